From an optimization exercise on the open Yosys and OpenROAD flow, aimed at small area and few clock cycles; shortcuts taken in it are not production practice.
At most, simulation tests tie the RTL to the original design; equivalence was not proved.
Order is by start time. A run may have started before the one above it ended, and the first run may already hold edits.
Not every run is shown, and edits may drop behaviour that the tests do not exercise.
Function not checked in run 3: the RTL went through the layout flow alone.

<file path="flow/config.mk">
export PLATFORM = sky130hd
export DESIGN_NAME = sobel_top
export DESIGN_NICKNAME = sobel_top
export VERILOG_FILES = /design/flow/design.v
export SDC_FILE = /design/flow/constraint.sdc
export NUM_CORES = 4
export LEC_CHECK = 0
export CAP_MARGIN = 20
export CORE_MARGIN = 2
export CORE_UTILIZATION = 40
export SLEW_MARGIN = 20
</file>
<file path="flow/constraint.sdc">
create_clock -name core_clock -period 5.0 [get_ports {i_clk}]
set_input_delay 1.0000 -clock core_clock [delete_from_list [all_inputs] [get_ports {i_clk}]]
set_output_delay 1.0000 -clock core_clock [all_outputs]
set_load 0.01 [all_outputs]
</file>
<file path="flow/design.v">
module line_buffer(
  clka,
  wea,
  addra,
  dina,
  clkb,
  addrb,
  doutb
);
input clka;
input [0 : 0] wea;
input [2 : 0] addra;
input [63 : 0] dina;
input clkb;
input [5 : 0] addrb;
output reg [7 : 0] doutb;
reg [63:0] mem [0:7];
always @(posedge clka)
begin
    if(wea)
        mem[addra] <= dina;
end
always @(posedge clkb)
begin
    doutb <= mem[addrb[5:3]][8*addrb[2:0] +: 8];
end
endmodule
module output_fifo(
  rst,
  wr_clk,
  rd_clk,
  din,
  wr_en,
  rd_en,
  dout,
  full,
  empty
);
input rst;
input wr_clk;
input rd_clk;
input [7 : 0] din;
input wr_en;
input rd_en;
output [63 : 0] dout;
output full;
output empty;
reg [7:0] mem [0:63];
reg [5:0] wr_ptr;
reg [2:0] rd_ptr;
reg [6:0] count;
wire do_wr = wr_en & ~full;
wire do_rd = rd_en & ~empty;
assign full  = (count == 7'd64);
assign empty = (count < 7'd8);
assign dout  = {mem[{rd_ptr,3'd0}], mem[{rd_ptr,3'd1}], mem[{rd_ptr,3'd2}], mem[{rd_ptr,3'd3}],
                mem[{rd_ptr,3'd4}], mem[{rd_ptr,3'd5}], mem[{rd_ptr,3'd6}], mem[{rd_ptr,3'd7}]};
always @(posedge wr_clk)
begin
    if(do_wr)
        mem[wr_ptr] <= din;
end
always @(posedge wr_clk)
begin
    if(rst)
    begin
        wr_ptr <= 0;
        rd_ptr <= 0;
        count  <= 0;
    end
    else
    begin
        if(do_wr)
            wr_ptr <= wr_ptr + 1'b1;
        if(do_rd)
            rd_ptr <= rd_ptr + 1'b1;
        count <= count + (do_wr ? 7'd1 : 7'd0) - (do_rd ? 7'd8 : 7'd0);
    end
end
endmodule
module filter_x(
input            i_clk,
input            i_rst,
input [7:0]      i_pixel_1,
input [7:0]      i_pixel_2,
input [7:0]      i_pixel_3,
input            i_pixel_valid,
output           o_pixel_ack,
output reg       o_pixel_valid,
input            i_pixel_ack,
output  [9:0]    o_pixel
);
reg [23:0] line1;
reg [23:0] line2;
reg [23:0] line3;
reg        pix_val_int;
reg        pix_val_int_1;
reg [9:0]  line1_filt;
reg [9:0]  line3_filt;
reg [9:0]  int_pixel;
assign o_pixel_ack = i_pixel_ack;
assign o_pixel = int_pixel;
always @(posedge i_clk)
begin
    if(i_pixel_valid)
	 begin
	     line1  <=  {i_pixel_1,i_pixel_2,i_pixel_3};
		  line2  <=  line1;
		  line3  <=  line2;
	 end
end
always @(posedge i_clk)
begin
   line1_filt   <=  line1[23:16] + 2*line1[15:8] + line1[7:0];
   line3_filt   <=  line3[23:16] + 2*line3[15:8] + line3[7:0];
end
always @(posedge i_clk)
begin
    if(line1_filt > line3_filt)
        int_pixel  <=  line1_filt-line3_filt;
    else
	     int_pixel  <=  line3_filt-line1_filt;
end
always @(posedge i_clk)
begin
   if(!i_rst)
   begin
      pix_val_int    <=   1'b0;
      pix_val_int_1  <=   1'b0;
   end
   else
   begin
      pix_val_int    <=   i_pixel_valid & o_pixel_ack;  
      pix_val_int_1  <=   pix_val_int;
   end
end
always @(posedge i_clk)
begin
    if(!i_rst)
        o_pixel_valid   <=    1'b0;
    else if(pix_val_int_1)
	     o_pixel_valid   <=    1'b1;
	  else if(o_pixel_valid & i_pixel_ack)
        o_pixel_valid   <=    1'b0;
end		  
endmodule
module filter_y(
input            i_clk,
input            i_rst,
input [7:0]      i_pixel_1,
input [7:0]      i_pixel_2,
input [7:0]      i_pixel_3,
input            i_pixel_valid,
output           o_pixel_ack,
output reg       o_pixel_valid,
input            i_pixel_ack,
output  [9:0]    o_pixel
);
reg [23:0] line1;
reg [23:0] line2;
reg [23:0] line3;
reg        pix_val_int;
reg        pix_val_int_1;
reg [9:0]  line1_filt;
reg [9:0]  line3_filt;
reg [9:0]  int_pixel;
assign o_pixel_ack = i_pixel_ack;
assign o_pixel = int_pixel;
always @(posedge i_clk)
begin
    if(i_pixel_valid)
	 begin
	     line1  <=  {i_pixel_1,i_pixel_2,i_pixel_3};
		  line2  <=  line1;
		  line3  <=  line2;
	 end
end
always @(posedge i_clk)
begin
   line1_filt   <=  line1[23:16] + 2*line2[23:16] + line3[23:16];
   line3_filt   <=  line1[7:0] + 2*line2[7:0] + line3[7:0];
end
always @(posedge i_clk)
begin
    if(line1_filt > line3_filt)
        int_pixel  <=  line1_filt-line3_filt;
    else
	     int_pixel  <=  line3_filt-line1_filt;
end
always @(posedge i_clk)
begin
   if(!i_rst)
   begin
      pix_val_int    <=   1'b0;
      pix_val_int_1  <=   1'b0;
   end
   else
   begin
      pix_val_int    <=   i_pixel_valid & o_pixel_ack;  
      pix_val_int_1  <=   pix_val_int;
   end
end
always @(posedge i_clk)
begin
    if(!i_rst)
        o_pixel_valid   <=    1'b0;
    else if(pix_val_int_1)
	     o_pixel_valid   <=    1'b1;
	  else if(o_pixel_valid & i_pixel_ack)
        o_pixel_valid   <=    1'b0;
end		  
endmodule
module sobel_top(
input        i_clk,
input        i_rst,
input        i_line1_data_valid,
input [63:0] i_line1_data,
output       o_line1_data_ack,
input        i_line2_data_valid,
input [63:0] i_line2_data,
output       o_line2_data_ack,
input        i_line3_data_valid,
input [63:0] i_line3_data,
output       o_line3_data_ack,
output       o_sobel_data_valid,
output [63:0]o_sobel_data,
input        i_sobel_data_ack,
input        i_filter
);
reg [2:0]  line1_wr_addr;
reg [2:0]  line2_wr_addr;
reg [2:0]  line3_wr_addr;
reg [5:0]  line_rd_addr;
wire [7:0] line1_data;
wire [7:0] line2_data;
wire [7:0] line3_data;
wire [7:0] filt_out_pixel;
wire [9:0] x_filt_out_pixel;
wire [9:0] y_filt_out_pixel;
reg        line_data_valid;
wire       filter_rdy;
wire       filt_pixel_valid;
wire       out_fifo_full;
wire       out_fifo_empty;
localparam IDLE    = 'b0,
           RD_LINE = 'b1;
reg    rd_state;
assign o_line1_data_ack =  filter_rdy;
assign o_line2_data_ack =  filter_rdy;
assign o_line3_data_ack =  filter_rdy;
assign o_sobel_data_valid =  !out_fifo_empty;
assign filt_out_pixel =  ((x_filt_out_pixel +  y_filt_out_pixel)>>1) > 60 ? 8'h00 : 8'hFF;
always @(posedge i_clk)
begin
    if(!i_rst)
    begin
	     rd_state    <=    IDLE;
	     line_rd_addr  <=  0;
	     line_data_valid <=   1'b0;
    end
	 else
    begin	 
		case(rd_state)
			IDLE:begin
					line_rd_addr  <=  0;
					line_data_valid <=   1'b0;
					if(i_filter)
					begin
						line_data_valid <=   1'b1;
						line_rd_addr    <=   line_rd_addr + 1'b1;
						rd_state        <=   RD_LINE;
					end
			end
			RD_LINE:begin
					if((line_rd_addr != 0) & filter_rdy)
						line_rd_addr    <=   line_rd_addr + 1'b1;
					if(line_rd_addr == 0)
					begin
						line_data_valid <=   1'b0;
						if(!i_filter)
							rd_state    <=   IDLE;
					end	 
			end
		endcase
	end
end
always @(posedge i_clk)
begin
   if(!i_rst)
	begin
		line1_wr_addr <=  0;
      line2_wr_addr <=  0;
      line3_wr_addr <=  0;
	end
	else
	begin
		if(i_line1_data_valid)
			line1_wr_addr <= line1_wr_addr + 1'b1;
		if(i_line2_data_valid)
			line2_wr_addr <= line2_wr_addr + 1'b1;	 
		if(i_line3_data_valid)
			line3_wr_addr <= line3_wr_addr + 1'b1;	 
	end
end	
line_buffer lb1 (
  .clka(i_clk),  
  .wea(i_line1_data_valid),  
  .addra(line1_wr_addr),  
  .dina({i_line1_data[31:24],i_line1_data[23:16],i_line1_data[15:8],i_line1_data[7:0],i_line1_data[63:56],i_line1_data[55:48],i_line1_data[47:40],i_line1_data[39:32]}),  
  .clkb(i_clk),  
  .addrb(line_rd_addr),  
  .doutb(line1_data)  
);
line_buffer lb2 (
  .clka(i_clk),  
  .wea(i_line2_data_valid),  
  .addra(line2_wr_addr),  
  .dina({i_line2_data[31:24],i_line2_data[23:16],i_line2_data[15:8],i_line2_data[7:0],i_line2_data[63:56],i_line2_data[55:48],i_line2_data[47:40],i_line2_data[39:32]}),  
  .clkb(i_clk),  
  .addrb(line_rd_addr),  
  .doutb(line2_data)  
);
line_buffer lb3 (
  .clka(i_clk),  
  .wea(i_line3_data_valid),  
  .addra(line3_wr_addr),  
  .dina({i_line3_data[31:24],i_line3_data[23:16],i_line3_data[15:8],i_line3_data[7:0],i_line3_data[63:56],i_line3_data[55:48],i_line3_data[47:40],i_line3_data[39:32]}),  
  .clkb(i_clk),  
  .addrb(line_rd_addr),  
  .doutb(line3_data)  
);
filter_x filtx (
    .i_clk(i_clk), 
    .i_rst(i_rst), 
    .i_pixel_1(line1_data), 
    .i_pixel_2(line2_data), 
    .i_pixel_3(line3_data), 
    .i_pixel_valid(line_data_valid), 
    .o_pixel_ack(filter_rdy), 
    .o_pixel_valid(filt_pixel_valid), 
    .i_pixel_ack(~out_fifo_full), 
    .o_pixel(x_filt_out_pixel)
    );
filter_y filty (
    .i_clk(i_clk), 
    .i_rst(i_rst), 
    .i_pixel_1(line1_data), 
    .i_pixel_2(line2_data), 
    .i_pixel_3(line3_data), 
    .i_pixel_valid(line_data_valid), 
    .o_pixel_ack(), 
    .o_pixel_valid(), 
    .i_pixel_ack(~out_fifo_full), 
    .o_pixel(y_filt_out_pixel)
    );	 
output_fifo op_fifo (
  .wr_clk(i_clk),  
  .rd_clk(i_clk),  
  .rst(~i_rst),
  .din(filt_out_pixel),  
  .wr_en(filt_pixel_valid),  
  .rd_en(i_sobel_data_ack),  
  .dout({o_sobel_data[39:32],o_sobel_data[47:40],o_sobel_data[55:48],o_sobel_data[63:56],o_sobel_data[7:0],o_sobel_data[15:8],o_sobel_data[23:16],o_sobel_data[31:24]}),  
  .full(out_fifo_full),  
  .empty(out_fifo_empty)  
);	 
endmodule
</file>
<file path="flow/run.sh">
#!/bin/bash
# synth_recipe.tcl (not shown) runs the flow's synth.tcl, then flattens the netlist and writes it again
# the make line also repeats each setting of config.mk as NAME=value (left out here)
make -C /OpenROAD-flow-scripts/flow DESIGN_CONFIG=/design/flow/config.mk WORK_HOME=/design/flow/orfs CLKGATE_MAP_FILE= SYNTH_SCRIPT=/design/flow/synth_recipe.tcl finish
</file>
==> results of run 1 <==
registers in the layout, indices dropped and copies added, names as in the netlist, 6 cells and up, named ones only:
| name | count |
|---|---|
| filtx.int_pixel | 10 |
| filtx.line1 | 24 |
| filtx.line1_filt | 10 |
| filtx.line2 | 24 |
| filtx.line3 | 24 |
| filtx.line3_filt | 10 |
| filty.int_pixel | 10 |
| filty.line1_filt | 10 |
| filty.line3_filt | 10 |
| lb1.doutb | 8 |
| lb1.mem | 512 |
| lb2.doutb | 8 |
| lb2.mem | 512 |
| lb3.doutb | 8 |
| lb3.mem | 512 |
| line_rd_addr | 6 |
| op_fifo.count | 7 |
| op_fifo.mem | 64 |
| op_fifo.wr_ptr | 6 |
cells in the mapped netlist (3+ instances only):
library cell / instances
nor2_1: 124
a22o_1: 9
nand4_1: 6
nand2b_1: 14
a22oi_1: 19
nand3_1: 24
buf_4: 76
nand2_1: 67
buf_2: 45
nor2b_1: 41
clkbuf_1: 65
fa_1: 37
o21bai_1: 6
dfxtp_1: 126
a211oi_1: 20
and3_1: 5
mux2i_1: 62
a21oi_1: 69
inv_1: 84
o41ai_1: 4
and2_1: 22
o21ai_0: 26
a221oi_1: 4
a221o_1: 9
ha_1: 101
edfxtp_1: 1672
o21a_1: 11
a21o_1: 22
buf_6: 9
o221ai_1: 5
xor2_1: 26
mux2_2: 28
xnor2_1: 39
o211ai_1: 24
nor3_1: 18
or3_1: 3
a31oi_1: 7
mux4_2: 454
buf_1: 12
nor4_1: 3
path summary, 6_finish.rpt:
kind | to | slack, ps | depth (start not counted) | startpoint
setup reg to reg | lb1.doutb[1] | 1800 | 8 | register
hold / removal | filtx.line1[5] | 400 | 0 | lb3.doutb[5]
setup / recovery | o_sobel_data[42] | 1030 | 3 | register
hold reg to reg | filtx.line1[5] | 400 | 0 | lb3.doutb[5]
critical path: stages, from the launching register on:
cell and delay, ps:
dfxtp_1 850, mux4_2 410, mux2_2 370, clkdlybuf4s50_1 510
cell families (layout without fill, tap and decap cells):
kind of cell / after synthesis / after routing / synth area share
flip-flops: 1798 / 1798 / 0.740
other: 0 / 15 / 0
multiplexers: 544 / 544 / 0.157
AND/OR/NAND/NOR: 337 / 337 / 0.0224
XOR/XNOR: 65 / 65 / 0.00799
adder cells (fa/ha/maj): 138 / 138 / 0.0281
AO/OA/AOI/OAI: 247 / 247 / 0.0236
buffers and inverters: 292 / 774 / 0.0211
cell type report:
cell class                      count  share of cell area
Sequential cell                  1798               0.636
Multi-Input combinational cell   1331               0.208
Antenna cell                       15            0.000452
Inverter                           84             0.00380
Clock inverter                     99              0.0139
Tap cell                         2340              0.0353
Timing Repair Buffer              352              0.0443
Clock buffer                      239              0.0586
metal layers:
layer  part of all wire  routed length (um)  up-vias
met3              0.054                9050      297
met5            0.00091                 152        -
met1               0.41               68100    17700
met2               0.51               84600      960
li1                   -                   -    14600
met4              0.031                5190       22
stage by stage:
| stage | hold WS (ps) | area [um2] |
|---|---|---|
| after global routing | 425 | 82900 |
| after global placement | 389 | 76900 |
| final | 403 | 83000 |
| after detailed placement | 389 | 76900 |
| after floorplan | 386 | 71300 |
| after CTS | 403 | 82900 |
==> flow_metrics.py, run 1 <==
metrics = {
    "outcome": {
        "outcome": "timing/DRC/antenna clean",
    },
    "layout": {
        "seq_area_um2": 52800,
        "nFillCells": 14600,
        "final_common_cell": "edfxtp_1",
        "finish.utilization": 0.470,
        "multi_input_area_um2": 17200,
        "final_cells": 6258,
        "nNetsFinal": 4086,
        "layout-drive-gt1-share": 0.222,
        "mostFrequentLayoutCells": "1672 x edfxtp_1, 454 x mux4_2, 266 x clkdlybuf4s50_1",
        "syn2layout_area_growth_pct": 16.4,
    },
    "clocking": {
        "cts_hold_buf": 0,
        "clk_pin_slew_worst_paths_ps": 60,
        "cts_root_buffer": "clkbuf_16",
        "htreeDepth": 4,
        "clk_latency_ps": 840,
        "max-clock-path-buffers": 3,
        "cts_tree": "built",
        "cts_resized": 0,
        "clock_sinks": 1798,
        "post_cts_buffers": 0,
        "numCtsBuffers": 182,
    },
    "timing": {
        "rsz0062_at_grt": "false",
        "relSlewSlack": 0.317,
        "setup_tns_ps": 0,
        "slew_violations": 0,
        "finClkSkew_ps": 53.5,
        "final_hold_viol_count": 0,
        "final.period_utilization": 0.793,
        "fin_crit_ps": 3970,
        "max_slew.worst_pin.slew_ps": 1030,
        "fin_ws_ps": 1030,
        "fmax_mhz": 252,
        "setup_viol": 0,
    },
    "grt": {
        "busiest_layer": "met2",
        "grt_antenna_before_repair": 63,
        "met2_usage": 0.312,
        "grt_max_degree": 75,
        "grt_usage": 0.186,
        "grtUsageMet3": 0.0358,
        "grt_pass1_vias": 34500,
        "met1_usage": 0.241,
        "grt_overflow": 0,
        "grt_first_pass_wirelength_mm": 242,
    },
    "critical_path": {
        "worstSetupStartpointType": "register",
        "critPathCaptureType": "primary output",
        "cp_max_fo": 16,
        "critical_path_class": "reg2out",
        "cp.required_ps": 4000,
        "crit_arrival_ps": 2970,
    },
    "routing": {
        "drc_errors": 0,
        "drtAntennaViolNets": 0,
        "vias_per_cell": 5.37,
        "drt_iter0_drc": 3025,
        "dr.pass1.iters": 6,
        "vias": 33600,
        "post_drt_wl_per_cell_um": 26.7,
        "routed_wl_mm": 167,
    },
    "floorplanning": {
        "top_level_ports": 267,
        "die_h_um": 426,
        "die_w_um": 426,
        "fp.dieArea_um2": 182000,
        "core_area_um2": 176000,
        "initial_core_util": 0.404,
        "rows": 154,
    },
    "min_path": {
        "hold_class": "reg2reg",
    },
    "synthesis": {
        "yosysSeqAreaShare": 0.740,
        "synth_area_leader_cell": "edfxtp_1",
        "syn_nets": 3758,
        "ys_types": 60,
        "avgSynthCellArea_um2": 20.8,
        "yosysWarnings": 5,
        "ys_top_cells_by_area": "edfxtp_1 70%, mux4_2 14%, dfxtp_1 3.5%",
        "async_flop_share": 0,
        "syn_inst": 3421,
        "synth_enable_flop_cells": 1672,
        "synth_ff_type": "edfxtp_1",
        "synth.cell_area_um2": 71200,
        "ys_ff_latch": 1798,
        "yosysTopAreaCellShare": 0.705,
    },
    "placement": {
        "placedCellCount": 5905,
        "gp_congestion": 0.775,
        "dp_slack_ps": 1230,
        "hpwl_mm": 106,
        "portBuffers": 266,
    },
    "flow_run": {
        "maxCapViolations": 0,
    },
}
Testbench counts, summed over its fixed seeds: cycles 14,784.
Power of run 1 is not shown: the default activity estimate is doubtful for this run.
==> run 2: changes to the inputs <==
==> flow/design.v (replaced) <==
module line_buffer(
  input             i_clk,
  input             i_shift,
  input      [63:0] i_word,
  input             i_take_prev,
  output     [63:0] o_cur,
  output     [15:0] o_prev
);
reg [63:0] w0, w1, w2, w3, w4, w5, w6, w7;
reg [15:0] prev;
always @(posedge i_clk)
begin
    if(i_shift)
    begin
        w0 <= i_word;
        w1 <= w0;
        w2 <= w1;
        w3 <= w2;
        w4 <= w3;
        w5 <= w4;
        w6 <= w5;
        w7 <= w6;
    end
end
always @(posedge i_clk)
begin
    if(i_take_prev)
        prev <= w7[63:48];
end
assign o_cur  = w7;
assign o_prev = prev;
endmodule
module filter_x(
input      [7:0] a0, b0, c0,
input      [7:0] a1, c1,
input      [7:0] a2, b2, c2,
output     [7:0] o_pixel
);
wire [10:0] p = {3'd0,a0} + {3'd0,b0} + {3'd0,a1} + 11'd60
              - {3'd0,b2} - {3'd0,c1} - {3'd0,c2};
wire [10:0] q = {3'd0,b0} + {3'd0,c0} + {3'd0,c1} + 11'd60
              - {3'd0,a1} - {3'd0,a2} - {3'd0,b2};
wire edge_p = (p > 11'd120);
wire edge_q = (q > 11'd120);
assign o_pixel = (edge_p | edge_q) ? 8'h00 : 8'hFF;
endmodule
module sobel_top(
input        i_clk,
input        i_rst,
input        i_line1_data_valid,
input [63:0] i_line1_data,
output       o_line1_data_ack,
input        i_line2_data_valid,
input [63:0] i_line2_data,
output       o_line2_data_ack,
input        i_line3_data_valid,
input [63:0] i_line3_data,
output       o_line3_data_ack,
output       o_sobel_data_valid,
output [63:0]o_sobel_data,
input        i_sobel_data_ack,
input        i_filter
);
reg  [2:0] rd_word;     
reg        rd_done;     
wire out_valid = i_filter & ~rd_done;
wire out_take  = out_valid & i_sobel_data_ack;
always @(posedge i_clk)
begin
    if(!i_rst)
    begin
        rd_word <= 3'd0;
        rd_done <= 1'b0;
    end
    else
    begin
        if(out_take)
        begin
            rd_word <= rd_word + 1'b1;
            if(rd_word == 3'd7)
                rd_done <= 1'b1;
        end
        if(!i_filter)
            rd_done <= 1'b0;
    end
end
wire all_waiting = out_valid & (rd_word == 3'd0);
assign o_line1_data_ack   = ~all_waiting;
assign o_line2_data_ack   = ~all_waiting;
assign o_line3_data_ack   = ~all_waiting;
assign o_sobel_data_valid = out_valid;
function [63:0] lanes_to_pixels(input [63:0] d);
    lanes_to_pixels = {d[31:0], d[63:32]};
endfunction
wire [63:0] cur1, cur2, cur3;
wire [15:0] prev1, prev2, prev3;
line_buffer lb1 (
  .i_clk(i_clk),
  .i_shift(i_line1_data_valid | out_take),
  .i_word(lanes_to_pixels(i_line1_data)),
  .i_take_prev(out_take),
  .o_cur(cur1),
  .o_prev(prev1)
);
line_buffer lb2 (
  .i_clk(i_clk),
  .i_shift(i_line2_data_valid | out_take),
  .i_word(lanes_to_pixels(i_line2_data)),
  .i_take_prev(out_take),
  .o_cur(cur2),
  .o_prev(prev2)
);
line_buffer lb3 (
  .i_clk(i_clk),
  .i_shift(i_line3_data_valid | out_take),
  .i_word(lanes_to_pixels(i_line3_data)),
  .i_take_prev(out_take),
  .o_cur(cur3),
  .o_prev(prev3)
);
wire [79:0] col1 = {cur1, prev1};
wire [79:0] col2 = {cur2, prev2};
wire [79:0] col3 = {cur3, prev3};
wire [63:0] res;    
genvar i;
generate
for(i = 0; i < 8; i = i + 1)
begin : lane
    filter_x f (
        .a0(col1[8*i+16 +: 8]), .b0(col2[8*i+16 +: 8]), .c0(col3[8*i+16 +: 8]),
        .a1(col1[8*i+8  +: 8]),                          .c1(col3[8*i+8  +: 8]),
        .a2(col1[8*i    +: 8]), .b2(col2[8*i    +: 8]), .c2(col3[8*i    +: 8]),
        .o_pixel(res[8*i +: 8])
    );
end
endgenerate
assign o_sobel_data = {res[31:0], res[63:32]};
endmodule
==> run 2 against run 1 <==
- now fails the layout checks on setup timing
- die area shrank 1.6%
- cell count increased by 24%
- clock-buffer cell count down 52
- synthesized cell count increased by 22%
- utilization is 4.1 points higher
- design area grew 7.2%
- critical path type unchanged
==> flow_metrics.py, run 2 <==
metrics = {
    "layout": {
        "diodes": 0,
        "seq_area_um2": 47600,
        "nFillCells": 14400,
        "syn2layout_area_growth_pct": 26.8,
        "nNetsFinal": 6311,
        "multi_input_area_um2": 21400,
        "final_cells": 7738,
        "layout-drive-gt1-share": 0.264,
        "final_common_cell": "edfxtp_1",
        "mostFrequentLayoutCells": "1584 x edfxtp_1, 729 x inv_1, 658 x buf_4",
        "final_area_um2": 88900,
    },
    "floorplanning": {
        "core_area_um2": 174000,
        "rows": 153,
        "fp.dieArea_um2": 179000,
        "top_level_ports": 267,
        "die_w_um": 423,
        "die_h_um": 423,
        "initial_core_util": 0.403,
    },
    "flow_run": {
        "maxCapViolations": 0,
    },
    "critical_path": {
        "reg2reg_from": "rd_done",
        "critical_path_class": "reg2out",
        "cp_max_fo": 5,
        "cp.required_ps": 4000,
        "r2r-end": "lb2.w2[33]",
        "critPathCaptureType": "primary output",
        "reg2reg_depth": 4,
        "crit_arrival_ps": 6150,
        "worstSetupStartpointType": "register",
        "r2r_setup_slack_ps": 2840,
    },
    "timing": {
        "setup_tns_ps": -123450,
        "holdWs_ps": 388,
        "max_slew.worst_pin.slew_ps": 782,
        "rsz0062_at_grt": "true",
        "finClkSkew_ps": 56.6,
        "final.period_utilization": 1.43,
        "fin_ws_ps": -2150,
        "fmax_mhz": 140,
        "fin_crit_ps": 7150,
        "final_hold_viol_count": 0,
        "relSlewSlack": 0.478,
        "setup_viol": 64,
        "slew_violations": 0,
    },
    "clocking": {
        "clk_pin_slew_worst_paths_ps": 60,
        "cts_hold_buf": 0,
        "cts_root_buffer": "clkbuf_16",
        "clock_sinks": 1588,
        "htreeDepth": 4,
        "cts_tree": "built",
        "clk_latency_ps": 830,
        "max-clock-path-buffers": 3,
        "numCtsBuffers": 161,
    },
    "synthesis": {
        "syn_inst": 4179,
        "ys_ff_latch": 1588,
        "synth.cell_area_um2": 70100,
        "synth_area_leader_cell": "edfxtp_1",
        "syn_nets": 5197,
        "avgSynthCellArea_um2": 16.8,
        "synth_fa_ha_area_frac": 0.189,
        "synth.most_common_cell": "edfxtp_1",
        "muxShareOfSynthArea": 0.00204,
        "yosys.area_share.xor_xnor": 0.0162,
        "yosys.area_share.simple": 0.0283,
        "yosysTopAreaCellShare": 0.679,
        "yosysSeqAreaShare": 0.680,
        "synth_compound_area_frac": 0.0364,
        "yosysWarnings": 2,
        "synth_ff_type": "edfxtp_1",
        "synth_enable_flop_cells": 1584,
        "async_flop_share": 0,
        "synth_common_cells": "1584 x edfxtp_1, 780 x inv_1, 419 x ha_1",
        "ys_types": 69,
        "ys_top_cells_by_area": "edfxtp_1 68%, fa_1 11%, ha_1 7.5%",
        "synth_top_family_by_area": "adder cells",
    },
    "placement": {
        "gp_congestion": 0.922,
        "hpwl_mm": 107,
        "portBuffers": 266,
        "placedCellCount": 7327,
        "placed_area_um2": 80400,
    },
    "routing": {
        "dr.pass1.iters": 5,
        "routed_wl_mm": 145,
        "vias_per_cell": 4.57,
        "drc_errors": 0,
        "vias": 35400,
        "post_drt_wl_per_cell_um": 18.7,
        "drt_iter0_drc": 2107,
        "drtAntennaViolNets": 0,
    },
    "grt": {
        "grt_first_pass_wirelength_mm": 219,
        "grt_usage": 0.164,
        "grt_pass1_vias": 37300,
        "grt_overflow": 0,
        "grt_antenna_before_repair": 6,
        "grt_max_degree": 103,
    },
    "outcome": {
        "outcome": "finished with violations",
        "violations": "setup timing",
    },
    "min_path": {
        "min_to": "lb1.w7[11]",
        "hp-start": "lb1.w6[11]",
        "hold_class": "reg2reg",
        "hold_depth": 0,
    },
}
## run 2: layer usage
metal	vias to the layer above	track usage	wire, um
met3	228	0.0295	6440
met1	17600	0.224	64600
met5	-	0	0
met2	678	0.263	69200
li1	16900	-	-
met4	0	0.0612	4550
## run 2: cell families (layout without fill, tap and decap cells)
group	after synthesis	in the layout
multiplexers	14	14
AO/OA/AOI/OAI	384	384
AND/OR/NAND/NOR	406	406
adder cells (fa/ha/maj)	819	819
buffers and inverters	838	2072
XOR/XNOR	130	130
flip-flops	1588	1588
## run 2: final cells by class
class / count / share of cell area
sequential: 1588 / 0.536
tap: 2325 / 0.0327
clock buffer: 187 / 0.0469
timing repair buffer: 1009 / 0.100
clock inverter: 96 / 0.0102
multi-input combinational: 1753 / 0.241
inverter: 780 / 0.0329
## run 2: timing repair
item / 4_1_cts / 5_1_grt
setup buffers: 93 / 44
pin swaps: 208 / 242
endpoints found under the setup margin: 64 / 64
resized for setup: 644 / 207
## run 2: through the flow
stage          setup WS (ps)  utilization
2_1_floorplan           -923            -
3_3_place_gp           -1950        0.462
4_1_cts                -2340        0.504
6_report               -2150        0.511
3_5_place_dp           -1970        0.462
5_1_grt                -2390        0.511
## run 2: how the worst max path moves through the flow
stage / slack, ps / from / to / depth (start not counted)
2_1_floorplan: -920 / lb1.w7[24] / o_sobel_data[57] / 17
3_3_place_gp: -1950 / lb2.w7[34] / o_sobel_data[0] / 22
3_5_place_dp: -1970 / lb2.w7[24] / o_sobel_data[59] / 21
4_1_cts: -2340 / lb1.w7[24] / o_sobel_data[61] / 21
5_1_grt: -2390 / lb2.w7[40] / o_sobel_data[13] / 24
6_report: -2150 / lb1.w7[24] / o_sobel_data[57] / 21
## run 2: critical path, cell delays in order (launching register included)
cell and delay (ps):
edfxtp_1 390, ha_2 210, inv_2 40, fa_2 350, buf_4 150, xnor2_2 130, fa_1 480, inv_1 50
fa_1 490, inv_1 50, fa_1 490, ha_2 200, inv_1 60, fa_2 370, xor2_2 170, nor4_2 80
a221o_1 400, or4_4 500, nor4b_4 310, buf_4 220, buf_6 120, buf_6 90
Testbench counts for the RTL of run 2, summed over its fixed seeds: cycles 3,072.
Power of run 2 is not shown: the default activity estimate is doubtful for this run.
==> run 3: changes to the inputs <==
--- a/flow/design.v
+++ b/flow/design.v
@@ -31,18 +31,70 @@
 assign o_prev = prev;
 endmodule
 module filter_x(
-input      [7:0] a0, b0, c0,
-input      [7:0] a1, c1,
-input      [7:0] a2, b2, c2,
-output     [7:0] o_pixel
+input      [79:0] i_a,       
+input      [79:0] i_b,
+input      [79:0] i_c,
+output     [63:0] o_pixel    
 );
-wire [10:0] p = {3'd0,a0} + {3'd0,b0} + {3'd0,a1} + 11'd60
-              - {3'd0,b2} - {3'd0,c1} - {3'd0,c2};
-wire [10:0] q = {3'd0,b0} + {3'd0,c0} + {3'd0,c1} + 11'd60
-              - {3'd0,a1} - {3'd0,a2} - {3'd0,b2};
-wire edge_p = (p > 11'd120);
-wire edge_q = (q > 11'd120);
-assign o_pixel = (edge_p | edge_q) ? 8'h00 : 8'hFF;
+wire [8:0] u [0:9];
+wire [8:0] v [0:9];
+wire [8:0] e [0:9];    
+genvar j;
+generate
+for(j = 0; j < 10; j = j + 1)
+begin : colsum
+    y_filter #(.W(8)) add_u (.i_x(i_a[8*j +: 8]), .i_y(i_b[8*j +: 8]), .i_ci(1'b0), .o_s(u[j][7:0]), .o_co(u[j][8]));
+    y_filter #(.W(8)) add_v (.i_x(i_b[8*j +: 8]), .i_y(i_c[8*j +: 8]), .i_ci(1'b0), .o_s(v[j][7:0]), .o_co(v[j][8]));
+    if(j >= 1 && j <= 8)
+    begin : diff
+        wire co;
+        y_filter #(.W(8)) sub_e (.i_x(i_a[8*j +: 8]), .i_y(~i_c[8*j +: 8]), .i_ci(1'b1), .o_s(e[j][7:0]), .o_co(co));
+        assign e[j][8] = ~co;
+    end
+end
+for(j = 0; j < 8; j = j + 1)
+begin : col
+    wire [10:0] p, q;
+    sum3 sp (.i_x({2'b00, u[j+2]}), .i_y(~{2'b00, v[j]}), .i_z({{2{e[j+1][8]}}, e[j+1]}), .o_s(p));
+    sum3 sq (.i_x({2'b00, v[j+2]}), .i_y(~{2'b00, u[j]}), .i_z(~{{2{e[j+1][8]}}, e[j+1]}), .o_s(q));
+    wire big_p = p[10] ? (p[9:0] < 10'd964) : (p[9:0] > 10'd60);    
+    wire big_q = q[10] ? (q[9:0] < 10'd963) : (q[9:0] > 10'd59);    
+    assign o_pixel[8*j +: 8] = (big_p | big_q) ? 8'h00 : 8'hFF;
+end
+endgenerate
+endmodule
+module sum3(
+input  [10:0] i_x, i_y, i_z,
+output [10:0] o_s
+);
+wire [10:0] s, c;
+wire        co;
+genvar i;
+generate
+for(i = 0; i < 11; i = i + 1)
+begin : csa
+    assign {c[i], s[i]} = i_x[i] + i_y[i] + i_z[i];
+end
+endgenerate
+y_filter #(.W(11)) add (.i_x(s), .i_y({c[9:0], 1'b1}), .i_ci(1'b0), .o_s(o_s), .o_co(co));
+endmodule
+module y_filter #(parameter W = 8) (
+input  [W-1:0] i_x,
+input  [W-1:0] i_y,
+input          i_ci,
+output [W-1:0] o_s,
+output         o_co
+);
+wire [W:0] c;
+assign c[0] = i_ci;
+genvar i;
+generate
+for(i = 0; i < W; i = i + 1)
+begin : bit_
+    assign {c[i+1], o_s[i]} = i_x[i] + i_y[i] + c[i];
+end
+endgenerate
+assign o_co = c[W];
 endmodule
 module sobel_top(
 input        i_clk,
@@ -118,21 +170,12 @@
   .o_cur(cur3),
   .o_prev(prev3)
 );
-wire [79:0] col1 = {cur1, prev1};
-wire [79:0] col2 = {cur2, prev2};
-wire [79:0] col3 = {cur3, prev3};
 wire [63:0] res;    
-genvar i;
-generate
-for(i = 0; i < 8; i = i + 1)
-begin : lane
-    filter_x f (
-        .a0(col1[8*i+16 +: 8]), .b0(col2[8*i+16 +: 8]), .c0(col3[8*i+16 +: 8]),
-        .a1(col1[8*i+8  +: 8]),                          .c1(col3[8*i+8  +: 8]),
-        .a2(col1[8*i    +: 8]), .b2(col2[8*i    +: 8]), .c2(col3[8*i    +: 8]),
-        .o_pixel(res[8*i +: 8])
-    );
-end
-endgenerate
+filter_x filt (
+    .i_a({cur1, prev1}),
+    .i_b({cur2, prev2}),
+    .i_c({cur3, prev3}),
+    .o_pixel(res)
+);
 assign o_sobel_data = {res[31:0], res[63:32]};
 endmodule
==> run 3 against run 2 <==
- the layout still fails its checks (setup timing)
- setup slack got worse by 1400 ps
- cell count decreased by 25%
- clock-buffer cell count is 21 higher
- register-to-register slack got worse by 390 ps
- via count down 29%
- global-route usage down 1.9 points
- non-clock buffer count shrank 412
- die area shrank 12%
- largest cell class unchanged
- highest routed layer unchanged
==> flow_metrics.py, run 3 <==
metrics = {
    "routing": {
        "dr.pass1.iters": 5,
        "drt_iter0_drc": 1503,
        "routed_wl_mm": 111,
        "drc_errors": 0,
        "vias": 25100,
        "vias_per_cell": 4.33,
        "drtAntennaViolNets": 0,
        "post_drt_wl_per_cell_um": 19.1,
    },
    "grt": {
        "grt_usage": 0.145,
        "grt_first_pass_wirelength_mm": 168,
        "grt_pass1_vias": 27400,
        "grt_antenna_before_repair": 0,
        "grt_max_degree": 91,
        "grt_overflow": 0,
    },
    "timing": {
        "setup_tns_ps": -210730,
        "relSlewSlack": 0.467,
        "max_slew.worst_pin.slew_ps": 798,
        "holdWs_ps": 389,
        "finClkSkew_ps": 41.9,
        "fin_crit_ps": 8560,
        "fin_ws_ps": -3560,
        "final.period_utilization": 1.71,
        "slew_violations": 0,
        "rsz0062_at_grt": "true",
        "setup_viol": 64,
        "final_hold_viol_count": 0,
        "fmax_mhz": 117,
    },
    "clocking": {
        "clk_pin_slew_worst_paths_ps": 60,
        "max-clock-path-buffers": 3,
        "clock_sinks": 1588,
        "numCtsBuffers": 161,
        "cts_root_buffer": "clkbuf_16",
        "clk_latency_ps": 790,
        "htreeDepth": 4,
        "cts_tree": "built",
    },
    "floorplanning": {
        "rows": 144,
        "die_h_um": 397,
        "die_w_um": 397,
        "initial_core_util": 0.402,
        "fp.dieArea_um2": 158000,
        "core_area_um2": 154000,
        "top_level_ports": 267,
    },
    "synthesis": {
        "yosysWarnings": 3,
        "syn_nets": 3673,
        "synth_area_leader_cell": "edfxtp_1",
        "yosysSeqAreaShare": 0.770,
        "synth.most_common_cell": "edfxtp_1",
        "syn_inst": 2931,
        "synth_enable_flop_cells": 1584,
        "ys_types": 33,
        "avgSynthCellArea_um2": 21.1,
        "ys_top_cells_by_area": "edfxtp_1 77%, fa_1 16%, inv_1 3.2%",
        "synth_ff_type": "edfxtp_1",
        "synth.cell_area_um2": 61900,
        "yosysTopAreaCellShare": 0.769,
        "synth_common_cells": "1584 x edfxtp_1, 535 x inv_1, 484 x fa_1",
        "ys_ff_latch": 1588,
        "async_flop_share": 0,
    },
    "layout": {
        "syn2layout_area_growth_pct": 22.8,
        "nFillCells": 12600,
        "diodes": 0,
        "mostFrequentLayoutCells": "1584 x edfxtp_1, 495 x inv_1, 259 x fa_1",
        "seq_area_um2": 47600,
        "final_cells": 5802,
        "final_area_um2": 76000,
        "layout-drive-gt1-share": 0.246,
        "multi_input_area_um2": 12700,
        "nNetsFinal": 4375,
        "final_common_cell": "edfxtp_1",
    },
    "critical_path": {
        "crit_arrival_ps": 7560,
        "critical_path_class": "reg2out",
        "cp_max_fo": 4,
        "critPathCaptureType": "primary output",
        "cp.required_ps": 4000,
        "worstSetupStartpointType": "register",
    },
    "placement": {
        "placedCellCount": 5438,
        "placed_area_um2": 69400,
        "hpwl_mm": 80.2,
        "portBuffers": 266,
        "gp_congestion": 0.845,
    },
    "flow_run": {
        "maxCapViolations": 0,
    },
    "outcome": {
        "violations": "setup timing",
        "outcome": "finished with violations",
    },
    "min_path": {
        "hold_class": "reg2reg",
    },
}
==> run 3: cell types whose count changed in the layout (fill, tap and decap cells not counted), moves of 45 or more <==
cell	before	now
xnor2_1	71	11
buf_4	658	252
fa_2	32	225
inv_1	729	495
ha_1	350	46
nor2_1	125	31
a21o_1	45	0
fa_1	368	259
nand2_1	74	3
==> run 3: critical path: stages (launching register included) <==
cell and delay, ps:
edfxtp_1 480, ha_4 210, fa_2 380, fa_2 390
fa_2 420, fa_1 500, inv_1 60, fa_1 510
fa_2 410, fa_2 390, fa_2 410, fa_2 400
fa_2 350, fa_2 580, nand3_2 90, or4_4 430
a22oi_2 320, buf_12 160, buf_8 100, buf_6 90
buf_6 90
==> run 3: cell type report <==
cell class / count / area share
Multi-Input combinational cell: 750 / 0.167
Tap cell: 2044 / 0.0337
Timing Repair Buffer: 597 / 0.0771
Sequential cell: 1588 / 0.627
Inverter: 535 / 0.0266
Clock buffer: 208 / 0.0553
Clock inverter: 80 / 0.0130
==> run 3: worst paths after layout <==
path                            startpoint          endpoint  slack, ps  cells after the start
worst max-delay path             lb3.w7[0]  o_sobel_data[46]      -3560                     20
worst min-delay path             lb1.w5[3]         lb1.w6[3]        390                      0
worst max register to register     rd_done        lb3.w5[55]       2450                      4
worst min register to register   lb1.w5[3]         lb1.w6[3]        390                      0
==> run 3: per-stage QoR <==
step / worst slack [ps] / utilization
5_1_grt: -3750 / 0.494
3_5_place_dp: -3410 / 0.451
6_report: -3560 / 0.494
2_1_floorplan: -2250 / -
3_3_place_gp: -3310 / 0.451
4_1_cts: -3710 / 0.492
==> run 3: logic make-up after synthesis <==
kind of cell,synth area share
buffers and inverters,0.0395
XOR/XNOR,0.00410
AO/OA/AOI/OAI,0.00489
flip-flops,0.770
AND/OR/NAND/NOR,0.0132
adder cells (fa/ha/maj),0.168
==> run 3: metal layers <==
layer  GRT usage  share of wire  vias up
met2       0.227           0.48      454
met5           0              0        -
li1            -              -    11600
met3      0.0340          0.045      159
met1       0.202           0.45    12900
met4      0.0480          0.025        0
==> run 3: repair_timing <==
| action | in CTS | in global routing |
|---|---|---|
| pin swaps | 192 | 83 |
| hold buffers | 0 | 0 |
| endpoints found under the hold margin | 0 | 0 |
| gates resized for setup | 469 | 73 |
| endpoints found under the setup margin | 64 | 64 |
| buffers inserted | 63 | 16 |
Power of run 3 is not shown: the default activity estimate is doubtful for this run.
==> run 4: changes to the inputs <==
==> flow/design.v (replaced) <==
module line_buffer(
  input             i_clk,
  input             i_load,
  input      [63:0] i_word,
  input             i_rot,
  output     [63:0] o_next,    
  output     [15:0] o_top,     
  output     [15:0] o_prev
);
reg [63:0] w0, w1, w2, w3, w4, w5, w6, w7;
reg [15:0] prev;
always @(posedge i_clk)
begin
    if(i_load | i_rot)
    begin
        w0 <= i_load ? i_word : w7;
        w1 <= w0;
        w2 <= w1;
        w3 <= w2;
        w4 <= w3;
        w5 <= w4;
        w6 <= w5;
        w7 <= w6;
    end
end
always @(posedge i_clk)
begin
    if(i_load)
        prev <= w7[63:48];
end
assign o_next = w6;
assign o_top  = w7[63:48];
assign o_prev = prev;
endmodule
module filter_x(
input      [79:0] i_a,       
input      [79:0] i_b,
input      [79:0] i_c,
output     [7:0]  o_flat
);
genvar j;
generate
for(j = 0; j < 8; j = j + 1)
begin : col
    wire [7:0] a0 = i_a[8*(j+2) +: 8], a1 = i_a[8*(j+1) +: 8], a2 = i_a[8*j +: 8];
    wire [7:0] b0 = i_b[8*(j+2) +: 8],                           b2 = i_b[8*j +: 8];
    wire [7:0] c0 = i_c[8*(j+2) +: 8], c1 = i_c[8*(j+1) +: 8], c2 = i_c[8*j +: 8];
    wire p_in, q_in;
    y_filter sp (.x0(a0), .x1(b0), .x2(a1), .y0(b2), .y1(c1), .y2(c2), .o_in(p_in));
    y_filter sq (.x0(b0), .x1(c0), .x2(c1), .y0(a1), .y1(a2), .y2(b2), .o_in(q_in));
    assign o_flat[j] = p_in & q_in;
end
endgenerate
endmodule
module y_filter(
input  [7:0] x0, x1, x2,
input  [7:0] y0, y1, y2,
output       o_in
);
wire [7:0] sx, cx, sy, cy;
genvar i;
generate
for(i = 0; i < 8; i = i + 1)
begin : l1
    assign {cx[i], sx[i]} = x0[i] + x1[i] + x2[i];
    assign {cy[i], sy[i]} = y0[i] + y1[i] + y2[i];
end
endgenerate
wire [10:0] v0 = {3'b000, sx};
wire [10:0] v1 = {2'b00, cx, 1'b0};
wire [10:0] v2 = ~{3'b000, sy};
wire [10:0] v3 = ~{2'b00, cy, 1'b0};
wire [10:0] s2, c2, s3, c3;
generate
for(i = 0; i < 11; i = i + 1)
begin : l2
    assign {c2[i], s2[i]} = v0[i] + v1[i] + v2[i];
end
endgenerate
wire [10:0] c2s = {c2[9:0], 1'b0};
generate
for(i = 0; i < 11; i = i + 1)
begin : l3
    assign {c3[i], s3[i]} = s2[i] + c2s[i] + v3[i];
end
endgenerate
wire [10:0] d = s3 + {c3[9:0], 1'b0} + 11'd62;
assign o_in = (d <= 11'd120);
endmodule
module sobel_top(
input        i_clk,
input        i_rst,
input        i_line1_data_valid,
input [63:0] i_line1_data,
output       o_line1_data_ack,
input        i_line2_data_valid,
input [63:0] i_line2_data,
output       o_line2_data_ack,
input        i_line3_data_valid,
input [63:0] i_line3_data,
output       o_line3_data_ack,
output       o_sobel_data_valid,
output [63:0]o_sobel_data,
input        i_sobel_data_ack,
input        i_filter
);
reg  [2:0] rd_word;     
reg        rd_done;     
reg        res_ok;      
reg        recov;       
reg  [7:0] res;
wire out_valid = i_filter & ~rd_done & res_ok & ~recov;
wire out_take  = out_valid & i_sobel_data_ack;
wire rot       = out_take | recov;
wire shift1 = i_line1_data_valid | rot;
wire shift2 = i_line2_data_valid | rot;
wire shift3 = i_line3_data_valid | rot;
wire all_shift = shift1 & shift2 & shift3;
wire any_shift = shift1 | shift2 | shift3;
always @(posedge i_clk)
begin
    if(!i_rst)
    begin
        rd_word <= 3'd0;
        rd_done <= 1'b0;
        res_ok  <= 1'b0;
        recov   <= 1'b0;
    end
    else
    begin
        if(rot)
            rd_word <= rd_word + 1'b1;
        if(out_take && rd_word == 3'd7)
            rd_done <= 1'b1;
        if(!i_filter)
            rd_done <= 1'b0;
        if(all_shift)
            res_ok <= 1'b1;
        else if(any_shift)
            res_ok <= 1'b0;
        if(i_filter & ~rd_done & ~res_ok & ~recov)
            recov <= 1'b1;
        else if(recov && rd_word == 3'd7)
            recov <= 1'b0;
    end
end
wire all_waiting = out_valid & (rd_word == 3'd0);
assign o_line1_data_ack   = ~all_waiting;
assign o_line2_data_ack   = ~all_waiting;
assign o_line3_data_ack   = ~all_waiting;
assign o_sobel_data_valid = out_valid;
function [63:0] lanes_to_pixels(input [63:0] d);
    lanes_to_pixels = {d[31:0], d[63:32]};
endfunction
wire [63:0] next1, next2, next3;
wire [15:0] top1, top2, top3;
wire [15:0] prev1, prev2, prev3;
line_buffer lb1 (
  .i_clk(i_clk),
  .i_load(i_line1_data_valid),
  .i_word(lanes_to_pixels(i_line1_data)),
  .i_rot(rot),
  .o_next(next1),
  .o_top(top1),
  .o_prev(prev1)
);
line_buffer lb2 (
  .i_clk(i_clk),
  .i_load(i_line2_data_valid),
  .i_word(lanes_to_pixels(i_line2_data)),
  .i_rot(rot),
  .o_next(next2),
  .o_top(top2),
  .o_prev(prev2)
);
line_buffer lb3 (
  .i_clk(i_clk),
  .i_load(i_line3_data_valid),
  .i_word(lanes_to_pixels(i_line3_data)),
  .i_rot(rot),
  .o_next(next3),
  .o_top(top3),
  .o_prev(prev3)
);
wire [7:0] res_next;
filter_x filt (
    .i_a({next1, recov ? prev1 : top1}),
    .i_b({next2, recov ? prev2 : top2}),
    .i_c({next3, recov ? prev3 : top3}),
    .o_flat(res_next)
);
always @(posedge i_clk)
begin
    if(all_shift)
        res <= res_next;
end
wire [63:0] res_bytes = {{8{res[7]}}, {8{res[6]}}, {8{res[5]}}, {8{res[4]}},
                         {8{res[3]}}, {8{res[2]}}, {8{res[1]}}, {8{res[0]}}};
assign o_sobel_data = {res_bytes[31:0], res_bytes[63:32]};
endmodule
==> run 4 against run 3 <==
- now clean on timing, DRC and antenna
- maximum frequency rose by 74%
- global-route usage up 3.1 points
- design area increased by 12%
- clock-buffer cell count fell by 8
- clock skew increased by 23 ps
==> flow_metrics.py, run 4 <==
metrics = {
    "floorplanning": {
        "rows": 155,
        "die_h_um": 428,
        "core_area_um2": 178000,
        "die_w_um": 428,
        "top_level_ports": 267,
        "fp.dieArea_um2": 183000,
        "initial_core_util": 0.403,
    },
    "clocking": {
        "cts_root_buffer": "clkbuf_16",
        "clock_sinks": 1598,
        "numCtsBuffers": 166,
        "htreeDepth": 4,
        "cts_hold_buf": 0,
        "cts_tree": "built",
        "max-clock-path-buffers": 3,
        "clk_pin_slew_worst_paths_ps": 80,
        "clk_latency_ps": 840,
    },
    "routing": {
        "post_drt_wl_per_cell_um": 22.2,
        "dr.pass1.iters": 7,
        "drc_errors": 0,
        "vias": 34100,
        "vias_per_cell": 4.72,
        "drtAntennaViolNets": 0,
        "drt_iter0_drc": 2782,
        "routed_wl_mm": 160,
    },
    "timing": {
        "setup_viol": 0,
        "fin_crit_ps": 4930,
        "rsz0062_at_grt": "true",
        "holdWs_ps": 383,
        "fmax_mhz": 203,
        "slew_violations": 0,
        "final.period_utilization": 0.986,
        "relSlewSlack": 0.335,
        "max_slew.worst_pin.slew_ps": 997,
        "final_hold_viol_count": 0,
        "finClkSkew_ps": 64.5,
    },
    "placement": {
        "gp_congestion": 0.871,
        "portBuffers": 266,
        "hpwl_mm": 116,
    },
    "layout": {
        "syn2layout_area_growth_pct": 18.5,
        "layout-drive-gt1-share": 0.157,
        "mostFrequentLayoutCells": "1592 x edfxtp_1, 841 x inv_1, 506 x fa_1",
        "final_common_cell": "edfxtp_1",
        "nNetsFinal": 5718,
    },
    "synthesis": {
        "synth_enable_flop_cells": 1592,
        "ys_top_cells_by_area": "edfxtp_1 66%, fa_1 14%, ha_1 4.8%",
        "synth_ff_type": "edfxtp_1",
        "synth.most_common_cell": "edfxtp_1",
        "avgSynthCellArea_um2": 17.3,
        "ys_ff_latch": 1598,
        "synth.cell_area_um2": 71900,
        "synth_common_cells": "1592 x edfxtp_1, 849 x inv_1, 512 x fa_1",
        "synth_area_leader_cell": "edfxtp_1",
        "yosysSeqAreaShare": 0.667,
        "ys_types": 71,
        "async_flop_share": 0,
        "yosysWarnings": 2,
        "syn_inst": 4160,
        "yosysTopAreaCellShare": 0.665,
        "syn_nets": 5146,
    },
    "critical_path": {
        "critPathCaptureType": "register",
        "crit_arrival_ps": 5480,
        "critical_path_class": "reg2reg",
        "worstSetupStartpointType": "register",
        "cp_max_fo": 8,
        "cp.required_ps": 5550,
    },
    "grt": {
        "grt_first_pass_wirelength_mm": 232,
        "grt_pass1_vias": 34800,
        "grt_max_degree": 142,
        "grt_antenna_before_repair": 11,
        "grt_usage": 0.176,
        "grt_overflow": 0,
    },
    "flow_run": {
        "maxCapViolations": 0,
    },
    "outcome": {
        "outcome": "timing/DRC/antenna clean",
    },
    "min_path": {
        "hold_class": "reg2reg",
    },
}
## run 4: worst paths after layout
kind               endpoint  slack, ps  depth (start not counted)  startpoint
hold / removal    lb2.w6[6]        380                          0   lb2.w5[6]
setup reg to reg     res[0]         70                         19       recov
setup / recovery     res[0]         70                         19       recov
hold reg to reg   lb2.w6[6]        380                          0   lb2.w5[6]
## run 4: routing by layer
| metal | part of all wire | global-route usage | up-vias |
|---|---|---|---|
| met5 | 0.00016 | 0 | - |
| met4 | 0.028 | 0.0559 | 4 |
| met3 | 0.044 | 0.0331 | 244 |
| met2 | 0.49 | 0.289 | 751 |
| met1 | 0.44 | 0.238 | 17600 |
| li1 | - | - | 15600 |
## run 4: cells by family after synthesis
kind of cell             count (synthesis)  synth area share
XOR/XNOR                                69           0.00841
buffers and inverters                  937            0.0520
multiplexers                           251            0.0386
AO/OA/AOI/OAI                          259            0.0237
adder cells (fa/ha/maj)                787             0.190
flip-flops                            1598             0.667
AND/OR/NAND/NOR                        259            0.0201
## run 4: through the flow
stage | area, um2 | cells | setup TNS (ps) | setup WS (ps) | utilization
2_1_floorplan | 71900 | 4160 | -903810 | -1260 | -
3_3_place_gp | 78800 | 6890 | 0 | 7.02 | 0.442
3_5_place_dp | 78800 | 6890 | -38.4 | -23.3 | 0.442
4_1_cts | 84500 | 7197 | 0 | 1.93 | 0.474
5_1_grt | 85200 | 7224 | -139 | -123 | 0.478
6_report | 85200 | 7227 | 0 | 69.4 | 0.478
## run 4: final cells by class
type / instances / area, um2
repair buffers: 492 / 4790
multi-input cells: 1625 / 20700
diodes: 4 / 10.0
inverters: 849 / 3190
clock buffers: 200 / 4300
fillers: 15200 / 93200
well taps: 2355 / 2950
clock inverters: 104 / 1340
flip-flops and latches: 1598 / 47900
## run 4: critical path, cell delays in order (launching register included)
cell and delay, ps:
dfxtp_4 360, buf_12 120, buf_12 140, buf_8 150, buf_4 140, mux2i_4 240
inv_1 80, fa_1 550, fa_1 430, fa_1 460, ha_1 300, inv_1 110
ha_4 230, a21oi_2 120, o22ai_1 100, o21a_1 240, o21ai_1 130, mux2_2 360
a311oi_2 320, nor4_1 100
## run 4: timing repair
| action | CTS | global route |
|---|---|---|
| pin swaps | 0 | 43 |
| setup buffers | 3 | 26 |
| resized for setup | 10 | 88 |
| cloned | 0 | 0 |
| setup endpoints to repair | 2 | 7 |
Testbench counts for the RTL of run 4, summed over its fixed seeds: cycles 3,072.
Power of run 4 is not shown: the default activity estimate is doubtful for this run.
==> run 5: changes to the inputs <==
--- a/flow/design.v
+++ b/flow/design.v
@@ -66,26 +66,26 @@
     assign {cy[i], sy[i]} = y0[i] + y1[i] + y2[i];
 end
 endgenerate
-wire [10:0] v0 = {3'b000, sx};
-wire [10:0] v1 = {2'b00, cx, 1'b0};
-wire [10:0] v2 = ~{3'b000, sy};
-wire [10:0] v3 = ~{2'b00, cy, 1'b0};
-wire [10:0] s2, c2, s3, c3;
-generate
-for(i = 0; i < 11; i = i + 1)
+wire [9:0] v0 = {2'b00, sx};
+wire [9:0] v1 = {1'b0, cx, 1'b0};
+wire [9:0] v2 = {2'b00, ~sy};
+wire [9:0] v3 = {1'b0, ~cy, 1'b0};
+wire [9:0] s2, c2, s3, c3;
+generate
+for(i = 0; i < 10; i = i + 1)
 begin : l2
     assign {c2[i], s2[i]} = v0[i] + v1[i] + v2[i];
 end
 endgenerate
-wire [10:0] c2s = {c2[9:0], 1'b0};
-generate
-for(i = 0; i < 11; i = i + 1)
+wire [9:0] c2s = {c2[8:0], 1'b0};
+generate
+for(i = 0; i < 10; i = i + 1)
 begin : l3
     assign {c3[i], s3[i]} = s2[i] + c2s[i] + v3[i];
 end
 endgenerate
-wire [10:0] d = s3 + {c3[9:0], 1'b0} + 11'd62;
-assign o_in = (d <= 11'd120);
+wire [10:0] r = {1'b0, s3} + {c3, 1'b0};
+assign o_in = (r >= 11'd705) && (r <= 11'd825);
 endmodule
 module sobel_top(
 input        i_clk,
--- a/flow/config.mk
+++ b/flow/config.mk
@@ -7,5 +7,8 @@
 export LEC_CHECK = 0
 export CAP_MARGIN = 20
 export CORE_MARGIN = 2
-export CORE_UTILIZATION = 40
+export CORE_UTILIZATION = 60
+export CTS_BUF_LIST = sky130_fd_sc_hd__clkbuf_8
+export CTS_CLUSTER_DIAMETER = 60
+export CTS_CLUSTER_SIZE = 18
 export SLEW_MARGIN = 20
==> run 5 against run 4 <==
- still clean
- register-to-register slack improved by 240 ps
- via count fell by 7.0%
- cell count fell by 19%
- synthesized cell count fell by 7.2%
- die area fell by 35%
- global-route usage rose by 6.2 points
- hold slack improved by 24 ps
- clock skew fell by 11 ps
- design area fell by 9.8%
- maximum frequency rose by 5.0%
- routed wire length fell by 14%
- sequential share of layout area rose by 6.1 points
- critical endpoint unchanged
==> flow_metrics.py, run 5 <==
metrics = {
    "synthesis": {
        "ys_ff_latch": 1598,
        "synth_enable_flop_cells": 1592,
        "syn_inst": 3861,
        "ys_types": 83,
        "yosysWarnings": 2,
        "synth_common_cells": "1592 x edfxtp_1, 682 x inv_1, 512 x fa_1",
        "avgSynthCellArea_um2": 18.1,
        "yosysTopAreaCellShare": 0.685,
        "async_flop_share": 0,
        "synth_ff_type": "edfxtp_1",
        "ys_top_cells_by_area": "edfxtp_1 69%, fa_1 15%, inv_1 3.7%",
        "synth.cell_area_um2": 69700,
        "yosysSeqAreaShare": 0.687,
        "synth_area_leader_cell": "edfxtp_1",
        "syn_nets": 4703,
        "synth.most_common_cell": "edfxtp_1",
    },
    "critical_path": {
        "reg2reg_from": "recov",
        "r2r_setup_slack_ps": 310,
        "critPathCaptureType": "register",
        "cp_common_cell": "fa_1",
        "critPathBufInv": 3,
        "cp_max_fo": 20,
        "path_delay_family": "adder cells",
        "cp.required_ps": 5660,
        "critical_path_class": "reg2reg",
        "critical_path.cell_chain": "buf_4 > mux2_2 > fa_1 > inv_1 > fa_1 > fa_1 > inv_1 > ha_1 > o21ai_0 > nand2b_1 > a221oi_1 > o2111ai_1 > mux2_2 > nor4_2",
        "worstSetupStartpointType": "register",
        "r2r-end": "res[0]",
        "critPathSlowestCell": "fa_1",
        "cpPeakStageDelay_ps": 510,
        "crit_arrival_ps": 5360,
        "reg2reg_depth": 14,
    },
    "floorplanning": {
        "rows": 125,
        "die_w_um": 345,
        "die_h_um": 345,
        "initial_core_util": 0.603,
        "top_level_ports": 267,
        "core_area_um2": 116000,
        "fp.dieArea_um2": 119000,
    },
    "flow_run": {
        "maxCapViolations": 0,
    },
    "timing": {
        "final_hold_viol_count": 0,
        "fin_crit_ps": 4690,
        "max_slew.worst_pin.slew_ps": 902,
        "holdWs_ps": 407,
        "fmax_mhz": 213,
        "setup_tns_ps": 0,
        "final.period_utilization": 0.939,
        "fin_ws_ps": 306,
        "finClkSkew_ps": 53.3,
        "slew_violations": 0,
        "rsz0062_at_grt": "false",
        "relSlewSlack": 0.399,
        "setup_viol": 0,
    },
    "routing": {
        "drt_iter0_drc": 2820,
        "dr.pass1.iters": 5,
        "vias_per_cell": 5.45,
        "post_drt_wl_per_cell_um": 23.7,
        "vias": 31800,
        "routed_wl_mm": 138,
        "drtAntennaViolNets": 0,
        "drc_errors": 0,
    },
    "min_path": {
        "hold_class": "reg2reg",
        "hold_depth": 0,
        "hp-start": "lb3.w3[27]",
        "min_to": "lb3.w4[27]",
    },
    "outcome": {
        "outcome": "timing/DRC/antenna clean",
    },
    "layout": {
        "final_common_cell": "edfxtp_1",
        "seq_area_um2": 47900,
        "multi_input_area_um2": 18800,
        "finish.utilization": 0.664,
        "syn2layout_area_growth_pct": 10.2,
        "mostFrequentLayoutCells": "1592 x edfxtp_1, 700 x inv_1, 512 x fa_1",
        "nFillCells": 8009,
        "layout-drive-gt1-share": 0.114,
        "nNetsFinal": 5089,
    },
    "clocking": {
        "numCtsBuffers": 112,
        "post_cts_buffers": 0,
        "cts_root_buffer": "clkbuf_8",
        "clk_latency_ps": 840,
        "htreeDepth": 3,
        "clk_pin_slew_worst_paths_ps": 100,
        "clock_sinks": 1598,
        "max-clock-path-buffers": 3,
        "cts_hold_buf": 0,
        "cts_resized": 0,
        "cts_tree": "built",
    },
    "grt": {
        "grt_antenna_before_repair": 8,
        "grt_first_pass_wirelength_mm": 202,
        "grt_usage": 0.238,
        "grt_max_degree": 113,
        "grt_overflow": 0,
        "grt_pass1_vias": 31600,
    },
    "placement": {
        "hpwl_mm": 102,
        "portBuffers": 266,
        "dp_slack_ps": 158,
        "gp_congestion": 0.919,
    },
}
## run 5: changes by cell type in the layout (fill, tap and decap cells not counted), sizes merged, moves of 22 or more
cell    delta
xnor2     -22
clkbuf    -85
ha       -144
nand2b    -27
buf      -133
inv      -143
clkinv    -45
## run 5: cell families (layout without fill, tap and decap cells)
group	count (synthesis)	after routing	share of synthesized area
xor gates and xnor gates	42	42	0.00527
buffers and inverters	769	1211	0.0445
and+or+nand+nor	251	251	0.0204
other	0	4	0
DFF	1598	1598	0.687
adders and majority gates	643	643	0.170
muxes	256	256	0.0406
AOI/OAI and AO/OA	302	302	0.0316
## run 5: metal layers
layer  track usage  vias up  wire length [um]
met5             0        -                 0
met4        0.0522        0              2850
met3        0.0315      173              7140
met2         0.374      893             64900
met1         0.365    16300             63200
li1              -    14400                 -
## run 5: final cells by class
type,count,area share
well taps,1524,0.0248
repair buffers,359,0.0464
clock inverters,55,0.00684
inverters,682,0.0333
clock buffers,115,0.0206
diodes,4,0.000130
multi-input cells,1494,0.244
flip-flops and latches,1598,0.624
## run 5: worst max path at each step
stage              from      to  slack, ps  cells past startpoint
2_1_floorplan  i_filter  res[0]      -1090                      4
3_3_place_gp      recov  res[0]        270                     17
3_5_place_dp      recov  res[0]        160                     17
4_1_cts           recov  res[0]        120                     17
5_1_grt           recov  res[1]         20                     16
6_report          recov  res[0]        310                     14
## run 5: metrics by stage
step / area [um2] / instances
2_1_floorplan: 69800 / 3861
3_3_place_gp: 74700 / 5657
3_5_place_dp: 74700 / 5657
4_1_cts: 76800 / 5827
5_1_grt: 76800 / 5830
6_report: 76800 / 5831
Testbench counts for the RTL of run 5, summed over its fixed seeds: cycles 3,072.
Power of run 5 is not shown: the default activity estimate is doubtful for this run.
==> run 6: changes to the inputs <==
--- a/flow/config.mk
+++ b/flow/config.mk
@@ -8,7 +8,7 @@
 export CAP_MARGIN = 20
 export CORE_MARGIN = 2
 export CORE_UTILIZATION = 60
-export CTS_BUF_LIST = sky130_fd_sc_hd__clkbuf_8
-export CTS_CLUSTER_DIAMETER = 60
-export CTS_CLUSTER_SIZE = 18
+export CTS_BUF_LIST = sky130_fd_sc_hd__clkbuf_16
+export CTS_CLUSTER_DIAMETER = 100
+export CTS_CLUSTER_SIZE = 30
 export SLEW_MARGIN = 20
==> run 6 against run 5 <==
- utilization is 0.080 points lower
- routed wire length is 0.40% lower
- non-clock buffer count stayed put
- maximum frequency is 0.45% higher
- highest routed layer is now met5
==> flow_metrics.py, run 6 <==
metrics = {
    "critical_path": {
        "critPathSlowestCell": "fa_1",
        "critical_path_class": "reg2reg",
        "cpPeakStageDelay_ps": 500,
        "worstSetupStartpointType": "register",
        "crit_arrival_ps": 5080,
        "critical_path.cell_chain": "buf_4 > mux2i_1 > inv_1 > fa_1 > inv_1 > fa_1 > fa_1 > inv_1 > ha_1 > inv_1 > fa_1 > nor2b_1 > o21ai_0 > o221a_2 > o221a_2 > mux2i_1 > nor4_2",
        "cp_max_fo": 12,
        "critPathCaptureType": "register",
        "cp.required_ps": 5410,
        "reg2reg_depth": 17,
    },
    "timing": {
        "fmax_mhz": 214,
        "final_hold_viol_count": 0,
        "setup_viol": 0,
        "final.period_utilization": 0.935,
        "max_slew.worst_pin.slew_ps": 935,
        "slew_violations": 0,
        "fin_crit_ps": 4670,
        "relSlewSlack": 0.377,
        "rsz0062_at_grt": "false",
        "finClkSkew_ps": 39.0,
    },
    "floorplanning": {
        "core_area_um2": 116000,
        "initial_core_util": 0.603,
        "die_w_um": 345,
        "top_level_ports": 267,
        "rows": 125,
        "die_h_um": 345,
        "fp.dieArea_um2": 119000,
    },
    "grt": {
        "grt_max_degree": 113,
        "grt_pass1_vias": 31100,
        "grt_usage": 0.237,
        "grt_first_pass_wirelength_mm": 200,
        "grt_overflow": 0,
        "grt_antenna_before_repair": 6,
    },
    "synthesis": {
        "ys_ff_latch": 1598,
        "ys_top_cells_by_area": "edfxtp_1 69%, fa_1 15%, inv_1 3.7%",
        "async_flop_share": 0,
        "synth.cell_area_um2": 69700,
        "synth_enable_flop_cells": 1592,
        "synth_ff_type": "edfxtp_1",
        "syn_nets": 4703,
        "ys_types": 83,
        "yosysWarnings": 2,
        "yosysTopAreaCellShare": 0.685,
        "yosysSeqAreaShare": 0.687,
        "avgSynthCellArea_um2": 18.1,
        "syn_inst": 3861,
        "synth_common_cells": "1592 x edfxtp_1, 682 x inv_1, 512 x fa_1",
        "synth_area_leader_cell": "edfxtp_1",
        "synth.most_common_cell": "edfxtp_1",
    },
    "min_path": {
        "hold_class": "reg2reg",
        "hold_depth": 0,
    },
    "clocking": {
        "clk_pin_slew_worst_paths_ps": 110,
        "clk_latency_ps": 700,
        "clock_sinks": 1598,
        "htreeDepth": 3,
        "numCtsBuffers": 68,
        "cts_root_buffer": "clkbuf_16",
        "cts_tree": "built",
        "max-clock-path-buffers": 3,
        "post_cts_buffers": 0,
    },
    "routing": {
        "drc_errors": 0,
        "dr.pass1.iters": 5,
        "drtAntennaViolNets": 0,
        "vias_per_cell": 5.50,
        "post_drt_wl_per_cell_um": 23.9,
        "vias": 31600,
        "routed_wl_mm": 137,
        "drt_iter0_drc": 3153,
    },
    "placement": {
        "gp_congestion": 0.919,
        "hpwl_mm": 102,
        "portBuffers": 266,
    },
    "layout": {
        "syn2layout_area_growth_pct": 10.0,
        "mostFrequentLayoutCells": "1592 x edfxtp_1, 691 x inv_1, 512 x fa_1",
        "diodes": 0,
        "layout-drive-gt1-share": 0.101,
        "final_common_cell": "edfxtp_1",
        "nNetsFinal": 5045,
        "finish.utilization": 0.663,
        "nFillCells": 7979,
    },
    "outcome": {
        "outcome": "timing/DRC/antenna clean",
    },
    "flow_run": {
        "maxCapViolations": 0,
    },
}
run 6: cell types whose count changed in the layout (fill, tap and decap cells not counted), sizes merged:
cell      delta
bufinv       -3
diode        -4
inv         -21
clkbuf      -46
clkinv       -8
clkinvlp     -1
run 6: kinds of logic (layout without fill, tap and decap cells):
logic type / count (synthesis) / in the layout / synth area share
multiplexers: 256 / 256 / 0.0406
flip-flops: 1598 / 1598 / 0.687
XOR/XNOR: 42 / 42 / 0.00527
adder cells (fa/ha/maj): 643 / 643 / 0.170
buffers and inverters: 769 / 1132 / 0.0445
AO/OA/AOI/OAI: 302 / 302 / 0.0316
AND/OR/NAND/NOR: 251 / 251 / 0.0204
run 6: layout make-up:
cell class	count	area (um2)	share of cell area
timing repair buffer	359	3570	0.0465
inverter	682	2560	0.0334
clock buffer	69	1730	0.0225
sequential	1598	47900	0.624
clock inverter	22	295	0.00385
tap	1524	1910	0.0248
multi-input combinational	1494	18800	0.244
run 6: critical path, delay by kind of cell (launching register included):
| family | cells | cell delay [ps] |
|---|---|---|
| and+or+nand+nor | 2 | 240 |
| DFF | 1 | 450 |
| muxes | 2 | 470 |
| buffers and inverters | 5 | 550 |
| adders and majority gates | 5 | 1960 |
| AOI/OAI and AO/OA | 3 | 730 |
run 6: what timing repair did:
item	in CTS	in global routing
hold buffers	0	0
resized for setup	0	5
setup endpoints to repair	0	2
run 6: final timing paths:
check / startpoint / end / slack, ps
max: recov / res[0] / 330
min reg2reg: lb1.w3[13] / lb1.w4[13] / 400
max reg2reg: recov / res[0] / 330
min: lb1.w3[13] / lb1.w4[13] / 400
run 6: layer usage:
metal  share of wire  GRT usage
met1            0.46      0.363
met2            0.47      0.372
met3           0.049     0.0295
met4           0.021     0.0496
met5        0.000073          0
run 6: per-stage QoR:
step	area, um2	setup WS, ps	setup TNS [ps]	instances	hold WS, ps
global placement	74700	272	0	5657	400
floorplan	69800	-1090	-642820	3861	400
global route	76800	79.2	0	5748	407
finish	76800	327	0	5748	405
detailed placement	74700	158	0	5657	405
CTS	76700	104	0	5748	404
Power of run 6 is not shown: the default activity estimate is doubtful for this run.
==> run 7: changes to the inputs <==
--- a/flow/config.mk
+++ b/flow/config.mk
@@ -7,7 +7,7 @@
 export LEC_CHECK = 0
 export CAP_MARGIN = 20
 export CORE_MARGIN = 2
-export CORE_UTILIZATION = 60
+export CORE_UTILIZATION = 75
 export CTS_BUF_LIST = sky130_fd_sc_hd__clkbuf_16
 export CTS_CLUSTER_DIAMETER = 100
 export CTS_CLUSTER_SIZE = 30
==> run 7 against run 6 <==
- critical path type unchanged
- via count up 4.7%
- sequential cell count unchanged
- first-iteration DRC count up 30%
- still clean on timing, DRC and antenna
- register-to-register slack worse by 80 ps
- critical endpoint unchanged
==> flow_metrics.py, run 7 <==
metrics = {
    "synthesis": {
        "yosysTopAreaCellShare": 0.685,
        "yosysSeqAreaShare": 0.687,
        "yosys.area_share.xor_xnor": 0.00527,
        "syn_inst": 3861,
        "avgSynthCellArea_um2": 18.1,
        "yosys.area_share.simple": 0.0204,
        "synth_top_family_by_area": "adder cells",
        "yosysWarnings": 2,
        "synth_enable_flop_cells": 1592,
        "async_flop_share": 0,
        "synth_area_leader_cell": "edfxtp_1",
        "synth.most_common_cell": "edfxtp_1",
        "muxShareOfSynthArea": 0.0406,
        "synth.cell_area_um2": 69700,
        "ys_ff_latch": 1598,
        "ys_types": 83,
        "synth_ff_type": "edfxtp_1",
        "synth_fa_ha_area_frac": 0.170,
        "synth_common_cells": "1592 x edfxtp_1, 682 x inv_1, 512 x fa_1",
        "syn_nets": 4703,
        "ys_top_cells_by_area": "edfxtp_1 69%, fa_1 15%, inv_1 3.7%",
        "synth_compound_area_frac": 0.0316,
    },
    "clocking": {
        "cts_root_buffer": "clkbuf_16",
        "clock_sinks": 1598,
        "htreeDepth": 3,
        "max-clock-path-buffers": 3,
        "cts_hold_buf": 0,
        "clk_latency_ps": 700,
        "post_cts_buffers": 0,
        "clk_pin_slew_worst_paths_ps": 110,
        "numCtsBuffers": 66,
        "cts_tree": "built",
    },
    "timing": {
        "finClkSkew_ps": 40.1,
        "fmax_mhz": 210,
        "slew_violations": 0,
        "setup_viol": 0,
        "fin_crit_ps": 4760,
        "holdWs_ps": 412,
        "relSlewSlack": 0.369,
        "max_slew.worst_pin.slew_ps": 947,
        "final_hold_viol_count": 0,
        "final.period_utilization": 0.951,
    },
    "floorplanning": {
        "die_w_um": 309,
        "top_level_ports": 267,
        "rows": 111,
        "fp.dieArea_um2": 95400,
        "die_h_um": 309,
        "initial_core_util": 0.759,
        "core_area_um2": 91900,
    },
    "placement": {
        "portBuffers": 266,
        "gp_congestion": 0.956,
        "hpwl_mm": 103,
    },
    "critical_path": {
        "critPathCaptureType": "register",
        "cp.required_ps": 5520,
        "critical_path.cell_chain": "buf_4 > mux2i_1 > fa_1 > fa_1 > fa_1 > inv_1 > ha_1 > nor2b_4 > o21a_1 > or3_1 > a221o_1 > mux2_2 > nor4_2",
        "cp_common_cell": "fa_1",
        "critical_path_class": "reg2reg",
        "crit_arrival_ps": 5280,
        "critPathSlowestCell": "fa_1",
        "cp_max_fo": 14,
        "cpPeakStageDelay_ps": 520,
        "worstSetupStartpointType": "register",
    },
    "routing": {
        "dr.pass1.iters": 6,
        "drt_iter0_drc": 4084,
        "post_drt_wl_per_cell_um": 27.1,
        "vias": 33100,
        "drtAntennaViolNets": 0,
        "drc_errors": 0,
        "vias_per_cell": 6.06,
        "routed_wl_mm": 148,
    },
    "layout": {
        "nNetsFinal": 5027,
        "syn2layout_area_growth_pct": 9.26,
        "mostFrequentLayoutCells": "1592 x edfxtp_1, 696 x inv_1, 512 x fa_1",
        "final_common_cell": "edfxtp_1",
        "layout-drive-gt1-share": 0.0974,
    },
    "flow_run": {
        "maxCapViolations": 0,
    },
    "grt": {
        "grt_pass1_vias": 33700,
        "grt_max_degree": 125,
        "grt_usage": 0.320,
        "grt_first_pass_wirelength_mm": 214,
        "grt_overflow": 0,
        "grt_antenna_before_repair": 7,
    },
    "outcome": {
        "outcome": "timing/DRC/antenna clean",
    },
    "min_path": {
        "hold_class": "reg2reg",
    },
}
## run 7: path summary, 6_finish.rpt
kind                  start         to  slack, ps  cells after the start
setup / recovery      recov     res[0]        240                     13
setup reg to reg      recov     res[0]        240                     13
hold reg to reg   lb1.w3[5]  lb1.w4[5]        410                      0
hold / removal    lb1.w3[5]  lb1.w4[5]        410                      0
## run 7: routing by layer
metal | up-vias | track usage | part of all wire
met3 | 281 | 0.0471 | 0.075
met2 | 1668 | 0.525 | 0.50
met5 | - | 0 | 0.00011
li1 | 14200 | - | -
met1 | 16900 | 0.456 | 0.39
met4 | 2 | 0.104 | 0.036
## run 7: through the flow
step | setup slack (ps) | utilization | setup TNS, ps | cell area [um2] | instances
2_1_floorplan | -1090 | - | -642820 | 69800 | 3861
3_3_place_gp | 247 | 0.807 | 0 | 74200 | 5360
3_5_place_dp | 110 | 0.807 | 0 | 74200 | 5360
4_1_cts | 103 | 0.828 | 0 | 76200 | 5454
5_1_grt | -33.8 | 0.829 | -33.8 | 76200 | 5454
6_report | 243 | 0.829 | 0 | 76200 | 5456
## run 7: final cells by class
cell class	count	area (um2)
clock buffer	68	1700
inverter	682	2560
antenna	2	5.00
clock inverter	26	251
multi-input combinational	1494	18800
sequential	1598	47900
tap	1243	1560
fill	4313	15700
timing repair buffer	343	3420
## run 7: worst max-delay path, delay by kind of cell, from the launching register on
| family | cells | cell delay (ps) |
|---|---|---|
| fa+ha+maj | 4 | 1880 |
| simple gates | 3 | 710 |
| mux | 2 | 700 |
| compound gates | 2 | 520 |
| flops | 1 | 500 |
| buf+inv | 2 | 270 |
## run 7: cells by family (layout without fill, tap and decap cells)
family | Yosys count | in the layout
AOI/OAI and AO/OA | 302 | 302
xor gates and xnor gates | 42 | 42
adders and majority gates | 643 | 643
buffers and inverters | 769 | 1119
DFF | 1598 | 1598
muxes | 256 | 256
other | 0 | 2
and+or+nand+nor | 251 | 251
## run 7: timing repair
action	CTS	global route
endpoints found under the hold margin	0	0
resized for setup	0	9
endpoints found under the setup margin	0	2
Power of run 7 is not shown: the default activity estimate is doubtful for this run.
==> run 8: changes to the inputs <==
--- a/flow/design.v
+++ b/flow/design.v
@@ -13,7 +13,7 @@
 begin
     if(i_load | i_rot)
     begin
-        w0 <= i_load ? i_word : w7;
+        w0 <= ({64{i_load}} & i_word) | ({64{i_rot}} & w7);
         w1 <= w0;
         w2 <= w1;
         w3 <= w2;
--- a/flow/config.mk
+++ b/flow/config.mk
@@ -7,7 +7,7 @@
 export LEC_CHECK = 0
 export CAP_MARGIN = 20
 export CORE_MARGIN = 2
-export CORE_UTILIZATION = 75
+export CORE_UTILIZATION = 60
 export CTS_BUF_LIST = sky130_fd_sc_hd__clkbuf_16
 export CTS_CLUSTER_DIAMETER = 100
 export CTS_CLUSTER_SIZE = 30
==> run 8 against run 7 <==
- still clean
- routed wire length decreased by 2.3%
- global-route usage decreased by 7.1 points
- non-clock buffer count unchanged
- critical path depth increased by 1
- sequential cell count unchanged
- synthesized area decreased by 0.70%
- design area about the same
- maximum frequency increased by 0.72%
- sequential share of layout area increased by 0.056 points
- clock skew decreased by 3.7 ps
==> flow_metrics.py, run 8 <==
metrics = {
    "floorplanning": {
        "core_area_um2": 114000,
        "die_h_um": 344,
        "die_w_um": 344,
        "top_level_ports": 267,
        "rows": 124,
        "fp.dieArea_um2": 118000,
        "initial_core_util": 0.606,
    },
    "placement": {
        "dp_slack_ps": 138,
        "hpwl_mm": 104,
        "portBuffers": 266,
        "gp_congestion": 0.907,
        "placed_area_um2": 74000,
    },
    "routing": {
        "dr.pass1.iters": 5,
        "routed_wl_mm": 144,
        "vias": 32200,
        "drc_errors": 0,
        "post_drt_wl_per_cell_um": 25.3,
        "vias_per_cell": 5.64,
        "drt_iter0_drc": 3349,
        "drtAntennaViolNets": 0,
    },
    "min_path": {
        "hold_class": "reg2reg",
    },
    "synthesis": {
        "yosysTopAreaCellShare": 0.690,
        "yosysWarnings": 2,
        "syn_inst": 3876,
        "synth_area_leader_cell": "edfxtp_1",
        "synth_ff_type": "edfxtp_1",
        "ys_types": 83,
        "ys_top_cells_by_area": "edfxtp_1 69%, fa_1 15%, inv_1 3.7%",
        "synth_common_cells": "1592 x edfxtp_1, 683 x inv_1, 512 x fa_1",
        "async_flop_share": 0,
        "synth_enable_flop_cells": 1592,
        "avgSynthCellArea_um2": 17.9,
        "synth.cell_area_um2": 69300,
        "yosysSeqAreaShare": 0.692,
        "syn_nets": 4718,
        "synth.most_common_cell": "edfxtp_1",
        "ys_ff_latch": 1598,
    },
    "timing": {
        "final.period_utilization": 0.945,
        "setup_viol": 0,
        "fin_ws_ps": 277,
        "fmax_mhz": 212,
        "max_slew.worst_pin.slew_ps": 908,
        "relSlewSlack": 0.395,
        "final_hold_viol_count": 0,
        "rsz0062_at_grt": "false",
        "fin_crit_ps": 4720,
        "slew_violations": 0,
        "holdWs_ps": 397,
        "finClkSkew_ps": 36.4,
        "setup_tns_ps": 0,
    },
    "grt": {
        "grt_usage": 0.249,
        "grt_pass1_vias": 31600,
        "grt_antenna_before_repair": 4,
        "grt_first_pass_wirelength_mm": 207,
        "grt_overflow": 0,
        "grt_max_degree": 156,
    },
    "clocking": {
        "clock_sinks": 1598,
        "cts_tree": "built",
        "clk_pin_slew_worst_paths_ps": 110,
        "htreeDepth": 3,
        "max-clock-path-buffers": 3,
        "cts_root_buffer": "clkbuf_16",
        "clk_latency_ps": 690,
        "numCtsBuffers": 68,
    },
    "layout": {
        "syn2layout_area_growth_pct": 9.93,
        "mostFrequentLayoutCells": "1592 x edfxtp_1, 688 x inv_1, 512 x fa_1",
        "nNetsFinal": 5023,
        "layout-drive-gt1-share": 0.0524,
        "nFillCells": 7805,
        "final_area_um2": 76100,
        "final_common_cell": "edfxtp_1",
    },
    "critical_path": {
        "cp_max_fo": 4,
        "worstSetupStartpointType": "register",
        "critPathSlowestCell": "fa_1",
        "path_delay_family": "adder cells",
        "cpPeakStageDelay_ps": 620,
        "critical_path_class": "reg2reg",
        "critPathBufInv": 3,
        "crit_arrival_ps": 5220,
        "cp_common_cell": "fa_1",
        "critPathCaptureType": "register",
        "cp.required_ps": 5500,
        "critical_path.cell_chain": "clkinvlp_4 > fa_1 > inv_1 > fa_1 > fa_1 > inv_1 > ha_1 > fa_1 > a211oi_2 > nor2_1 > a2111oi_0 > o21ai_0 > a21boi_0 > nor4_2",
    },
    "flow_run": {
        "maxCapViolations": 0,
    },
    "outcome": {
        "outcome": "timing/DRC/antenna clean",
    },
}
==> run 8: cell count changes in the layout (fill, tap and decap cells not counted), moves of 6 or more <==
cell,change
a22o_1,+190
o21bai_1,+9
a21oi_1,+21
a211oi_1,+7
o21a_1,-10
a211o_1,-6
xnor2_1,+6
nand2_1,-7
mux2_2,-195
inv_1,-8
==> run 8: metrics by stage <==
stage,utilization,instances
2_1_floorplan,-,3876
3_3_place_gp,0.647,5623
3_5_place_dp,0.647,5623
4_1_cts,0.666,5713
5_1_grt,0.666,5713
6_report,0.666,5714
==> run 8: kinds of logic (layout without fill, tap and decap cells) <==
family / count (synthesis) / count (layout) / share of synthesized area
XOR/XNOR: 47 / 47 / 0.00594
AND/OR/NAND/NOR: 245 / 245 / 0.0200
multiplexers: 59 / 59 / 0.00892
adder cells (fa/ha/maj): 643 / 643 / 0.172
other: 0 / 1 / 0
buffers and inverters: 791 / 1116 / 0.0463
AO/OA/AOI/OAI: 493 / 493 / 0.0552
flip-flops: 1598 / 1598 / 0.692
==> run 8: cell type report <==
class / count / area, um2 / area share
Sequential cell: 1598 / 47900 / 0.630
Multi-Input combinational cell: 1487 / 18200 / 0.239
Timing Repair Buffer: 343 / 3480 / 0.0458
Inverter: 683 / 2570 / 0.0337
Tap cell: 1512 / 1890 / 0.0248
Clock buffer: 72 / 1800 / 0.0237
Clock inverter: 18 / 293 / 0.00385
Antenna cell: 1 / 2.50 / 0.0000329
==> run 8: final timing paths <==
check / from / endpoint / slack (ps) / depth (start not counted)
worst max register to register: lb1.w6[10] / res[2] / 280 / 14
worst max-delay path: lb1.w6[10] / res[2] / 280 / 14
worst min-delay path: lb3.w3[49] / lb3.w4[49] / 400 / 0
worst min register to register: lb3.w3[49] / lb3.w4[49] / 400 / 0
==> run 8: worst reg2reg max path: cells and delay by family (launching register included) <==
family	cells	cell delay, ps
adder cells (fa/ha/maj)	5	2310
AO/OA/AOI/OAI	4	1070
buffers and inverters	3	430
flip-flops	1	420
AND/OR/NAND/NOR	2	330
==> run 8: metal layers <==
metal	GRT usage	vias up	part of all wire
met5	0	-	0
met4	0.0629	0	0.026
met3	0.0360	173	0.061
met2	0.386	1004	0.47
met1	0.381	16700	0.45
li1	-	14300	-
==> run 8: what timing repair did <==
item	4_1_cts	5_1_grt
setup endpoints to repair	0	3
hold buffers	0	0
gates resized for setup	0	6
setup buffers	0	0
Testbench counts for the RTL of run 8, summed over its fixed seeds: cycles 3,072.
Power of run 8 is not shown: the default activity estimate is doubtful for this run.

static timing again, ports no longer ideal:
How much do the figures lean on ideal ports? The routed layouts below were timed once more, with nothing changed but the port constraints.
Step 1: set_driving_cell puts a clkbuf_16 on i_clk and a buf_2 on each other input, an assumption about the parent block.
Step 2, shift: input delay + t, output delay - t, t = (earliest + latest rising clock arrival at the registers) / 2. This alone moves slack from input paths to output paths.
Slacks: no drivers / after step 1 / after step 2; pairs: no drivers / after step 1.
run	shift t [ns]	slack for setup (ns)	worst setup path at the end	pins driven straight from the clock port
run 1	0.897	1.033 / 0.948 / 1.242	input to register	1
run 2	0.877	-2.147 / -2.230 / -1.353	register to output	1
run 3	0.841	-3.559 / -3.628 / -2.787	register to output	1
run 4	0.895	0.069 / 0.069 / 0.069	register to register	1
run 5	0.888	0.306 / 0.306 / 0.306	register to register	1
run 6	0.748	0.327 / 0.327 / 0.327	register to register	1
run 7	0.756	0.243 / 0.243 / 0.243	register to register	1
run 8	0.750	0.277 / 0.277 / 0.277	register to register	1
